This design comes from an exercise in tuning for small area on the open sky130 flow, not from production work. RTL that was checked went through simulation tests only; none was proved equivalent to the original. Runs are listed by start time; runs that overlapped did not see each other's results, and the first one shown may already differ from the original design. Some runs may be left out. An edit can pass the tests and still lose a function that they never use. No functional check of the RTL was part of run 3. The clock port is modelled as an ideal driver; clocking choices that lean on that would not hold on a real chip. Power figures rest on the tool's default switching activity, not on a simulated workload.

**flow/config.mk**
```make
export PLATFORM = sky130hd
export DESIGN_NAME = uart
export DESIGN_NICKNAME = uart
export VERILOG_FILES = /design/flow/design.v
export SDC_FILE = /design/flow/constraint.sdc
export NUM_CORES = 4
export LEC_CHECK = 0
export CAP_MARGIN = 20
export CORE_MARGIN = 2
export CORE_UTILIZATION = 40
export SLEW_MARGIN = 20
```
**flow/constraint.sdc**
```tcl
create_clock -name core_clock -period 5.0 [get_ports {clk}]
set_input_delay 1.0000 -clock core_clock [delete_from_list [all_inputs] [get_ports {clk}]]
set_output_delay 1.0000 -clock core_clock [all_outputs]
set_load 0.01 [all_outputs]
```
**flow/design.v**
```verilog
`timescale 1ns / 1ps
module uart_rx (
    input logic rx_en, rst, clk,
    output logic [7:0] data_out,
    output logic rx_done  
);
    parameter int baudrate = 50000000 / 115200;
    parameter logic [1:0] IDLE = 2'b00;
    parameter logic [1:0] START = 2'b01;
    parameter logic [1:0] DATA = 2'b10;
    parameter logic [1:0] STOP = 2'b11;
    logic [1:0] current;  
    logic [3:0] bit_counter;  
    logic [8:0] serial_data;  
    logic [15:0] deb_counter;
    always_ff @(posedge clk or negedge rst) begin
        if (!rst) begin
            current <= IDLE;
            bit_counter <= 4'd0;
            serial_data <= 9'd0;
            deb_counter <= 16'd0;
            rx_done <= 1'b0;
            data_out <= 8'd0;
        end else begin
            case (current)
                IDLE: begin
                    rx_done <= 1'b0;
                    if (!rx_en) begin
                        current <= START;
                        bit_counter <= 4'd0;
                        deb_counter <= 16'd0;
                    end
                end
                START: begin
                    deb_counter <= deb_counter + 1;
                    if (deb_counter == (baudrate >> 1)) begin
                        deb_counter <= 16'd0;
                        current <= DATA;
                    end
                end
                DATA: begin
                    deb_counter <= deb_counter + 1;
                    if (deb_counter == baudrate) begin
                        bit_counter <= bit_counter + 1;
                        deb_counter <= 16'd0;
                        serial_data <= {rx_en, serial_data[8:1]};  
                        if (bit_counter == 4'd8) begin
                            current <= STOP;
                            bit_counter <= 4'd0;
                        end
                    end
                end
                STOP: begin
                    data_out <= serial_data[7:0];
                    rx_done <= 1'b1;
                    current <= IDLE;
                    deb_counter <= 16'd0;
                end
            endcase
        end
    end
endmodule
`timescale 1ns / 1ps
module Fifo(
    input logic rst,
    input logic clk,
    input logic rd_en,
    input logic wr_en,
    input logic [7:0] fifo_data_in,
    output logic [7:0] data_out,
    output logic full,
    output logic empty
);
    logic [4:0] read, write;   
    logic [7:0] memory [31:0];   
    logic deb_write;
    logic deb_read, control_write, control_read;
    always_ff @(posedge clk or negedge rst) begin
        if (!rst) begin
            deb_write <= 1'b0;
            deb_read <= 1'b0;
            control_write <= 1'b0;
            control_read <= 1'b0;
        end else begin
            deb_write <= wr_en;
            deb_read  <= rd_en;
            control_write <= (wr_en == 1'b0 && deb_write == 1'b1);
            control_read  <= (rd_en == 1'b0 && deb_read == 1'b1);
        end
    end
    always_ff @(posedge clk or negedge rst) begin
        if (!rst) begin
            write <= 5'd0;
            read <= 5'd0;
            data_out <= 8'd0;
        end else begin
            if (control_write && !full) begin
                write <= write + 1;
            end
            if (control_read && !empty) begin
                data_out <= memory[read % 32];
                read <= read + 1;
            end
        end
    end
    always_ff @(posedge clk) begin
        if (control_write && !full) begin
            memory[write % 32] <= fifo_data_in;
        end
    end
    assign full = (write - read == 5'b10000);   
    assign empty = (read == write);
endmodule
`timescale 1ns / 1ps
module uart_tx(
    input logic full, empty,
    input logic clk, rst,
    output logic tx
);
    parameter int baudrate = 50000000 / 115200;
    parameter logic [1:0] IDLE = 2'b00;
    parameter logic [1:0] START = 2'b01;
    parameter logic [1:0] DATA = 2'b10;
    parameter logic [1:0] STOP = 2'b11;
    logic [1:0] current;  
    logic [3:0] bit_counter;  
    logic [8:0] serial_data;   
    logic [15:0] deb_counter;
    logic full_pre, empty_pre;
    logic [7:0] x;
    logic f, e;
    always_ff @(posedge clk or negedge rst) begin
        if (!rst) begin
            full_pre <= 1'b0;
            empty_pre <= 1'b0;
            x <= 8'd0;
            f <= 1'b0;
            e <= 1'b0;
        end else begin
            full_pre <= full;
            empty_pre <= empty;
            if (!full_pre && full) begin
                x <= 8'b0110_0110;   
                f <= 1'b1;
            end else if (!empty_pre && empty) begin
                x <= 8'b0110_0101;   
                e <= 1'b1;
            end else begin
                f <= 1'b0;
                e <= 1'b0;
            end
        end
    end
    always_ff @(posedge clk or negedge rst) begin
        if (!rst) begin
            current <= IDLE;
            deb_counter <= 16'b0;
            bit_counter <= 4'd0;
            serial_data <= 9'd0;
            tx <= 1'b1;
        end else begin
            case (current)
                IDLE: begin
                    tx <= 1'b1;
                    if (f) begin
                        tx <= 1'b0;
                        serial_data <= {1'b1, x};
                        current <= START;
                        bit_counter <= 4'd0;
                    end else if (e) begin
                        tx <= 1'b0;
                        serial_data <= {1'b1, x};
                        current <= START;
                        bit_counter <= 4'd0;
                    end
                end
                START: begin
                    deb_counter <= deb_counter + 1;
                    if (deb_counter == baudrate) begin
                        deb_counter <= 16'd0;
                        current <= DATA;
                    end
                end
                DATA: begin
                    tx <= serial_data[0];
                    deb_counter <= deb_counter + 1;
                    if (deb_counter == baudrate) begin
                        deb_counter <= 16'd0;
                        bit_counter <= bit_counter + 1;
                        serial_data <= {1'b1, serial_data[8:1]};
                        if (bit_counter == 4'd8) begin
                            current <= IDLE;
                            bit_counter <= 4'd0;
                        end
                    end
                end
                STOP: begin
                    deb_counter <= deb_counter + 1;
                    if (deb_counter == baudrate) begin
                        deb_counter <= 16'd0;
                        current <= IDLE;
                        tx <= 1'b0;
                        bit_counter <= 4'd0;
                    end
                end
            endcase
        end
    end
endmodule
`timescale 1ns / 1ps
module uart (
    input logic rst,
    input logic clk,
    input logic rd_en,
    input logic rx,
    output logic full,
    output logic empty,
    output logic [7:0] fifo_data_out,
    output logic tx
);
    logic rx_done;
    logic [7:0] rx_data_out;
    uart_rx u_rx (
        .clk(clk),
        .rst(rst),
        .rx_en(rx),
        .data_out(rx_data_out),
        .rx_done(rx_done)
    );
    Fifo f_fifo (
        .rst(rst),
        .clk(clk),
        .wr_en(rx_done),
        .rd_en(rd_en),
        .fifo_data_in(rx_data_out),
        .data_out(fifo_data_out),
        .full(full),
        .empty(empty)
    );
    uart_tx u_tx (
        .clk(clk),
        .rst(rst),
        .full(full),
        .empty(empty),
        .tx(tx)
    );
endmodule
```
**flow/run.sh**
```bash
#!/bin/bash
# synth_recipe.tcl (not shown) runs the flow's synth.tcl, then flattens the netlist and writes it again
# the make line also repeats each setting of config.mk as NAME=value (left out here)
make -C /OpenROAD-flow-scripts/flow DESIGN_CONFIG=/design/flow/config.mk WORK_HOME=/design/flow/orfs CLKGATE_MAP_FILE= SYNTH_SCRIPT=/design/flow/synth_recipe.tcl finish
```
==> impl_results.md, run 1 <==
* Simple-gate share of the synthesized area at 9.93%
* Period utilization at 88.7%
* Core area at around 37000 um^2
* Depth of the CTS H-tree at 2
* Root Driver: clkbuf_16
* Share of cells above drive strength 1 at 18.1%
* EDFF count, synth at around 260
* Sequential-to-total area share from yosys stat at ~68%
* Worst VDD drop at between 0.2 and 0.3 mV
* Max Clock Skew at 0.0239 ns
* Die area at 39100 um^2
* Largest net degree at the start of global routing at 76
* Worst Setup Path Type: reg2out
* Hold/Removal Path Class: reg2reg
* Placed Area at 15600 um^2
* Net Sw Frac at 30.7%
* Hold_buf cts at 0
* Unrepaired setup endpoints after global routing: false
* FF+latch count, synth at 357
* Final Max Tran Viols at 0
* PD cells at between 500 and 600 nW/um^2
* Fmax achieved at 0.225 GHz
* Top cells by area, synth: edfxtp_1 51%, dfrtp_1 17%, mux4_2 8.4%
* Mux share of post-synthesis cell area at 11.2%
* Initial antenna violation count at 0
* Status: complete, no violations
* Switching power at 2.63 mW
* Gr ovfl total at 0
* Combinational cell fraction of total power at 24.9%
* DRC viols at 0
* Internal Power at 5.93 mW
* Hold Path Cell Cnt at 0
* Input/output buffers at 14
* CTS Sinks at 357
* Drt total wl at just over 30000 um
* CP Capture Type: output port
* Synth cell types at 62
* Mean Syn Cell Area at 15.2 um^2
* Post-CTS Setup Inserts at 0
* Top layer in use: met4
* Setup Total Neg Slack at 0 ns
* CP Capture Point: full
* Fraction of the mapped netlist area in compound gates at 5.13%
* R2R depth at 7
* Vias/cell at 5.47
* GPL Wtd Cong at 0.832
* Largest family of logic cells by synthesized area: multiplexers
* Reg2reg start: f_fifo.read[3]$_DFFE_PN0P_
* Post-CTS Resized at 0
* # IOs at 15
* Normalized max-slew margin at 20.8%
* Seq pwr share at 41.3%
* CP max stage delay at between 0.6 and 0.7 ns
* Slowest-stage cell, CP: nor4_2
* Finish-stage setup viols at 0
* Critical path, cell by cell: clkinv_1 > ha_1 > nor4_2 > o21ai_2 > inv_1 > clkdlybuf4s50_1
* Post-layout total power at 8.56 mW
* Startpoint types: flop
* Metal2 WL at 14600 um
* TritonCTS clock tree: built
* Yosys warnings at 3
* Dominant synthesized flop cell: edfxtp_1
* 1st-pass router iterations at 5
* Design area at between 15000 and 20000 um^2
* Max Cap Violations at 0
* Post-route ant nets at 0
* Worst hold slack at 0.397 ns
* Commonest non-fill, non-tap cell in the layout: edfxtp_1
* Synthesized area at 15000 um^2
* Largest area contributor in the netlist: edfxtp_1
* Fin crit period at between 4 and 5 ns
* Fillers at 3213
* CTS buffer count at 38
* DP Wirelength at ~18000 um
* CTS max path bufs at 3
* Clock-pin transition on the worst setup and hold timing paths at 0.06 ns
* FP Rows at 70
* Initial DRC Count at ~710
* P_leak at 6.05 nW
* Global-route wire length before repair at 48000 um
* Skew-Pair Late Insertion Delay at 0.54 ns
* Post-synth top area share at 51.2%
* Post-Synth XOR/XNOR Area at about 1.7%
* GRT Total Usage at 16.0%
* Async SR Flop Fraction at 28.3%
* Crit path arrival time at 3.44 ns
* Wire per inst at 20.2 um
* Worst EP required at around 4.0 ns
* Commonest cells after routing, fill and taps aside: 256 x edfxtp_1, 92 x dfrtp_1, 58 x nor2_1
* # diodes at 0
* Width of the die at around 200 um
* Hold Vio Cnt, Final at 0
* Crit path max fanout at 13
* R2r endpoint: f_fifo.data_out[6]$_DFFE_PN0P_
* Vias in the first global route at around 8300
* Area growth, synth to finish at 12.8%
* Initial Utilization at 40.9%
* Vias at 8215
* Synthesized-area fraction occupied by adder cells at under 10%
* DR WL met3 at ~1500 um
* Net count, final at 1031
* Mapped Nets at between 1000 and 1500
* Die Y at 198 um
* CP Launch Point: f_fifo.read[3]$_DFFE_PN0P_
* Final core occ at between 40% and 50%
* Clk pwr share at roughly a third
* Synth Instances at 987
* Slew @ Worst Pin at 1.18 ns
* R2R setup slack at 1.67 ns
* Met1 wire length at about 14000 um
[power groups by stage]
stage	combinational [mW]	sequential, mW	clock [mW]
final	2.13	3.53	2.90
after global routing	2.36	3.56	3.07
after CTS	2.16	3.53	2.95
after detailed placement	2.15	3.59	0
after global placement	2.13	3.58	0
after floorplan	1.61	3.51	0
[cells in the mapped netlist (4+ instances only)]
| master | number |
|---|---|
| nand2_1 | 56 |
| nand3_1 | 14 |
| xnor2_1 | 16 |
| inv_1 | 30 |
| mux4_2 | 56 |
| nor3_1 | 35 |
| nand4_1 | 14 |
| and3_1 | 38 |
| clkbuf_1 | 34 |
| a21oi_1 | 30 |
| and2_1 | 10 |
| o21ai_1 | 4 |
| nand3b_1 | 4 |
| and2_0 | 4 |
| nor2b_1 | 7 |
| nor4_1 | 14 |
| o21ai_0 | 24 |
| buf_2 | 10 |
| o22ai_1 | 19 |
| mux2_2 | 34 |
| a31oi_1 | 8 |
| edfxtp_1 | 256 |
| buf_1 | 4 |
| nor3b_1 | 5 |
| nand2b_1 | 6 |
| dfrtp_1 | 100 |
| a211oi_1 | 9 |
| xor2_1 | 12 |
| ha_1 | 23 |
| nor2_1 | 58 |
[registers in the layout, summed over array words and instances, names as in the netlist, 2 cells and up]
register          flops
f_fifo.memory       256
u_rx.deb_counter     16
u_tx.deb_counter     16
u_rx.serial_data      9
u_tx.serial_data      9
f_fifo.data_out       8
u_rx.data_out         8
f_fifo.read           5
f_fifo.write          5
u_rx.bit_counter      4
u_tx.bit_counter      4
u_tx.x                3
u_rx.current          2
u_tx.current          2
[how the worst min path moves through the flow]
stage	from	to	slack, ns
3_5_place_dp	u_rx.rx_done$_DFFE_PN0P_	f_fifo.deb_write$_DFF_PN0_	0.39
2_1_floorplan	u_rx.rx_done$_DFFE_PN0P_	f_fifo.deb_write$_DFF_PN0_	0.37
6_report	u_rx.rx_done$_DFFE_PN0P_	f_fifo.deb_write$_DFF_PN0_	0.40
4_1_cts	u_rx.rx_done$_DFFE_PN0P_	f_fifo.deb_write$_DFF_PN0_	0.40
3_3_place_gp	u_rx.rx_done$_DFFE_PN0P_	f_fifo.deb_write$_DFF_PN0_	0.39
5_1_grt	u_rx.rx_done$_DFFE_PN0P_	f_fifo.deb_write$_DFF_PN0_	0.40
[routing by layer]
| layer | track usage [%] | vias up |
|---|---|---|
| met5 | 0 | - |
| li1 | - | 3821 |
| met3 | 2.52 | 46 |
| met2 | 26.4 | 195 |
| met4 | 4.09 | 0 |
| met1 | 22.3 | 4153 |
[per-stage QoR]
step | setup slack [ns] | instances
2_1_floorplan | 1.50 | 987
3_3_place_gp | 1.25 | 1432
3_5_place_dp | 1.16 | 1432
4_1_cts | 0.577 | 1502
5_1_grt | 0.323 | 1502
6_report | 0.564 | 1502
[worst max-delay path: cells and delay by family, from the launching register on]
family | cells | cell delay [ns]
buf+inv | 3 | 1.11
flops | 1 | 0.60
compound gates | 1 | 0.12
simple gates | 1 | 0.63
fa+ha+maj | 1 | 0.43
[area by class of cell]
cell class / instances / area, um^2 / share of cell area, %
sequential: 357 / 10200 / 60.3
multi-input combinational: 551 / 4500 / 26.6
clock buffer: 51 / 1080 / 6.38
tap: 468 / 586 / 3.45
clock inverter: 19 / 221 / 1.31
timing repair buffer: 25 / 220 / 1.30
inverter: 31 / 116 / 0.686
[cells by family after synthesis]
family	Yosys count
AO/OA/AOI/OAI	122
flip-flops	357
buffers and inverters	79
adder cells (fa/ha/maj)	23
AND/OR/NAND/NOR	283
multiplexers	94
XOR/XNOR	29
==> inputs of run 2 (changes only) <==
==> flow/design.v (replaced) <==
`timescale 1ns / 1ps
module uart (
    input  logic       rst,
    input  logic       clk,
    input  logic       rd_en,
    input  logic       rx,
    output logic       full,
    output logic       empty,
    output logic [7:0] fifo_data_out,
    output logic       tx
);
    localparam int BAUD = 50000000 / 115200;   
    localparam logic [1:0] R_IDLE = 2'd0, R_START = 2'd1, R_DATA = 2'd2, R_STOP = 2'd3;
    logic [1:0] rs;
    logic [8:0] rc;
    logic [8:0] sr;          
    logic       rq1, rq2, rq3;   
    logic       pend, late;  
    logic       rterm;
    assign rterm = (rc == 9'(BAUD));
    always_ff @(posedge clk or negedge rst) begin
        if (!rst) begin
            rs  <= R_IDLE;
            rq1 <= 1'b0;
            rq2 <= 1'b0;
            rq3 <= 1'b0;
        end else begin
            rq1 <= (rs == R_STOP);
            rq2 <= rq1;
            rq3 <= rq2;
            case (rs)
                R_IDLE:  if (!rx) rs <= R_START;
                R_START: if (rterm) rs <= R_DATA;
                R_DATA:  if (rterm && sr[0]) rs <= R_STOP;
                default: rs <= R_IDLE;
            endcase
        end
    end
    always_ff @(posedge clk) begin
        if (rs == R_IDLE) rc <= 9'(BAUD - (BAUD >> 1));
        else if (rterm) rc <= 9'd0;
        else rc <= rc + 9'd1;
    end
    always_ff @(posedge clk) begin
        if (rs == R_START && rterm) sr <= 9'b1_0000_0000;
        else if (rs == R_DATA && rterm && !sr[0]) sr <= {rx, sr[8:1]};
    end
    logic       dr, cr;
    logic [3:0] h, t;
    logic       fl;
    logic       eq, wr_ev, rd_ev, ins;
    logic [7:0] ring [16];
    assign eq    = (h == t);
    assign full  = eq & fl;
    assign empty = eq & ~fl;
    assign wr_ev = rq3 & ~full;
    assign rd_ev = cr & ~empty;
    assign ins   = pend & (late ? (t == 4'd0) : ((t == 4'd15) & ~full));
    always_ff @(posedge clk or negedge rst) begin
        if (!rst) begin
            dr <= 1'b0;
            cr <= 1'b0;
            h <= 4'd0;
            t <= 4'd0;
            fl <= 1'b0;
            pend <= 1'b0;
            late <= 1'b0;
            fifo_data_out <= 8'd0;
        end else begin
            dr <= rd_en;
            cr <= dr & ~rd_en;
            h <= h + 4'd1 + {3'd0, rd_ev};
            t <= t + 4'd1 + {3'd0, wr_ev};
            if (wr_ev && !rd_ev) fl <= 1'b1;
            else if (rd_ev && !wr_ev) fl <= 1'b0;
            if (rs == R_DATA && rterm && sr[1]) pend <= 1'b1;
            else if (ins) pend <= 1'b0;
            if (ins) late <= 1'b0;
            else if (wr_ev && pend) late <= 1'b1;
            if (rd_ev) fifo_data_out <= ring[h];
        end
    end
    always_ff @(posedge clk) begin
        ring[0] <= ins ? sr[8:1] : ring[15];
        for (int i = 1; i < 16; i++) ring[i] <= ring[i-1];
    end
    logic fp, ep, ev;
    always_ff @(posedge clk or negedge rst) begin
        if (!rst) begin
            fp <= 1'b0;
            ep <= 1'b0;
            ev <= 1'b0;
        end else begin
            fp <= full;
            ep <= empty;
            ev <= (full & ~fp) | (empty & ~ep);
        end
    end
    localparam logic [3:0] T_IDLE = 4'b1000, T_SF = 4'b0000, T_SE = 4'b0001,
        T_D0F = 4'b0010, T_D0E = 4'b1001, T_D1F = 4'b1010, T_D1E = 4'b0011,
        T_D2 = 4'b1011, T_D3 = 4'b0100, T_D4 = 4'b0101, T_D5 = 4'b1100,
        T_D6 = 4'b1101, T_D7 = 4'b0110, T_D8 = 4'b1110;
    logic [3:0] ts, ts_nx;
    logic [8:0] tc;
    logic       tterm, tacc;
    assign tterm = (tc == 9'(BAUD + 1));
    assign tacc  = ev & ((ts == T_IDLE) | ((ts == T_D8) & tterm));
    assign tx    = ts[3];
    always_comb begin
        case (ts)
            T_SF:    ts_nx = T_D0F;
            T_SE:    ts_nx = T_D0E;
            T_D0F:   ts_nx = T_D1F;
            T_D0E:   ts_nx = T_D1E;
            T_D1F:   ts_nx = T_D2;
            T_D1E:   ts_nx = T_D2;
            T_D2:    ts_nx = T_D3;
            T_D3:    ts_nx = T_D4;
            T_D4:    ts_nx = T_D5;
            T_D5:    ts_nx = T_D6;
            T_D6:    ts_nx = T_D7;
            T_D7:    ts_nx = T_D8;
            default: ts_nx = T_IDLE;
        endcase
    end
    always_ff @(posedge clk or negedge rst) begin
        if (!rst) begin
            ts <= T_IDLE;
        end else begin
            if (tacc) ts <= fp ? T_SF : T_SE;
            else if (ts != T_IDLE && tterm) ts <= ts_nx;
        end
    end
    always_ff @(posedge clk) begin
        if (tacc || ts == T_IDLE) tc <= 9'd0;
        else if (tterm) tc <= 9'd1;
        else tc <= tc + 9'd1;
    end
endmodule
==> run 2 against run 1 <==
Net effect: critical path depth is 1 lower; still clean on timing, DRC and antenna; cell count is 45% lower; die area is 56% lower; critical path type unchanged; global-route usage is 1.0 points higher; sequential power is 51% lower.
==> impl_results.md, run 2 <==
* Setup Total Neg Slack at 0 ns
* Final Max Tran Viols at 0
* CTS max path bufs at 2
* Crit path max-delay family: flip-flops
* FP Rows at 46
* # diodes at 0
* TritonCTS clock tree: built
* Design area at 7500 um^2
* Synth cell count leaders: 155 x dfxtp_1, 35 x nand2_1, 32 x dfrtp_1, 27 x nor2_1, 21 x inv_1
* Vias at 4334
* Synth Instances at a little under 600
* Root Driver: clkbuf_16
* Commonest non-fill, non-tap cell in the layout: dfxtp_1
* Top cells by area, synth: dfxtp_1 47%, dfrtp_1 12%, ha_1 3.4%
* Share of cells above drive strength 1 at 10.9%
* # IOs at 15
* 1st-pass router iterations at 5
* Drt total wl at 14100 um
* Fillers at 1445
* DRC viols at 0
* Hold Vio Cnt, Final at 0
* Async SR Flop Fraction at between 10% and 20%
* Max FFs per register at 128
* Reg2reg start: h[3]$_DFF_PN0_
* Post-CTS Resized at 0
* EDFF count, synth at 0
* CTS Sinks at 188
* Register with the most flip-flops: ring
* FF+latch count, synth at 188
* Footprint of the multi-input gates at roughly 2400 um^2
* Placed cells at roughly 790
* CTS buffer count at 17
* Slew @ Worst Pin at ~0.88 ns
* Worst Setup Path Type: reg2out
* Hold wc startpoint: ring[1][4]$_DFF_P_
* Status: complete, no violations
* Reg area at 3930 um^2
* Depth of the CTS H-tree at 4
* Fmax achieved at just over 0.3 GHz
* WHS Endpoint: ring[2][4]$_DFF_P_
* Startpoint types: flop
* Critical path, cell by cell: xnor2_1 > and4_4 > nand2_1 > inv_1 > clkdlybuf4s50_1
* Worst VDD drop at 0.260 mV
* Wire per inst at 17.3 um
* Hold_buf cts at 0
* Initial antenna violation count at 0
* Input/output buffers at 14
* Vias/cell at 5.29
* Synth cell types at 62
* Post-route ant nets at 0
* Hold/Removal Path Class: reg2reg
* Dominant synthesized flop cell: dfxtp_1
* R2R depth at 6
* Max Clock Skew at 0.00731 ns
* Mapped Nets at 599
* WP buf/inv at 2
* Global-route wire length before repair at 23200 um
* R2R setup slack at ~2.5 ns
* Post-synth top area share at 47.4%
* CP Capture Type: output port
* Largest net degree at the start of global routing at between 40 and 50
* Core area at roughly 16000 um^2
* Crit path max fanout at 15
* PD cells at 552 nW/um^2
* Crit path arrival time at roughly 2.3 ns
* Width of the die at 132 um
* Normalized max-slew margin at between 40% and 50%
* Initial DRC Count at 325
* Final std cells w/o fill at 819
* CP max stage delay at 0.70 ns
* Vias in the first global route at 4411
* Finish-stage setup viols at 0
* Synthesized area at 6550 um^2
* Most frequent cell after synthesis: dfxtp_1
* Mean Syn Cell Area at around 11 um^2
* Initial Utilization at 41.1%
* Die Y at 132 um
* Placed Area at roughly 7000 um^2
* Largest area contributor in the netlist: dfxtp_1
* P_leak at 2.95 nW
* Die area at between 15000 and 20000 um^2
* Post-CTS Setup Inserts at 0
* Max Cap Violations at 0
* Slowest-stage cell, CP: dfrtp_1
* Net count, final at 612
* Yosys warnings at 2
* Unrepaired setup endpoints after global routing: false
* GRT Total Usage at 17.0%
* GPL Wtd Cong at 0.833
* Skew-Pair Late Insertion Delay at 0.43 ns
* Hold Path Cell Cnt at 0
* Commonest cells after routing, fill and taps aside: 155 x dfxtp_1, 35 x nand2_1, 32 x dfrtp_1
* Sequential-to-total area share from yosys stat at 60.0%
* DP Wirelength at 9210 um
* Period utilization at 66.2%
* Fin crit period at approximately 3.3 ns
* Area growth, synth to finish at 14.5%
* Clock-pin transition on the worst setup and hold timing paths at 0.07 ns
* Gr ovfl total at 0
* Worst EP required at 4.00 ns
* R2r endpoint: fifo_data_out[2]$_DFFE_PN0P_
run 2: changes by cell type after synthesis, moves of 21 or more:
cell	change
mux4_2	-54
nand2_1	-21
dfxtp_1	+155
nor2_1	-31
nor3_1	-28
clkbuf_1	-23
and3_1	-30
dfrtp_1	-68
edfxtp_1	-256
run 2: power breakdown:
group          leakage [nW]  switching [mW]  total [mW]  internal, mW
Sequential             1.68           0.113        1.72          1.61
Combinational         0.970           0.670        1.02         0.353
Clock                 0.302           0.616        1.39         0.774
run 2: how the worst max path moves through the flow:
stage / cells past startpoint / end / startpoint / slack [ns]
6_report: 5 / full / h[1]$_DFF_PN0_ / 1.69
5_1_grt: 5 / full / h[1]$_DFF_PN0_ / 1.55
4_1_cts: 5 / full / h[1]$_DFF_PN0_ / 1.67
3_5_place_dp: 5 / full / h[1]$_DFF_PN0_ / 2.14
3_3_place_gp: 5 / full / h[1]$_DFF_PN0_ / 2.16
2_1_floorplan: 8 / h[2]$_DFF_PN0_ / h[2]$_DFF_PN0_ / 2.90
run 2: layout make-up:
cell class / count / area share, %
flip-flops and latches: 188 / 52.4
inverters: 21 / 1.05
repair buffers: 20 / 2.47
clock inverters: 14 / 2.32
clock buffers: 18 / 5.86
multi-input cells: 342 / 32.3
well taps: 216 / 3.61
run 2: kinds of logic after synthesis:
family          share of synthesized area [%]
flops                                    60.0
simple gates                             12.7
compound gates                           14.0
buf+inv                                  3.04
mux                                      4.36
xor+xnor                                 2.41
fa+ha+maj                                3.44
run 2: metal layers:
metal  GRT usage [%]  wire length [um]  share of wire [%]
met2            26.3              6430                 45
met3            4.58               584                4.1
met5               0                 0                  0
met4            6.76               250                1.8
met1            22.8              6870                 49
run 2: stage by stage:
stage | power, mW | hold slack (ns) | util, % | worst slack [ns]
floorplan | 2.46 | 0.323 | - | 2.90
global placement | 2.74 | 0.330 | 43.2 | 2.16
detailed placement | 2.78 | 0.335 | 43.2 | 2.14
CTS | 4.17 | 0.349 | 47.0 | 1.67
global route | 4.35 | 0.355 | 47.0 | 1.55
finish | 4.14 | 0.345 | 47.0 | 1.69
==> inputs of run 3 (changes only) <==
--- a/flow/design.v
+++ b/flow/design.v
@@ -18,5 +18,6 @@
     logic       pend, late;  
     logic       rterm;
-    assign rterm = (rc == 9'(BAUD));
+    localparam logic [8:0] C_T = 9'd104, C_R = 9'd209, C_K = 9'd404, C_S = 9'd360;
+    assign rterm = (rc == C_T);
     always_ff @(posedge clk or negedge rst) begin
         if (!rst) begin
@@ -38,7 +39,6 @@
     end
     always_ff @(posedge clk) begin
-        if (rs == R_IDLE) rc <= 9'(BAUD - (BAUD >> 1));
-        else if (rterm) rc <= 9'd0;
-        else rc <= rc + 9'd1;
+        if (rs == R_IDLE) rc <= C_K;
+        else rc <= {rc[7:0], rc[8] ^ rc[4] ^ rterm};
     end
     always_ff @(posedge clk) begin
@@ -104,5 +104,5 @@
     logic [8:0] tc;
     logic       tterm, tacc;
-    assign tterm = (tc == 9'(BAUD + 1));
+    assign tterm = (tc == C_T);
     assign tacc  = ev & ((ts == T_IDLE) | ((ts == T_D8) & tterm));
     assign tx    = ts[3];
@@ -133,7 +133,6 @@
     end
     always_ff @(posedge clk) begin
-        if (tacc || ts == T_IDLE) tc <= 9'd0;
-        else if (tterm) tc <= 9'd1;
-        else tc <= tc + 9'd1;
+        if (tacc || ts == T_IDLE) tc <= C_S;
+        else tc <= {tc[7:0], tc[8] ^ tc[4] ^ tterm};
     end
 endmodule
--- a/flow/config.mk
+++ b/flow/config.mk
@@ -9,3 +9,5 @@
 export CORE_MARGIN = 2
 export CORE_UTILIZATION = 40
+export CTS_BUF_LIST = sky130_fd_sc_hd__clkbuf_8
+export CTS_CLUSTER_SIZE = 20
 export SLEW_MARGIN = 20
==> run 3 against run 2 <==
Net effect: die area down 1.7%; maximum frequency up 7.1%; hold slack better by 0.0040 ns; highest routed layer unchanged; via count down 4.3%; sequential share of layout area up 2.5 points; routed wire length down 5.1%; synthesized area down 1.7%; critical path depth unchanged; register-to-register slack better by 0.17 ns; synthesized cell count down 3.1%; critical path type unchanged; core utilization down 1.8 points.
==> impl_results.md, run 3 <==
* EDFF count, synth at 0
* Skew-Pair Late Insertion Delay at 0.46 ns
* Top cells by area, synth: dfxtp_1 48%, dfrtp_1 12%, mux2_2 3.2%
* Drt total wl at ~13000 um
* Post-synth top area share at about half
* Post-route ant nets at 0
* Post-CTS Setup Inserts at 0
* Synth cell count leaders: 155 x dfxtp_1, 32 x dfrtp_1, 30 x nand2_1, 28 x nor2_1, 23 x inv_1
* Max Clock Skew at roughly 0.0093 ns
* Finish-stage setup viols at 0
* Design area at 7160 um^2
* Period utilization at 61.8%
* Area growth, synth to finish at 11.2%
* Share of cells above drive strength 1 at 11.9%
* 1st-pass router iterations at 5
* Dominant synthesized flop cell: dfxtp_1
* Normalized max-slew margin at 54.9%
* Worst Setup Path Type: reg2out
* Largest net degree at the start of global routing at 60
* Hold/Removal Path Class: reg2reg
* Yosys warnings at 2
* GRT Total Usage at 17.0%
* Synth cell types at 62
* FF+latch count, synth at between 150 and 200
* Width of the die at ~130 um
* Root Driver: clkbuf_8
* Input/output buffers at 14
* Crit path arrival time at 2.09 ns
* R2r endpoint: fifo_data_out[6]$_DFFE_PN0P_
* Commonest non-fill, non-tap cell in the layout: dfxtp_1
* Post-CTS Resized at 0
* Status: complete, no violations
* Vias at roughly 4100
* Startpoint types: flop
* Wire per inst at between 15 and 20 um
* Largest area contributor in the netlist: dfxtp_1
* Vias/cell at 5.17
* Placed cells at 771
* Die area at 17100 um^2
* Fmax achieved at about 0.32 GHz
* WHS Endpoint: ring[14][7]$_DFF_P_
* CTS Sinks at between 150 and 200
* DRC viols at 0
* Worst EP required at 4.00 ns
* Core area at 15800 um^2
* Hold_buf cts at 0
* Max FFs per register at 128
* Fin crit period at approximately 3 ns
* Setup Total Neg Slack at 0 ns
* Final std cells w/o fill at approximately 800
* Net count, final at about 590
* R2R setup slack at about 2.7 ns
* Crit path max fanout at 4
* Async SR Flop Fraction at 17.6%
* Gr ovfl total at 0
* Max Cap Violations at 0
* Worst hold slack at 0.349 ns
* Hold Path Cell Cnt at 0
* Final Max Tran Viols at 0
* TritonCTS clock tree: built
* Register with the most flip-flops: ring
* Most frequent cell after synthesis: dfxtp_1
* Slew @ Worst Pin at 0.674 ns
* Commonest cells after routing, fill and taps aside: 155 x dfxtp_1, 32 x dfrtp_1, 30 x nand2_1
* Synthesized area at 6430 um^2
* GPL Wtd Cong at 0.846
* Initial antenna violation count at 0
* Placed Area at roughly 6800 um^2
* # IOs at 15
* DP Wirelength at 9160 um
* CTS buffer count at 17
* Mean Syn Cell Area at 11.5 um^2
* Unrepaired setup endpoints after global routing: false
* Sequential-to-total area share from yosys stat at 61.1%
* Synth Instances at between 500 and 600
* R2R depth at 5
* Global-route wire length before repair at 21800 um
* Hold Vio Cnt, Final at 0
* Initial DRC Count at 309
* Die Y at 131 um
* FP Rows at 46
* Clock-pin transition on the worst setup and hold timing paths at 0.09 ns
* CP Capture Type: output port
* CTS max path bufs at 2
* Hold wc startpoint: ring[13][7]$_DFF_P_
* Vias in the first global route at 4138
* Mapped Nets at between 500 and 600
* Depth of the CTS H-tree at 4
* Reg2reg start: h[1]$_DFF_PN0_
* # diodes at 0
* Initial Utilization at about two fifths
* CP Launch Point: t[1]$_DFF_PN0_
[run 3: cell count changes in the layout (fill, tap and decap cells not counted), moves of 8 or more]
| cell | before | now |
|---|---|---|
| clkbuf_16 | 17 | 0 |
| a22oi_1 | 20 | 9 |
| and3_1 | 8 | 16 |
| nand3_1 | 19 | 10 |
| clkbuf_8 | 1 | 20 |
| mux2i_1 | 6 | 15 |
[run 3: logic make-up after synthesis]
group,count (synthesis),share of synthesized area (%)
muxes,34,5.83
DFF,188,61.1
and+or+nand+nor,158,13.8
buffers and inverters,48,3.11
xor gates and xnor gates,8,1.09
adders and majority gates,16,3.11
AOI/OAI and AO/OA,107,12.0
[run 3: layer usage]
layer | wire length [um] | up-vias | GRT usage [%]
met5 | 0 | - | 0
met4 | 187 | 0 | 6.26
met3 | 568 | 13 | 5.05
met2 | 6210 | 81 | 26.4
met1 | 6450 | 2045 | 22.6
li1 | - | 2010 | -
[run 3: worst max-delay path by stage]
| stage | end | cells after the start |
|---|---|---|
| global placement | full | 5 |
| CTS | full | 5 |
| global route | full | 5 |
| floorplan | full | 5 |
| finish | full | 5 |
| detailed placement | full | 5 |
[run 3: worst max-delay path, cell delays in order (launching register included)]
cell             delay, ns
dfrtp_1               0.43
xnor2_1               0.23
and4_4                0.27
nand2_1               0.09
inv_1                 0.09
clkdlybuf4s50_1       0.53
[run 3: layout make-up]
type / instances / area [um^2]
clock buffers: 20 / 275
clock inverters: 12 / 98.8
fillers: 1498 / 8670
inverters: 23 / 86.3
multi-input cells: 323 / 2300
flip-flops and latches: 188 / 3930
well taps: 216 / 270
repair buffers: 21 / 193
[run 3: per-stage QoR]
stage / util [%] / setup slack [ns]
floorplan: - / 2.89
global placement: 42.9 / 2.42
detailed placement: 42.9 / 2.40
CTS: 45.2 / 1.87
global route: 45.2 / 1.75
finish: 45.2 / 1.91
Power of run 3 is not shown: the default activity estimate is doubtful for this run.
==> inputs of run 4 (changes only) <==
--- a/flow/design.v
+++ b/flow/design.v
@@ -78,6 +78,13 @@
             if (ins) late <= 1'b0;
             else if (wr_ev && pend) late <= 1'b1;
-            if (rd_ev) fifo_data_out <= ring[h];
+            if (rd_ev) fifo_data_out <= rdata;
         end
+    end
+    logic [7:0] m1 [4];
+    logic [7:0] rdata;
+    always_comb begin
+        for (int j = 0; j < 4; j++)
+            m1[j] = h[1] ? (h[0] ? ring[4*j+3] : ring[4*j+2]) : (h[0] ? ring[4*j+1] : ring[4*j]);
+        rdata = h[3] ? (h[2] ? m1[3] : m1[2]) : (h[2] ? m1[1] : m1[0]);
     end
     always_ff @(posedge clk) begin
==> flow/flow/run.sh (new file) <==
#!/bin/bash
set -euo pipefail
export CTS_ARGS="-sink_clustering_enable -repair_clock_nets -dont_use_dummy_load -buf_list sky130_fd_sc_hd__clkbuf_16 -sink_clustering_size 40"
export BUFFER_PORTS_ARGS="-buffer_cell sky130_fd_sc_hd__buf_1"
bash standard.sh > standard.log 2>&1
==> flow/standard.sh (new file) <==
#!/bin/bash
# synth_recipe.tcl (not shown) runs the flow's synth.tcl, then flattens the netlist and writes it again
# the make line also repeats each setting of config.mk as NAME=value (left out here)
make -C /OpenROAD-flow-scripts/flow DESIGN_CONFIG=/design/flow/config.mk WORK_HOME=/design/flow/orfs CLKGATE_MAP_FILE= SYNTH_SCRIPT=/design/flow/synth_recipe.tcl "${@:-finish}"
--- a/flow/config.mk
+++ b/flow/config.mk
@@ -9,5 +9,3 @@
 export CORE_MARGIN = 2
 export CORE_UTILIZATION = 40
-export CTS_BUF_LIST = sky130_fd_sc_hd__clkbuf_8
-export CTS_CLUSTER_SIZE = 20
 export SLEW_MARGIN = 20
removed: flow/run.sh
==> run 4 against run 3 <==
Net effect: setup slack lost 0.056 ns; hold slack worse by 0.0041 ns; critical path depth grew 1; count of clock-buffer cells in the layout fell by 3; cell area decreased by 5.3%; global-route usage shrank 3.6 points; still clean; clock skew increased by 0.0068 ns; synthesized area fell by 4.9%; register-to-register slack lost 0.57 ns; first-iteration DRC count fell by 54%.
==> impl_results.md, run 4 <==
* Clock-pin transition on the worst setup and hold timing paths at 0.06 ns
* Synth cell count leaders: 155 x dfxtp_1, 33 x mux4_2, 32 x dfrtp_1
* Largest area contributor in the netlist: dfxtp_1
* Net count, final at 459
* # diodes at 0
* Commonest cells after routing, fill and taps aside: 155 x dfxtp_1, 33 x mux4_2, 31 x dfrtp_1
* Post-route ant nets at 0
* Finish-stage setup viols at 0
* Mean Syn Cell Area at 14.5 um^2
* Largest net degree at the start of global routing at 36
* Worst EP required at 4.00 ns
* Fraction of the mapped netlist area in compound gates at 4.81%
* R2R depth at 9
* Period utilization at 62.9%
* Async SR Flop Fraction at 17.6%
* CTS max path bufs at 2
* Hold/Removal Path Class: reg2reg
* Core area at 15100 um^2
* Post-synth top area share at approximately half
* 1st-pass router iterations at 4
* CP Capture Type: output port
* Crit path arrival time at 2.15 ns
* Fin crit period at 3.15 ns
* Sequential-to-total area share from yosys stat at between 60% and 70%
* Worst hold slack at approximately 0.34 ns
* R2R setup slack at 2.13 ns
* Slew @ Worst Pin at 0.882 ns
* Max Cap Violations at 0
* Post-CTS Resized at 0
* Commonest non-fill, non-tap cell in the layout: dfxtp_1
* Synth Instances at 421
* CTS Sinks at 188
* Initial antenna violation count at 0
* Hold Path Cell Cnt at 0
* Worst Setup Path Type: reg2out
* Design area at 6770 um^2
* DP Wirelength at 6240 um
* Global-route wire length before repair at between 15000 and 20000 um
* Reg2reg start: h[1]$_DFF_PN0_
* Simple-gate share of the synthesized area at 7.57%
* Vias in the first global route at 3305
* EDFF count, synth at 0
* Mux share of post-synthesis cell area at between 10% and 20%
* CP Launch Point: h[1]$_DFF_PN0_
* Wire per inst at 15.5 um
* Fillers at 1336
* Startpoint types: flop
* Die area at 16300 um^2
* Crit path max fanout at 35
* Input/output buffers at 14
* Fmax achieved at 0.318 GHz
* Gr ovfl total at 0
* Setup Total Neg Slack at 0 ns
* DRC viols at 0
* Top cells by area, synth: dfxtp_1 51%, dfrtp_1 13%, mux4_2 12%
* Skew-Pair Late Insertion Delay at 0.42 ns
* GPL Wtd Cong at approximately 0.74
* Initial DRC Count at 142
* Root Driver: clkbuf_16
* Largest family of logic cells by synthesized area: multiplexers
* FP Rows at 45
* Synthesized-area fraction occupied by adder cells at 3.07%
* Depth of the CTS H-tree at 4
* Initial Utilization at 40.5%
* Final Max Tran Viols at 0
* Share of cells above drive strength 1 at 18.9%
* Vias/cell at 4.94
* Area growth, synth to finish at 10.8%
* TritonCTS clock tree: built
* Unrepaired setup endpoints after global routing: false
* Vias at 3092
* FF+latch count, synth at 188
* Hold Vio Cnt, Final at 0
* Status: complete, no violations
* Yosys warnings at 3
* WHS Endpoint: ring[7][2]$_DFF_P_
* Mapped Nets at 440
* Synthesized area at 6120 um^2
* Most frequent cell after synthesis: dfxtp_1
* Register with the most flip-flops: ring
* Synth cell types at 47
* Hold wc startpoint: ring[6][2]$_DFF_P_
* Normalized max-slew margin at 41.1%
* GRT Total Usage at 13.4%
* Hold_buf cts at 0
* Drt total wl at slightly below 10000 um
* Dominant synthesized flop cell: dfxtp_1
* Post-CTS Setup Inserts at 0
* Placed Area at 6350 um^2
* # IOs at 15
* Width of the die at approximately 130 um
* Die Y at 128 um
* CTS buffer count at 17
* Max Clock Skew at approximately 0.016 ns
* R2r endpoint: h[2]$_DFF_PN0_
* Post-Synth XOR/XNOR Area at 1.15%
* Max FFs per register at 128
[run 4: changes by cell type after synthesis, sizes merged, moves of 9 or more]
| cell | previous run | this run |
|---|---|---|
| a32oi | 10 | 0 |
| and3 | 16 | 2 |
| mux4 | 1 | 33 |
| nand2 | 30 | 17 |
| nor2 | 28 | 14 |
| nor2b | 17 | 8 |
| nor3b | 11 | 1 |
| o21ai | 24 | 6 |
[run 4: per-stage QoR]
stage	util (%)	cells	worst slack [ns]
2_1_floorplan	-	421	2.72
4_1_cts	44.9	626	1.78
3_5_place_dp	42.1	609	2.07
6_report	44.9	626	1.85
3_3_place_gp	42.1	609	2.18
5_1_grt	44.9	626	1.65
[run 4: kinds of logic after synthesis]
family	Yosys count
compound gates	38
xor+xnor	8
fa+ha+maj	15
buf+inv	32
flops	188
mux	60
simple gates	80
[run 4: worst max-delay path, stage by stage (launching register included)]
cell and delay, ns:
dfrtp_1 0.32, buf_4 0.43, xor2_1 0.18, nor4_4 0.42
nand2_1 0.15, inv_1 0.09, buf_1 0.14
[run 4: metal layers]
metal  global-route usage (%)  share of wire, %  vias up
met5                        0                 0        -
met4                     5.43               1.1        0
met3                     4.51               3.0       11
met2                     20.5                47       28
met1                     17.6                48     1545
li1                         -                 -     1508
[run 4: how the worst max path moves through the flow]
stage                      to  slack (ns)  cells past startpoint
2_1_floorplan            full        2.72                      5
3_3_place_gp   h[2]$_DFF_PN0_        2.18                      9
3_5_place_dp   h[2]$_DFF_PN0_        2.07                      9
4_1_cts                  full        1.78                      6
5_1_grt                  full        1.65                      6
6_report                 full        1.85                      6
[run 4: final cells by class]
type	instances	area [um^2]	area share [%]
Clock buffer	17	425	6.28
Sequential cell	188	3930	58.0
Inverter	15	56.3	0.831
Tap cell	188	235	3.47
Timing Repair Buffer	17	76.3	1.13
Multi-Input combinational cell	201	2050	30.3
Power of run 4 is not shown: the default activity estimate is doubtful for this run.
==> inputs of run 5 (changes only) <==
==> flow/flow/run.sh (replaced) <==
#!/bin/bash
set -euo pipefail
export CTS_ARGS="-sink_clustering_enable -repair_clock_nets -dont_use_dummy_load -buf_list sky130_fd_sc_hd__clkbuf_8"
export BUFFER_PORTS_ARGS="-buffer_cell sky130_fd_sc_hd__buf_1"
bash standard.sh > standard.log 2>&1
==> run 5 against run 4 <==
Net effect: still clean; die area did not move; core utilization decreased by 1.3 points; sequential share of layout area rose by 1.7 points; via count grew 0.45%; first-iteration DRC count increased by 9.2%; synthesized cell count did not move; global-route usage down 0.088 points; critical path type unchanged.
==> impl_results.md, run 5 <==
* Reg area at 3930 um^2
* Core area at 15100 um^2
* Worst Setup Path Type: reg2out
* Gr ovfl total at 0
* Max Cap Violations at 0
* Yosys warnings at 3
* DRC viols at 0
* Largest net degree at the start of global routing at 36
* Hold_buf cts at 0
* Crit path max fanout at 35
* Slew @ Worst Pin at 0.875 ns
* Synthesized area at 6120 um^2
* Input/output buffers at 14
* Design area at 6580 um^2
* Wire per inst at between 15 and 20 um
* Top cells by area, synth: dfxtp_1 51%, dfrtp_1 13%, mux4_2 12%
* DP Wirelength at 6240 um
* Most frequent cell after synthesis: dfxtp_1
* CP Capture Type: output port
* Post-CTS Setup Inserts at 0
* Sequential-to-total area share from yosys stat at 64.3%
* Critical path, cell by cell: buf_4 > xor2_1 > nor4_4 > nand2_1 > inv_1 > buf_1
* Synth cell types at 47
* Global-route wire length before repair at approximately 17000 um
* Placed Area at 6350 um^2
* Hold/Removal Path Class: reg2reg
* GRT Total Usage at 13.3%
* # diodes at 0
* Startpoint types: flop
* Post-synth top area share at 50.7%
* FF+latch count, synth at 188
* Clock-pin transition on the worst setup and hold timing paths at approximately 0.08 ns
* CTS buffer count at 17
* Setup Total Neg Slack at 0 ns
* Vias in the first global route at 3298
* Finish-stage setup viols at 0
* Largest area contributor in the netlist: dfxtp_1
* Footprint of the multi-input gates at 2050 um^2
* Commonest cells after routing, fill and taps aside: 155 x dfxtp_1, 33 x mux4_2, 31 x dfrtp_1
* Mean Syn Cell Area at 14.5 um^2
* Normalized max-slew margin at 41.6%
* Top layer in use: met4
* Final Max Tran Viols at 0
* Worst EP required at 4.00 ns
* CTS Sinks at 188
* Drt total wl at a little under 10000 um
* Die area at 16300 um^2
* Crit path arrival time at 2.19 ns
* Period utilization at 63.7%
* Fillers at 1359
* DR WL met3 at between 200 and 300 um
* Post-CTS Resized at 0
* CTS max path bufs at 2
* Max Clock Skew at roughly 0.021 ns
* Max FFs per register at roughly 130
* Register with the most flip-flops: ring
* Synth Instances at 421
* Depth of the CTS H-tree at 4
* Fin crit period at 3.19 ns
* Post-route ant nets at 0
* Async SR Flop Fraction at 17.6%
* GPL Wtd Cong at 0.740
* Initial DRC Count at 155
* Initial antenna violation count at 0
* CP max stage delay at 0.43 ns
* Mapped Nets at 440
* Vias at ~3100
* Initial Utilization at ~41%
* Commonest non-fill, non-tap cell in the layout: dfxtp_1
* Dominant synthesized flop cell: dfxtp_1
* EDFF count, synth at 0
* Unrepaired setup endpoints after global routing: false
* Skew-Pair Late Insertion Delay at between 0.4 and 0.5 ns
* Fmax achieved at 0.314 GHz
* Width of the die at ~130 um
* Hold Vio Cnt, Final at 0
* Root Driver: clkbuf_8
* Metal2 WL at 4500 um
* 1st-pass router iterations at 4
* Synth cell count leaders: 155 x dfxtp_1, 33 x mux4_2, 32 x dfrtp_1
* Vias/cell at 4.96
* Net count, final at 459
* # IOs at 15
* TritonCTS clock tree: built
* Status: complete, no violations
* Met1 wire length at 4670 um
* FP Rows at 45
* Area growth, synth to finish at 7.63%
* Die Y at 128 um
* R2R setup slack at 2.14 ns
* Slowest-stage cell, CP: buf_4
* Share of cells above drive strength 1 at 18.9%
* Worst hold slack at 0.336 ns
[run 5: path summary, 6_finish.rpt]
path,start,end,cells past startpoint
setup / recovery,h[1]$_DFF_PN0_,full,6
hold / removal,ring[6][2]$_DFF_P_,ring[7][2]$_DFF_P_,0
setup reg to reg,h[1]$_DFF_PN0_,h[2]$_DFF_PN0_,9
hold reg to reg,ring[6][2]$_DFF_P_,ring[7][2]$_DFF_P_,0
max in group asynchronous,rst,h[0]$_DFF_PN0_,1
min in group asynchronous,rst,fifo_data_out[6]$_DFFE_PN0P_,1
[run 5: cells by family (layout without fill, tap and decap cells)]
| logic type | count (synthesis) | after routing | share of synthesized area, % |
|---|---|---|---|
| flip-flops | 188 | 188 | 64.3 |
| AND/OR/NAND/NOR | 80 | 80 | 7.57 |
| multiplexers | 60 | 60 | 16.9 |
| AO/OA/AOI/OAI | 38 | 38 | 4.81 |
| buffers and inverters | 32 | 49 | 2.23 |
| adder cells (fa/ha/maj) | 15 | 15 | 3.07 |
| XOR/XNOR | 8 | 8 | 1.15 |
[run 5: final cells by class]
class | count | share of cell area, %
clock buffers | 17 | 3.55
multi-input cells | 201 | 31.1
flip-flops and latches | 188 | 59.7
repair buffers | 17 | 1.16
inverters | 15 | 0.855
well taps | 188 | 3.57
[run 5: metal layers]
metal	vias to the layer above	track usage, %
met2	36	20.3
met4	0	6.53
met5	-	0
met1	1543	17.6
met3	19	3.80
li1	1508	-
[run 5: worst max-delay path: cells and delay by family, from the launching register on]
| kind | cells | cell delay [ns] |
|---|---|---|
| buffers and inverters | 3 | 0.66 |
| xor gates and xnor gates | 1 | 0.18 |
| DFF | 1 | 0.32 |
| and+or+nand+nor | 2 | 0.57 |
[run 5: per-stage QoR]
stage | util [%] | cells | setup WS [ns]
2_1_floorplan | - | 421 | 2.72
3_3_place_gp | 42.1 | 609 | 2.18
3_5_place_dp | 42.1 | 609 | 2.07
4_1_cts | 43.6 | 626 | 1.74
5_1_grt | 43.6 | 626 | 1.60
6_report | 43.6 | 626 | 1.81
Power of run 5 is not shown: the default activity estimate is doubtful for this run.
==> inputs of run 6 (changes only) <==
==> flow/flow/run.sh (replaced) <==
#!/bin/bash
set -euo pipefail
export CTS_ARGS="-sink_clustering_enable -repair_clock_nets -dont_use_dummy_load -buf_list {sky130_fd_sc_hd__clkbuf_4 sky130_fd_sc_hd__clkbuf_8} -sink_clustering_size 10"
export BUFFER_PORTS_ARGS="-buffer_cell sky130_fd_sc_hd__buf_1"
bash standard.sh > standard.log 2>&1
==> run 6 against run 5 <==
Net effect: synthesized area did not move; cell area did not move; die area did not move; core utilization did not move; highest routed layer unchanged; global-route usage did not move; critical path type unchanged; sequential cell count did not move; synthesized cell count did not move; register-to-register slack barely moved.
==> impl_results.md, run 6 <==
* Post-synth top area share at 50.7%
* Width of the die at 128 um
* R2R setup slack at 2.14 ns
* GRT Total Usage at 13.3%
* Net count, final at 459
* 1st-pass router iterations at 4
* Post-CTS Setup Inserts at 0
* Input/output buffers at 14
* Max Clock Skew at between 0.02 and 0.025 ns
* Max FFs per register at between 100 and 150
* Hold_buf cts at 0
* Core area at 15100 um^2
* Vias at 3106
* Initial antenna violation count at 0
* Share of cells above drive strength 1 at 18.9%
* Fin crit period at 3.19 ns
* Commonest non-fill, non-tap cell in the layout: dfxtp_1
* Normalized max-slew margin at 41.6%
* Vias in the first global route at 3298
* Commonest cells after routing, fill and taps aside: 155 x dfxtp_1, 33 x mux4_2, 31 x dfrtp_1
* # diodes at 0
* Top cells by area, synth: dfxtp_1 51%, dfrtp_1 13%, mux4_2 12%
* FF+latch count, synth at 188
* Most frequent cell after synthesis: dfxtp_1
* Fillers at 1359
* CTS Sinks at around 190
* Worst EP required at 4.00 ns
* Finish-stage setup viols at 0
* Hold Vio Cnt, Final at 0
* Mapped Nets at between 400 and 500
* Hold/Removal Path Class: reg2reg
* Startpoint types: flop
* Largest net degree at the start of global routing at 36
* WP buf/inv at 3
* Mean Syn Cell Area at 14.5 um^2
* Dominant synthesized flop cell: dfxtp_1
* Critical path, cell by cell: buf_4 > xor2_1 > nor4_4 > nand2_1 > inv_1 > buf_1
* EDFF count, synth at 0
* Sequential-to-total area share from yosys stat at 64.3%
* Wire per inst at 15.4 um
* DRC viols at 0
* Crit path arrival time at 2.19 ns
* Unrepaired setup endpoints after global routing: false
* Vias/cell at 4.96
* CP max stage delay at 0.43 ns
* Skew-Pair Late Insertion Delay at roughly 0.45 ns
* Global-route wire length before repair at ~17000 um
* Largest area contributor in the netlist: dfxtp_1
* Gr ovfl total at 0
* Synthesized area at 6120 um^2
* Synth Instances at 421
* Status: complete, no violations
* R2R depth at 9
* Max Cap Violations at 0
* Slew @ Worst Pin at 0.875 ns
* Yosys warnings at 3
* Initial DRC Count at 155
* Synth cell count leaders: 155 x dfxtp_1, 33 x mux4_2, 32 x dfrtp_1
* Post-CTS Resized at 0
* DP Wirelength at 6240 um
* Initial Utilization at 40.5%
* Post-route ant nets at 0
* CTS max path bufs at 2
* Die area at about 16000 um^2
* Drt total wl at 9670 um
* Die Y at 128 um
* Hold Path Cell Cnt at 0
* Synth cell types at 47
* CTS buffer count at 17
* Period utilization at 63.7%
* Register with the most flip-flops: ring
* Crit path max fanout at 35
* TritonCTS clock tree: built
* Depth of the CTS H-tree at 4
* Area growth, synth to finish at 7.63%
* Async SR Flop Fraction at around 18%
* Root Driver: clkbuf_8
* Slowest-stage cell, CP: buf_4
* CP Depth at 6
* FP Rows at between 40 and 50
* Worst Setup Path Type: reg2out
* Final Max Tran Viols at 0
* Setup Total Neg Slack at 0 ns
* Clock-pin transition on the worst setup and hold timing paths at 0.08 ns
* # IOs at 15
* Fmax achieved at roughly 0.31 GHz
* CP Capture Type: output port
* GPL Wtd Cong at 0.740
* Crit path max-delay family: buffers and inverters
[run 6: cell counts in the layout (fill, tap and decap cells not counted)]
No cell type changed its count.
[run 6: final cells by class]
type                    count  area (um^2)  area share (%)
multi-input cells         201         2050            31.1
inverters                  15         56.3           0.855
repair buffers             17         76.3            1.16
clock buffers              17          234            3.55
well taps                 188          235            3.57
flip-flops and latches    188         3930            59.7
[run 6: cells by family after synthesis]
| group | count (synthesis) | synth area share, % |
|---|---|---|
| XOR/XNOR | 8 | 1.15 |
| adder cells (fa/ha/maj) | 15 | 3.07 |
| multiplexers | 60 | 16.9 |
| flip-flops | 188 | 64.3 |
| AND/OR/NAND/NOR | 80 | 7.57 |
| buffers and inverters | 32 | 2.23 |
| AO/OA/AOI/OAI | 38 | 4.81 |
[run 6: final timing paths]
kind                                                 to                from
hold / removal                       ring[7][2]$_DFF_P_  ring[6][2]$_DFF_P_
setup / recovery                                   full      h[1]$_DFF_PN0_
max in group asynchronous                h[0]$_DFF_PN0_                 rst
hold reg to reg                      ring[7][2]$_DFF_P_  ring[6][2]$_DFF_P_
min in group asynchronous  fifo_data_out[6]$_DFFE_PN0P_                 rst
setup reg to reg                         h[2]$_DFF_PN0_      h[1]$_DFF_PN0_
[run 6: metrics by stage]
step | cell area (um^2) | setup WS (ns) | std cells | hold slack (ns) | utilization [%]
3_5_place_dp | 6350 | 2.07 | 609 | 0.332 | 42.1
6_report | 6580 | 1.81 | 626 | 0.336 | 43.6
2_1_floorplan | 6120 | 2.72 | 421 | 0.326 | -
4_1_cts | 6580 | 1.74 | 626 | 0.338 | 43.6
5_1_grt | 6580 | 1.60 | 626 | 0.343 | 43.6
3_3_place_gp | 6350 | 2.18 | 609 | 0.329 | 42.1
[run 6: worst register-to-register path: cells and delay by family, from the launching register on]
| kind | cells | cell delay (ns) |
|---|---|---|
| DFF | 1 | 0.32 |
| xor gates and xnor gates | 2 | 0.35 |
| and+or+nand+nor | 3 | 1.14 |
| buffers and inverters | 2 | 0.48 |
| adders and majority gates | 2 | 0.44 |
[run 6: metal layers]
layer / GRT usage [%] / routed length (um)
met2: 20.3 / 4500
met1: 17.6 / 4670
met3: 3.80 / 261
met5: 0 / 0
met4: 6.53 / 230
Power of run 6 is not shown: the default activity estimate is doubtful for this run.
==> inputs of run 7 (changes only) <==
--- a/flow/design.v
+++ b/flow/design.v
@@ -92,28 +92,27 @@
         for (int i = 1; i < 16; i++) ring[i] <= ring[i-1];
     end
-    logic fp, ep, ev;
+    logic eqp, rise;
     always_ff @(posedge clk or negedge rst) begin
-        if (!rst) begin
-            fp <= 1'b0;
-            ep <= 1'b0;
-            ev <= 1'b0;
-        end else begin
-            fp <= full;
-            ep <= empty;
-            ev <= (full & ~fp) | (empty & ~ep);
-        end
+        if (!rst) eqp <= 1'b0;
+        else eqp <= eq;
     end
-    localparam logic [3:0] T_IDLE = 4'b1000, T_SF = 4'b0000, T_SE = 4'b0001,
+    assign rise = eq & ~eqp;
+    localparam logic [3:0] T_IDLE = 4'b1000, T_PF = 4'b1111, T_PE = 4'b0111,
+        T_SF = 4'b0000, T_SE = 4'b0001,
         T_D0F = 4'b0010, T_D0E = 4'b1001, T_D1F = 4'b1010, T_D1E = 4'b0011,
         T_D2 = 4'b1011, T_D3 = 4'b0100, T_D4 = 4'b0101, T_D5 = 4'b1100,
         T_D6 = 4'b1101, T_D7 = 4'b0110, T_D8 = 4'b1110;
+    localparam logic [8:0] C_P = 9'd308;   
     logic [3:0] ts, ts_nx;
     logic [8:0] tc;
-    logic       tterm, tacc;
+    logic       tterm, tpre, tfree;
     assign tterm = (tc == C_T);
-    assign tacc  = ev & ((ts == T_IDLE) | ((ts == T_D8) & tterm));
-    assign tx    = ts[3];
+    assign tfree = (ts == T_IDLE) | ((ts == T_PF) | (ts == T_PE));
+    assign tpre  = rise & ((ts == T_IDLE) | ((ts == T_D8) & (tterm | (tc == C_P))));
+    assign tx    = ts[3] | (ts[2:0] == 3'b111);
     always_comb begin
         case (ts)
+            T_PF:    ts_nx = T_SF;
+            T_PE:    ts_nx = T_SE;
             T_SF:    ts_nx = T_D0F;
             T_SE:    ts_nx = T_D0E;
@@ -135,10 +134,10 @@
             ts <= T_IDLE;
         end else begin
-            if (tacc) ts <= fp ? T_SF : T_SE;
-            else if (ts != T_IDLE && tterm) ts <= ts_nx;
+            if (tpre) ts <= full ? T_PF : T_PE;
+            else if (ts == T_PF || ts == T_PE || (ts != T_IDLE && tterm)) ts <= ts_nx;
         end
     end
     always_ff @(posedge clk) begin
-        if (tacc || ts == T_IDLE) tc <= C_S;
+        if (tfree) tc <= C_S;
         else tc <= {tc[7:0], tc[8] ^ tc[4] ^ tterm};
     end
==> flow/flow/run.sh (replaced) <==
#!/bin/bash
# The standard layout (standard.sh), with three changes:
#  - synthesis maps logic with an area-oriented ABC script (flow/abc_map.script)
#    and without the half/full-adder extraction step;
#  - clock tree built from clkbuf_8 cells, without dummy loads;
#  - port buffers are buf_1.
set -euo pipefail
rm -rf scripts_area
cp -r "$FLOW_HOME/scripts" scripts_area
cp flow/abc_map.script scripts_area/abc_speed.script
export SCRIPTS_DIR="$PWD/scripts_area"
export ADDER_MAP_FILE=
export CTS_ARGS="-sink_clustering_enable -repair_clock_nets -dont_use_dummy_load -buf_list sky130_fd_sc_hd__clkbuf_8"
export BUFFER_PORTS_ARGS="-buffer_cell sky130_fd_sc_hd__buf_1"
bash standard.sh > standard.log 2>&1
==> flow/flow/abc_map.script (new file) <==
&get -n
&st
&dch
&nf -R 1000 -p
&st
&syn2
&if -g -K 6
&synch2
&nf -R 1000 -p
&st
&syn2
&if -g -K 6
&synch2
&nf -R 1000 -p
&st
&syn3
&synch2
&nf -R 1000 -p -F 8 -A 4 -a
&put
==> run 7 against run 6 <==
Net effect: critical path type unchanged; largest cell class unchanged; global-route usage increased by 1.2 points; sequential cell count down 2; cell count down 2.6%; sequential share of layout area grew 2.2 points.
==> impl_results.md, run 7 <==
* Status: complete, no violations
* Final Max Tran Viols at 0
* Fillers at around 1200
* DP Wirelength at slightly above 6000 um
* Unrepaired setup endpoints after global routing: false
* Crit path max fanout at 6
* Initial DRC Count at 229
* Post-CTS Setup Inserts at 0
* Hold wc startpoint: ring[10][3]$_DFF_P_
* CTS max path bufs at 2
* Reg area at 3880 um^2
* Startpoint types: flop
* Die Y at approximately 120 um
* Setup Total Neg Slack at 0 ns
* Async SR Flop Fraction at 16.7%
* Dominant synthesized flop cell: dfxtp_1
* Most frequent cell after synthesis: dfxtp_1
* Synth cell types at 34
* Clock-pin transition on the worst setup and hold timing paths at 0.06 ns
* Commonest non-fill, non-tap cell in the layout: dfxtp_1
* Period utilization at about three fifths
* GRT Total Usage at 14.6%
* Synthesized-area fraction occupied by adder cells at 0%
* Largest net degree at the start of global routing at 35
* Skew-Pair Late Insertion Delay at 0.44 ns
* GPL Wtd Cong at 0.784
* Share of cells above drive strength 1 at 12.6%
* TritonCTS clock tree: built
* Sequential-to-total area share from yosys stat at 67.6%
* Crit path arrival time at 2.10 ns
* Post-Synth XOR/XNOR Area at around 1.8%
* Synth cell count leaders: 155 x dfxtp_1, 32 x mux4_2, 30 x dfrtp_1, 21 x nand2_1, 18 x o21ai_0
* Register with the most flip-flops: ring
* Post-synth top area share at 54.1%
* Net count, final at 436
* Fmax achieved at 0.323 GHz
* CTS Sinks at 186
* Max FFs per register at 128
* Largest area contributor in the netlist: dfxtp_1
* # IOs at 15
* Hold Vio Cnt, Final at 0
* Vias at 3061
* Root Driver: clkbuf_8
* Drt total wl at 9560 um
* Normalized max-slew margin at approximately 42%
* CP Launch Point: t[0]$_DFF_PN0_
* Footprint of the multi-input gates at 1830 um^2
* Area growth, synth to finish at 9.22%
* EDFF count, synth at 0
* # diodes at 0
* DRC viols at 0
* Top cells by area, synth: dfxtp_1 54%, dfrtp_1 13%, mux4_2 13%
* Mapped Nets at 401
* Max Clock Skew at 0.0226 ns
* Yosys warnings at 3
* Depth of the CTS H-tree at 4
* Input/output buffers at 14
* Largest family of logic cells by synthesized area: multiplexers
* Fin crit period at 3.10 ns
* Max Cap Violations at 0
* Simple-gate share of the synthesized area at 8.18%
* Hold/Removal Path Class: reg2reg
* Synth Instances at around 400
* Synthesized area at around 5700 um^2
* 1st-pass router iterations at 4
* Worst EP required at 4.00 ns
* Vias/cell at 5.02
* CTS buffer count at 17
* FP Rows at 43
* Die area at 15300 um^2
* Initial antenna violation count at 0
* Reg2reg start: t[0]$_DFF_PN0_
* Vias in the first global route at 3199
* Mux share of post-synthesis cell area at 15.7%
* Commonest cells after routing, fill and taps aside: 155 x dfxtp_1, 32 x mux4_2, 29 x dfrtp_1
* Finish-stage setup viols at 0
* Initial Utilization at 41.2%
* Worst Setup Path Type: reg2out
* R2R depth at 8
* Core area at 13900 um^2
* Mean Syn Cell Area at 14.5 um^2
* Gr ovfl total at 0
* Fraction of the mapped netlist area in compound gates at 6.24%
* CP Capture Type: output port
* Hold Path Cell Cnt at 0
* Slew @ Worst Pin at 0.866 ns
* Wire per inst at 15.7 um
* Post-CTS Resized at 0
* FF+latch count, synth at around 190
* Post-route ant nets at 0
* Hold_buf cts at 0
* Width of the die at about 120 um
* Global-route wire length before repair at around 16000 um
[run 7: changes by cell type after synthesis, sizes merged, moves of 10 or more]
cell	before	now
o21ai	6	18
ha	15	0
inv	15	0
buf	10	0
a22oi	17	0
[run 7: layout make-up]
cell class	instances	share of cell area, %
Multi-Input combinational cell	204	29.2
Timing Repair Buffer	16	1.10
Tap cell	180	3.59
Clock buffer	17	3.73
Inverter	7	0.419
Sequential cell	186	61.9
[run 7: metrics by stage]
step                std cells  instance area [um^2]  setup WS, ns  util (%)  hold slack, ns
global route              610                  6270          1.70      45.0           0.353
finish                    610                  6270          1.90      45.0           0.348
global placement          593                  6030          2.32      43.3           0.327
CTS                       610                  6270          1.86      45.0           0.347
floorplan                 397                  5740          1.51         -           0.326
detailed placement        593                  6030          2.22      43.3           0.331
[run 7: layer usage]
metal / vias to the layer above / GRT usage, % / share of wire [%] / routed length, um
met5: - / 0 / 0 / 0
met4: 0 / 5.97 / 1.5 / 142
met3: 14 / 5.40 / 3.5 / 337
met2: 32 / 22.3 / 46 / 4440
met1: 1516 / 18.7 / 49 / 4640
li1: 1499 / - / - / -
[run 7: cells by family after synthesis]
| kind of cell | Yosys count |
|---|---|
| compound gates | 54 |
| xor+xnor | 12 |
| buf+inv | 7 |
| flops | 186 |
| mux | 49 |
| simple gates | 89 |
[run 7: worst paths after layout]
| kind | endpoint | slack, ns |
|---|---|---|
| max in group asynchronous | h[0]$_DFF_PN0_ | 3.81 |
| hold reg to reg | ring[11][3]$_DFF_P_ | 0.35 |
| min in group asynchronous | rs[1]$_DFFE_PN0P_ | 0.64 |
| hold / removal | ring[11][3]$_DFF_P_ | 0.35 |
| setup / recovery | full | 1.90 |
| setup reg to reg | h[3]$_DFF_PN0_ | 2.20 |
[run 7: critical path, cell delays in order (launching register included)]
cell and delay [ns]:
dfrtp_1 0.45, xor2_1 0.19, nor4_1 0.58, and2_0 0.29
buf_1 0.17
Power of run 7 is not shown: the default activity estimate is doubtful for this run.
==> inputs of run 8 (changes only) <==
--- a/flow/design.v
+++ b/flow/design.v
@@ -23,9 +23,7 @@
         if (!rst) begin
             rs  <= R_IDLE;
-            rq1 <= 1'b0;
             rq2 <= 1'b0;
             rq3 <= 1'b0;
         end else begin
-            rq1 <= (rs == R_STOP);
             rq2 <= rq1;
             rq3 <= rq2;
@@ -38,4 +36,5 @@
         end
     end
+    always_ff @(posedge clk) rq1 <= (rs == R_STOP);
     always_ff @(posedge clk) begin
         if (rs == R_IDLE) rc <= C_K;
@@ -57,8 +56,8 @@
     assign rd_ev = cr & ~empty;
     assign ins   = pend & (late ? (t == 4'd0) : ((t == 4'd15) & ~full));
+    always_ff @(posedge clk) cr <= dr & ~rd_en;
     always_ff @(posedge clk or negedge rst) begin
         if (!rst) begin
             dr <= 1'b0;
-            cr <= 1'b0;
             h <= 4'd0;
             t <= 4'd0;
@@ -69,5 +68,4 @@
         end else begin
             dr <= rd_en;
-            cr <= dr & ~rd_en;
             h <= h + 4'd1 + {3'd0, rd_ev};
             t <= t + 4'd1 + {3'd0, wr_ev};
==> flow/flow/run.sh (replaced) <==
#!/bin/bash
# The standard layout (standard.sh), with these changes:
#  - synthesis maps logic with an area-oriented ABC script (flow/abc_map.script)
#    and without the half/full-adder extraction step;
#  - the clock tree is built from clkbuf_4 cells without dummy loads, and
#    flow/post_cts.tcl upsizes the leaf buffers that drive too much load;
#  - port buffers are buf_1.
set -euo pipefail
rm -rf scripts_area
cp -r "$FLOW_HOME/scripts" scripts_area
cp flow/abc_map.script scripts_area/abc_speed.script
export SCRIPTS_DIR="$PWD/scripts_area"
export ADDER_MAP_FILE=
export CTS_ARGS="-sink_clustering_enable -repair_clock_nets -dont_use_dummy_load -buf_list sky130_fd_sc_hd__clkbuf_4"
export POST_CTS_TCL="$PWD/flow/post_cts.tcl"
export BUFFER_PORTS_ARGS="-buffer_cell sky130_fd_sc_hd__buf_1"
bash standard.sh > standard.log 2>&1
==> flow/flow/post_cts.tcl (new file) <==
# Runs at the end of ORFS's CTS step (POST_CTS_TCL). The clock tree is built
# from clkbuf_4; a leaf buffer whose flip-flop clock pins would see a slew
# above 0.115 ns (estimated from placement) is upsized to clkbuf_8.
estimate_parasitics -placement
set upsized 0
foreach inst [get_cells clkbuf_*] {
  if { [get_property $inst ref_name] ne "sky130_fd_sc_hd__clkbuf_4" } { continue }
  set net [get_nets -of_objects [get_pins [get_name $inst]/X]]
  set worst 0.0
  foreach p [get_pins -of_objects $net] {
    if { [get_property $p direction] eq "input" } {
      set s [get_property $p slew_max]
      if { $s > $worst } { set worst $s }
    }
  }
  if { $worst > 0.115 } {
    replace_cell $inst sky130_fd_sc_hd__clkbuf_8
    incr upsized
  }
  puts "post_cts: [get_name $inst] worst sink slew $worst"
}
puts "post_cts: upsized $upsized clock buffers to clkbuf_8"
if { $upsized > 0 } {
  detailed_placement
  check_placement -verbose
  estimate_parasitics -placement
}
==> run 8 against run 7 <==
Net effect: still clean; core utilization decreased by 0.43 points; sequential share of layout area increased by 0.44 points; hold slack worse by 0.027 ns; maximum frequency shrank 1.2%; routed wire length increased by 0.39%; register-to-register slack improved by 0.05 ns; non-clock buffer count unchanged; synthesized area down 0.17%; via count about the same; critical path depth unchanged; cell count is the same; critical endpoint unchanged; largest cell class unchanged.
==> impl_results.md, run 8 <==
* Share of cells above drive strength 1 at ~13%
* Final Max Tran Viols at 0
* Width of the die at 124 um
* FP Rows at 43
* Input/output buffers at 14
* Max Clock Skew at about 0.034 ns
* Critical path, cell by cell: xor2_1 > nor4_1 > and2_0 > buf_1
* Yosys warnings at 3
* Register with the most flip-flops: ring
* Initial Utilization at ~40%
* Unrepaired setup endpoints after global routing: false
* Most frequent cell after synthesis: dfxtp_1
* Gr ovfl total at 0
* Sequential-to-total area share from yosys stat at 67.5%
* Post-route ant nets at 0
* Vias in the first global route at ~3100
* Final core occ at 44.6%
* Initial DRC Count at 198
* Commonest non-fill, non-tap cell in the layout: dfxtp_1
* Mean Syn Cell Area at between 10 and 15 um^2
* Finish-stage setup viols at 0
* Worst Setup Path Type: reg2out
* CTS Sinks at 186
* Hold Path Cell Cnt at 0
* Worst EP required at 4.00 ns
* Reg area at 3870 um^2
* Core area at 13900 um^2
* Max FFs per register at around 130
* Clock-pin transition on the worst setup and hold timing paths at 0.11 ns
* Crit path max-delay family: simple AND/OR/NAND/NOR gates
* Commonest cells after routing, fill and taps aside: 157 x dfxtp_1, 32 x mux4_2, 27 x dfrtp_1
* Fmax achieved at 0.319 GHz
* Vias at 3059
* TritonCTS clock tree: built
* DRC viols at 0
* CP Capture Type: output port
* # IOs at 15
* Setup Total Neg Slack at 0 ns
* Footprint of the multi-input gates at approximately 1800 um^2
* Hold Vio Cnt, Final at 0
* Fin crit period at 3.13 ns
* WP buf/inv at 1
* Largest area contributor in the netlist: dfxtp_1
* Async SR Flop Fraction at 15.6%
* Wire per inst at 15.7 um
* Dominant synthesized flop cell: dfxtp_1
* DR WL met3 at 309 um
* Design area at 6210 um^2
* Global-route wire length before repair at 16100 um
* Top cells by area, synth: dfxtp_1 55%, mux4_2 13%, dfrtp_1 12%
* Max Cap Violations at 0
* CP max stage delay at slightly below 0.6 ns
* Area growth, synth to finish at 8.36%
* CP Launch Point: h[3]$_DFF_PN0_
* FF+latch count, synth at approximately 190
* Mapped Nets at between 400 and 500
* Reg2reg start: h[3]$_DFF_PN0_
* Crit path max fanout at 6
* Synth cell types at 34
* Top layer in use: met4
* GPL Wtd Cong at 0.768
* Skew-Pair Late Insertion Delay at 0.44 ns
* Slew @ Worst Pin at 0.850 ns
* Synth cell count leaders: 157 x dfxtp_1, 32 x mux4_2, 28 x dfrtp_1, 21 x nand2_1, 18 x o21ai_0
* EDFF count, synth at 0
* Slowest-stage cell, CP: nor4_1
* Vias/cell at 5.01
* R2R setup slack at approximately 2.3 ns
* GRT Total Usage at between 10% and 20%
* # diodes at 0
* 1st-pass router iterations at 6
* Net count, final at 436
* Normalized max-slew margin at 43.2%
* Hold wc startpoint: ring[7][7]$_DFF_P_
* Synth Instances at between 300 and 400
* Period utilization at 62.7%
* Startpoint types: flop
* Die area at 15300 um^2
* Post-synth top area share at 54.9%
* Dpl ws at 2.20 ns
* Die Y at approximately 120 um
* Final WS setup at 1.87 ns
* WHS Endpoint: ring[8][7]$_DFF_P_
* Drt total wl at 9590 um
* Metal2 WL at between 4000 and 5000 um
* Largest net degree at the start of global routing at 35
* R2r endpoint: ring[0][3]$_DFF_P_
* Initial antenna violation count at 0
* Hold/Removal Path Class: reg2reg
* Placed Area at 6020 um^2
* Status: complete, no violations
* Crit path arrival time at ~2.1 ns
* Synthesized area at 5730 um^2
* Fillers at 1263
* R2R depth at 7
* DP Wirelength at roughly 6200 um
* Met1 wire length at 4710 um
run 8: cells by family after synthesis:
| logic type | after synthesis | synth area share (%) |
|---|---|---|
| DFF | 186 | 67.5 |
| and+or+nand+nor | 89 | 8.19 |
| AOI/OAI and AO/OA | 54 | 6.25 |
| muxes | 49 | 15.7 |
| xor gates and xnor gates | 12 | 1.83 |
| buffers and inverters | 7 | 0.459 |
run 8: worst max-delay path by stage:
| stage | endpoint | cells after the start |
|---|---|---|
| 6_report | full | 4 |
| 2_1_floorplan | h[3]$_DFF_PN0_ | 8 |
| 3_5_place_dp | h[3]$_DFF_PN0_ | 8 |
| 3_3_place_gp | h[3]$_DFF_PN0_ | 8 |
| 5_1_grt | full | 4 |
run 8: cell type report:
type | count | area share (%)
clock buffer | 17 | 2.96
multi-input combinational | 204 | 29.5
sequential | 186 | 62.4
inverter | 7 | 0.423
tap | 180 | 3.63
timing repair buffer | 16 | 1.11
run 8: metal layers:
layer	up-vias	global-route usage (%)
li1	1504	-
met1	1508	18.3
met2	38	22.1
met3	9	5.04
met4	0	5.18
met5	-	0
run 8: per-stage QoR:
step                instances  hold slack (ns)
floorplan                 397            0.316
global placement          593            0.317
detailed placement        593            0.320
global route              610            0.326
finish                    610            0.321
Power of run 8 is not shown: the default activity estimate is doubtful for this run.
==> inputs of run 9 (changes only) <==
--- a/flow/flow/post_cts.tcl
+++ b/flow/flow/post_cts.tcl
@@ -1,4 +1,4 @@
 # Runs at the end of ORFS's CTS step (POST_CTS_TCL). The clock tree is built
-# from clkbuf_4; a leaf buffer whose flip-flop clock pins would see a slew
+# from clkbuf_4; a buffer whose flip-flop clock pins would see a slew
 # above 0.115 ns (estimated from placement) is upsized to clkbuf_8.
 estimate_parasitics -placement
@@ -9,5 +9,5 @@
   set worst 0.0
   foreach p [get_pins -of_objects $net] {
-    if { [get_property $p direction] eq "input" } {
+    if { [get_property $p direction] eq "input" && [string match */CLK [get_full_name $p]] } {
       set s [get_property $p slew_max]
       if { $s > $worst } { set worst $s }
==> run 9 against run 8 <==
Net effect: still clean; cell count up 0.16%; hold slack worse by 0.00071 ns; non-clock buffer count unchanged; core utilization about the same; count of clock-buffer cells in the layout unchanged; critical endpoint unchanged; largest cell class unchanged.
==> impl_results.md, run 9 <==
* Setup Total Neg Slack at 0 ns
* DP Wirelength at between 6000 and 7000 um
* Global-route wire length before repair at roughly 16000 um
* Hold/Removal Path Class: reg2reg
* Startpoint types: flop
* Net count, final at between 400 and 500
* Unrepaired setup endpoints after global routing: false
* Hold wc startpoint: ring[7][7]$_DFF_P_
* Max FFs per register at 128
* Status: complete, no violations
* R2R depth at 8
* Crit path max fanout at 6
* Share of cells above drive strength 1 at 12.6%
* Final Max Tran Viols at 0
* Reg2reg start: h[3]$_DFF_PN0_
* Skew-Pair Late Insertion Delay at 0.56 ns
* Synth cell types at 34
* CP Capture Type: output port
* Input/output buffers at 14
* Core area at 13900 um^2
* Fmax achieved at 0.307 GHz
* Period utilization at 65.1%
* Clock-pin transition on the worst setup and hold timing paths at 0.11 ns
* Fin crit period at about 3.3 ns
* Vias in the first global route at 3130
* FF+latch count, synth at around 190
* Sequential-to-total area share from yosys stat at 67.5%
* Yosys warnings at 3
* Commonest cells after routing, fill and taps aside: 157 x dfxtp_1, 32 x mux4_2, 27 x dfrtp_1
* Register with the most flip-flops: ring
* Slew @ Worst Pin at 0.880 ns
* Die area at 15300 um^2
* Fillers at 1267
* Top cells by area, synth: dfxtp_1 55%, mux4_2 13%, dfrtp_1 12%
* Gr ovfl total at 0
* DRC viols at 0
* CTS Sinks at 186
* Synthesized area at 5730 um^2
* Crit path arrival time at 2.26 ns
* Most frequent cell after synthesis: dfxtp_1
* Worst Setup Path Type: reg2out
* TritonCTS clock tree: built
* GPL Wtd Cong at a little under 0.8
* Max Clock Skew at 0.0375 ns
* Post-route ant nets at 0
* Largest net degree at the start of global routing at 35
* Width of the die at roughly 120 um
* Post-synth top area share at between 50% and 60%
* Vias at roughly 3100
* Synth cell count leaders: 157 x dfxtp_1, 32 x mux4_2, 28 x dfrtp_1, 21 x nand2_1, 18 x o21ai_0
* Mean Syn Cell Area at 14.4 um^2
* Dominant synthesized flop cell: dfxtp_1
* Async SR Flop Fraction at 15.6%
* Drt total wl at 9600 um
* Initial Utilization at 41.1%
* 1st-pass router iterations at 4
* GRT Total Usage at 14.2%
* Area growth, synth to finish at 8.30%
* Max Cap Violations at 0
* Mapped Nets at 401
* # IOs at 15
* Initial antenna violation count at 1
* Finish-stage setup viols at 0
* Initial DRC Count at 194
* FP Rows at between 40 and 50
* R2r endpoint: h[3]$_DFF_PN0_
* Die Y at around 120 um
* Largest area contributor in the netlist: dfxtp_1
* Vias/cell at 5.02
* WHS Endpoint: ring[8][7]$_DFF_P_
* Normalized max-slew margin at between 40% and 50%
* EDFF count, synth at 0
* Hold Vio Cnt, Final at 0
* R2R setup slack at 2.24 ns
* Wire per inst at approximately 16 um
* Hold Path Cell Cnt at 0
* Synth Instances at 397
* Commonest non-fill, non-tap cell in the layout: dfxtp_1
* Worst EP required at 4.00 ns
run 9: cell families (layout without fill, tap and decap cells):
group	after synthesis	count (layout)	synth area share [%]
and+or+nand+nor	89	89	8.19
AOI/OAI and AO/OA	54	54	6.25
muxes	49	49	15.7
buffers and inverters	7	40	0.459
DFF	186	186	67.5
xor gates and xnor gates	12	12	1.83
other	0	1	0
run 9: worst max-delay path: stages (launching register included):
cell	delay [ns]
dfrtp_1	0.46
xor2_1	0.18
nor4_1	0.58
and2_0	0.30
buf_1	0.17
run 9: how the worst max path moves through the flow:
stage,end,slack [ns],start,cells after the start
after detailed placement,h[3]$_DFF_PN0_,2.20,t[0]$_DFF_PN0_,8
after floorplan,h[3]$_DFF_PN0_,1.51,h[0]$_DFF_PN0_,8
final,full,1.74,h[3]$_DFF_PN0_,4
after global placement,h[3]$_DFF_PN0_,2.33,t[0]$_DFF_PN0_,8
after global routing,full,1.54,h[3]$_DFF_PN0_,4
run 9: metrics by stage:
stage	hold slack, ns	std cells	worst slack [ns]	cell area (um^2)	utilization, %
6_report	0.321	611	1.74	6200	44.5
5_1_grt	0.323	611	1.54	6200	44.5
3_5_place_dp	0.320	593	2.20	6020	43.2
3_3_place_gp	0.317	593	2.33	6020	43.2
2_1_floorplan	0.316	397	1.51	5730	-
run 9: cell type report:
cell class	instances	area (um^2)	area share [%]
antenna	1	2.50	0.0403
clock buffer	17	178	2.86
inverter	7	26.3	0.423
multi-input combinational	204	1830	29.5
sequential	186	3870	62.4
tap	180	225	3.63
timing repair buffer	16	68.8	1.11
run 9: metal layers:
layer	GRT usage (%)	wire, um
met1	18.3	4640
met3	5.04	385
met5	0	0
met4	5.18	138
met2	22.1	4430
Power of run 9 is not shown: the default activity estimate is doubtful for this run.
==> inputs of run 10 (changes only) <==
--- a/flow/config.mk
+++ b/flow/config.mk
@@ -8,4 +8,4 @@
 export CAP_MARGIN = 20
 export CORE_MARGIN = 2
-export CORE_UTILIZATION = 40
+export CORE_UTILIZATION = 70
 export SLEW_MARGIN = 20
==> run 10 against run 9 <==
Net effect: still clean; cell area shrank 1.7%; setup slack lost 0.38 ns; via count grew 2.7%; maximum frequency shrank 10%; synthesized cell count is the same; count of clock-buffer cells in the layout is the same; die area shrank 42%; critical path type unchanged; largest cell class unchanged.
==> impl_results.md, run 10 <==
* Dpl ws at 1.77 ns
* Footprint of the multi-input gates at about 1800 um^2
* Synth cell count leaders: 157 x dfxtp_1, 32 x mux4_2, 28 x dfrtp_1, 21 x nand2_1, 18 x o21ai_0
* Synthesized area at 5730 um^2
* FF+latch count, synth at approximately 190
* Reg area at 3870 um^2
* Clock-pin transition on the worst setup and hold timing paths at 0.09 ns
* Drt total wl at 10000 um
* Fillers at 503
* Fmax achieved at around 0.27 GHz
* Die Y at 94.5 um
* EDFF count, synth at 0
* Most frequent cell after synthesis: dfxtp_1
* Period utilization at between 70% and 80%
* Slowest-stage cell, CP: nor4_1
* Hold Vio Cnt, Final at 0
* Worst EP required at around 4.0 ns
* Max FFs per register at 128
* Skew-Pair Late Insertion Delay at 0.56 ns
* Dominant synthesized flop cell: dfxtp_1
* Synth cell types at 34
* Status: complete, no violations
* Normalized max-slew margin at 33.0%
* TritonCTS clock tree: built
* Placed Area at 5930 um^2
* Post-route ant nets at 0
* # IOs at 15
* Commonest non-fill, non-tap cell in the layout: dfxtp_1
* Crit path max fanout at 35
* Largest net degree at the start of global routing at 36
* Crit path max-delay family: simple AND/OR/NAND/NOR gates
* Worst Setup Path Type: reg2out
* DP Wirelength at approximately 6500 um
* Hold/Removal Path Class: reg2reg
* Net count, final at 436
* CP Capture Type: output port
* Commonest cells after routing, fill and taps aside: 157 x dfxtp_1, 32 x mux4_2, 27 x dfrtp_1
* # diodes at 0
* Register with the most flip-flops: ring
* Max Cap Violations at 0
* Largest area contributor in the netlist: dfxtp_1
* Die area at 8920 um^2
* Setup Total Neg Slack at 0 ns
* Vias at 3151
* Wire per inst at 18.9 um
* WP buf/inv at 2
* Input/output buffers at 14
* Fin crit period at 3.64 ns
* Critical path, cell by cell: buf_4 > xor2_1 > nor4_1 > and2_0 > buf_1
* Final WS setup at 1.36 ns
* Unrepaired setup endpoints after global routing: false
* Area growth, synth to finish at 6.44%
* Vias in the first global route at 3293
* Gr ovfl total at 0
* CP max stage delay at 0.61 ns
* Startpoint types: flop
* Yosys warnings at 3
* Global-route wire length before repair at approximately 16000 um
* Crit path arrival time at about 2.6 ns
* Top cells by area, synth: dfxtp_1 55%, mux4_2 13%, dfrtp_1 12%
* Mean Syn Cell Area at 14.4 um^2
* DRC viols at 0
* Mapped Nets at 401
* Core area at 7850 um^2
* Vias/cell at 5.92
* Final Max Tran Viols at 0
* Finish-stage setup viols at 0
* Sequential-to-total area share from yosys stat at 67.5%
* Share of cells above drive strength 1 at 12.6%
* Slew @ Worst Pin at 1.00 ns
* Initial DRC Count at 122
* Max Clock Skew at between 0.03 and 0.04 ns
* GPL Wtd Cong at between 0.8 and 0.9
* Width of the die at 94.5 um
* Final core occ at 77.7%
* GRT Total Usage at 25.0%
* Synth Instances at 397
* Design area at 6100 um^2
* CTS Sinks at 186
* FP Rows at 32
* Initial antenna violation count at 0
* 1st-pass router iterations at 5
* Async SR Flop Fraction at 15.6%
* Initial Utilization at 73.0%
* Post-synth top area share at 54.9%
==> run 10: per-stage QoR <==
| stage | instances | hold slack, ns |
|---|---|---|
| 2_1_floorplan | 397 | 0.316 |
| 3_3_place_gp | 515 | 0.318 |
| 3_5_place_dp | 515 | 0.320 |
| 5_1_grt | 532 | 0.336 |
| 6_report | 532 | 0.329 |
==> run 10: kinds of logic (layout without fill, tap and decap cells) <==
| group | count (synthesis) | count (layout) | share of synthesized area, % |
|---|---|---|---|
| AOI/OAI and AO/OA | 54 | 54 | 6.25 |
| muxes | 49 | 49 | 15.7 |
| and+or+nand+nor | 89 | 89 | 8.19 |
| buffers and inverters | 7 | 40 | 0.459 |
| xor gates and xnor gates | 12 | 12 | 1.83 |
| DFF | 186 | 186 | 67.5 |
==> run 10: worst paths after layout <==
kind,start,end,slack [ns],depth (start not counted)
setup / recovery,h[0]$_DFF_PN0_,full,1.36,5
hold / removal,ring[10][3]$_DFF_P_,ring[11][3]$_DFF_P_,0.33,0
setup reg to reg,h[0]$_DFF_PN0_,h[3]$_DFF_PN0_,1.77,9
hold reg to reg,ring[10][3]$_DFF_P_,ring[11][3]$_DFF_P_,0.33,0
max in group asynchronous,rst,h[0]$_DFF_PN0_,3.95,1
min in group asynchronous,rst,ts[2]$_DFFE_PN0P_,0.50,1
==> run 10: final cells by class <==
cell class | instances | share of cell area, %
multi-input cells | 204 | 30.1
inverters | 7 | 0.431
repair buffers | 16 | 1.13
clock buffers | 17 | 2.81
well taps | 102 | 2.09
flip-flops and latches | 186 | 63.5
==> run 10: layer usage <==
layer | part of all wire (%) | GRT usage (%) | vias to the layer above
li1 | - | - | 1502
met1 | 46 | 32.3 | 1598
met4 | 1.0 | 10.0 | 0
met3 | 3.4 | 6.78 | 9
met5 | 0 | 0 | -
met2 | 49 | 40.7 | 42
Power of run 10 is not shown: the default activity estimate is doubtful for this run.
==> inputs of run 11 (changes only) <==
--- a/flow/design.v
+++ b/flow/design.v
@@ -96,9 +96,5 @@
     end
     assign rise = eq & ~eqp;
-    localparam logic [3:0] T_IDLE = 4'b1000, T_PF = 4'b1111, T_PE = 4'b0111,
-        T_SF = 4'b0000, T_SE = 4'b0001,
-        T_D0F = 4'b0010, T_D0E = 4'b1001, T_D1F = 4'b1010, T_D1E = 4'b0011,
-        T_D2 = 4'b1011, T_D3 = 4'b0100, T_D4 = 4'b0101, T_D5 = 4'b1100,
-        T_D6 = 4'b1101, T_D7 = 4'b0110, T_D8 = 4'b1110;
+    localparam logic [3:0] T_IDLE = 4'd15, T_PF = 4'd14, T_PE = 4'd9, T_SF = 4'd13, T_SE = 4'd3, T_D0F = 4'd10, T_D0E = 4'd6, T_D1F = 4'd4, T_D1E = 4'd12, T_D2 = 4'd8, T_D3 = 4'd0, T_D4 = 4'd1, T_D5 = 4'd2, T_D6 = 4'd5, T_D7 = 4'd11, T_D8 = 4'd7;
     localparam logic [8:0] C_P = 9'd308;   
     logic [3:0] ts, ts_nx;
@@ -108,24 +104,18 @@
     assign tfree = (ts == T_IDLE) | ((ts == T_PF) | (ts == T_PE));
     assign tpre  = rise & ((ts == T_IDLE) | ((ts == T_D8) & (tterm | (tc == C_P))));
-    assign tx    = ts[3] | (ts[2:0] == 3'b111);
     always_comb begin
         case (ts)
-            T_PF:    ts_nx = T_SF;
-            T_PE:    ts_nx = T_SE;
-            T_SF:    ts_nx = T_D0F;
-            T_SE:    ts_nx = T_D0E;
-            T_D0F:   ts_nx = T_D1F;
-            T_D0E:   ts_nx = T_D1E;
-            T_D1F:   ts_nx = T_D2;
-            T_D1E:   ts_nx = T_D2;
-            T_D2:    ts_nx = T_D3;
-            T_D3:    ts_nx = T_D4;
-            T_D4:    ts_nx = T_D5;
-            T_D5:    ts_nx = T_D6;
-            T_D6:    ts_nx = T_D7;
-            T_D7:    ts_nx = T_D8;
-            default: ts_nx = T_IDLE;
+            T_D0E, T_D1F, T_D2, T_D5, T_D6, T_D8, T_IDLE, T_PE, T_PF: tx = 1'b1;
+            default: tx = 1'b0;
         endcase
     end
+    logic fb;
+    always_comb begin
+        case (ts)
+            T_PF, T_PE, T_D3, T_D5, T_D6, T_D7, T_D8: fb = 1'b1;
+            default: fb = 1'b0;
+        endcase
+    end
+    assign ts_nx = {ts[2:0], fb};
     always_ff @(posedge clk or negedge rst) begin
         if (!rst) begin
==> run 11 against run 10 <==
Net effect: sequential share of layout area is 0.13 points higher; via count is 0.41% higher; setup slack better by 0.72 ns; synthesized cell count down 0.25%; critical path depth down 1; cell count did not move; core utilization up 0.32 points; register-to-register slack gained 0.84 ns; routed wire length decreased by 1.2%; cell area is 0.10% lower; largest cell class unchanged.
==> impl_results.md, run 11 <==
* Dominant synthesized flop cell: dfxtp_1
* # IOs at 15
* Commonest cells after routing, fill and taps aside: 157 x dfxtp_1, 32 x mux4_2, 24 x nand2_1, 24 x dfrtp_1, 23 x nor2_1
* Wire per inst at 18.6 um
* Async SR Flop Fraction at 15.6%
* Width of the die at 94.4 um
* DRC viols at 0
* Initial Utilization at 73.3%
* Crit path max-delay family: simple AND/OR/NAND/NOR gates
* Fin crit period at 2.92 ns
* Synth Instances at 396
* Input/output buffers at 14
* Mapped Nets at 400
* Gr ovfl total at 0
* Synthesized area at 5720 um^2
* Vias/cell at just under 6
* Vias at 3164
* TritonCTS clock tree: built
* Vias in the first global route at 3278
* Largest area contributor in the netlist: dfxtp_1
* Final std cells w/o fill at 532
* Period utilization at 58.3%
* Max Cap Violations at 0
* Placed cells at 515
* Largest net degree at the start of global routing at 36
* Crit path arrival time at 1.92 ns
* Share of cells above drive strength 1 at 13.5%
* Fillers at 459
* Initial DRC Count at 121
* Worst Setup Path Type: reg2out
* M1 GR Usage at 32.0%
* CP Capture Type: output port
* Top cells by area, synth: dfxtp_1 55%, mux4_2 13%, dfrtp_1 11%
* Synth cell count leaders: 157 x dfxtp_1, 32 x mux4_2, 25 x dfrtp_1, 24 x nand2_1, 23 x nor2_1
* Drt total wl at between 9000 and 10000 um
* Max Clock Skew at 0.0453 ns
* Commonest non-fill, non-tap cell in the layout: dfxtp_1
* Hold Vio Cnt, Final at 0
* # diodes at 0
* Clock-pin transition on the worst setup and hold timing paths at 0.10 ns
* Yosys warnings at 3
* Net count, final at 436
* Gr busiest metal: met2
* Initial antenna violation count at 0
* DP Wirelength at 6380 um
* Post-route ant nets at 0
* Most frequent cell after synthesis: dfxtp_1
* Hold/Removal Path Class: reg2reg
* Mean Syn Cell Area at ~14 um^2
* Core area at 7810 um^2
* GRT Total Usage at 25.3%
* Global-route wire length before repair at about 16000 um
* Register with the most flip-flops: ring
* Final Max Tran Viols at 0
* FP Rows at 32
* Fmax achieved at about 0.34 GHz
* Post-synth top area share at 54.9%
* Die area at about 9000 um^2
* Finish-stage setup viols at 0
* Synth cell types at 33
* 1st-pass router iterations at 4
* Slowest-stage cell, CP: dfrtp_1
* M3 GR Usage at 7.42%
* Sequential-to-total area share from yosys stat at 67.7%
* Final core occ at around four fifths
* Max FFs per register at 128
* Slew @ Worst Pin at 0.986 ns
* Setup Total Neg Slack at 0 ns
* Normalized max-slew margin at 34.1%
* Worst EP required at around 4.0 ns
* Skew-Pair Late Insertion Delay at 0.57 ns
* Design area at slightly above 6000 um^2
* CTS Sinks at about 190
* Critical path, cell by cell: xnor2_1 > nand4_1 > nor2b_1 > buf_1
* Status: complete, no violations
* Startpoint types: flop
* Placed Area at 5930 um^2
* Area growth, synth to finish at 6.47%
* GPL Wtd Cong at 0.841
* CP max stage delay at 0.47 ns
* WP buf/inv at 1
* Die Y at approximately 94 um
* Unrepaired setup endpoints after global routing: false
* Crit path max fanout at 7
* Met2 GRT Util at approximately 41%
* EDFF count, synth at 0
* FF+latch count, synth at 186
-- run 11: changes by cell type after synthesis, moves of 2 or more --
cell and change:
and2_0 -2, dfrtp_1 -3, nand2b_1 -3, o21ai_0 -4, dfstp_2 +3, a31oi_1 -2, nor2_1 +6, mux2i_1 +2
nand2_1 +3, xor2_1 -3, xnor2_1 +3, nor4b_1 +2
-- run 11: worst register-to-register path: stages, from the launching register on --
cell and delay (ns):
dfrtp_1 0.47, xnor2_1 0.18, nand4_1 0.26, nor2b_1 0.27, nor4_1 0.09, a31oi_1 0.18
nand2b_1 0.42, mux2_1 0.36
-- run 11: metrics by stage --
stage	setup slack (ns)	hold WS, ns
global placement	2.68	0.318
floorplan	1.53	0.316
finish	2.08	0.308
global route	1.90	0.318
detailed placement	2.65	0.328
-- run 11: area by class of cell --
class,instances,area [um^2],share of cell area [%]
timing repair buffer,17,76.3,1.25
tap,102,128,2.09
sequential,186,3870,63.6
multi-input combinational,203,1820,29.9
inverter,7,26.3,0.431
clock buffer,17,165,2.71
-- run 11: path summary, 6_finish.rpt --
check / from / end / slack (ns) / cells past startpoint
max: h[2]$_DFF_PN0_ / full / 2.08 / 4
min: ring[2][1]$_DFF_P_ / ring[3][1]$_DFF_P_ / 0.31 / 0
max reg2reg: h[2]$_DFF_PN0_ / ring[0][1]$_DFF_P_ / 2.61 / 7
min reg2reg: ring[2][1]$_DFF_P_ / ring[3][1]$_DFF_P_ / 0.31 / 0
max in group asynchronous: rst / h[0]$_DFF_PN0_ / 3.94 / 1
min in group asynchronous: rst / fifo_data_out[3]$_DFFE_PN0P_ / 0.51 / 1
-- run 11: metal layers --
metal / wire length [um] / vias up
met2: 4930 / 63
met4: 202 / 0
met5: 0 / -
li1: - / 1490
met3: 360 / 22
met1: 4430 / 1589
-- run 11: logic make-up after synthesis --
group                  Yosys count  synth area share (%)
AO/OA/AOI/OAI                   46                  5.38
flip-flops                     186                  67.7
buffers and inverters            7                 0.459
XOR/XNOR                        12                  1.84
multiplexers                    52                  16.3
AND/OR/NAND/NOR                 93                  8.33
Power of run 11 is not shown: the default activity estimate is doubtful for this run.

afterwards: timing with drivers on the ports:
How much do the figures lean on ideal ports? The routed layouts below were timed once more, with nothing changed but the port constraints. Step 1 (the two cells are an assumption about what drives the block):
set clk [get_ports {clk}]
set_driving_cell -lib_cell sky130_fd_sc_hd__clkbuf_16 $clk
set_driving_cell -lib_cell sky130_fd_sc_hd__buf_2 [delete_from_list [all_inputs] $clk]
Step 2 adds t to the input delays and takes it off the output delays; t is the mean of the earliest and latest rising clock arrival at the registers after step 1. Input paths then give back, and output paths get back, about the clock's delay inside the block. a / b / c = ideal / step 1 / step 2; a / b = the first two.
run | t (ns) | slack for setup (ns) | latest minus earliest clock arrival (ns) | worst register clock-pin slew, ns | pins driven straight from the clock port
run 1 | 0.577 | 0.564 / 0.512 / 1.089 | 0.025 / 0.025 | 0.06 / 0.06 | 1
run 2 | 0.472 | 1.691 / 1.646 / 2.118 | 0.010 / 0.009 | 0.07 / 0.07 | 1
run 3 | 0.493 | 1.909 / 1.872 / 2.365 | 0.013 / 0.013 | 0.09 / 0.09 | 1
run 4 | 0.447 | 1.853 / 1.815 / 2.129 | 0.019 / 0.018 | 0.06 / 0.06 | 1
run 5 | 0.472 | 1.814 / 1.781 / 2.138 | 0.023 / 0.023 | 0.09 / 0.09 | 1
run 6 | 0.472 | 1.814 / 1.781 / 2.138 | 0.023 / 0.023 | 0.09 / 0.09 | 1
run 7 | 0.467 | 1.905 / 1.870 / 2.196 | 0.023 / 0.023 | 0.08 / 0.08 | 1
run 8 | 0.458 | 1.867 / 1.831 / 2.248 | 0.037 / 0.037 | 0.11 / 0.11 | 1
run 9 | 0.581 | 1.743 / 1.708 / 2.245 | 0.039 / 0.039 | 0.11 / 0.11 | 1
run 10 | 0.573 | 1.362 / 1.331 / 1.772 | 0.032 / 0.032 | 0.10 / 0.10 | 1
run 11 | 0.577 | 2.085 / 2.053 / 2.612 | 0.046 / 0.045 | 0.12 / 0.12 | 1
After both steps every run listed still meets setup and hold.
